Source: an optimization exercise on an open RTL-to-GDS flow (aim: small area). Production flows keep margins and buffers that such runs may drop. Only simulation tests tie the RTL to the original design; equivalence was not proved. Runs are listed by start time; runs that overlapped did not see each other's results, and the first one shown may already differ from the original design. Some runs may be left out. An edit can pass the tests and still lose a function that they never use. In runs 10 to 15 the design's own scripts or RTL, not TritonCTS, make the clock network. The clock port is modelled as an ideal driver, which makes a skipped or thinned clock tree look cheaper than it is; a real chip needs a root buffer or a tree. Power is estimated from default activity; no workload was simulated.

==> flow/design.v <==
`timescale 1ns / 1ps
module main(clock_in,rst,A,B,C,D,E,F,G,anode,button,BIN2,TMP);
	input clock_in;
	input rst;
	output [3:0] anode;
	input button;
	output TMP;
	output A,B,C,D,E,F,G;
	output [3:0] BIN2;
	reg [4:0] c25;
	reg       h;
	reg [3:0] d10;
	reg [1:0] e4;
	reg [2:0] f5;
	reg [3:0] r1;
	reg [3:0] g1, g2, g3;
	reg [3:0] q1, q2, q3;
	reg [4:0] s;
	wire t25   = (c25 == 5'd24);
	wire t50   = t25 & h;
	wire t500  = t50 & (d10 == 4'd9);
	wire t2000 = t500 & (e4 == 2'd3);
	wire t1hz  = t2000 & (f5 == 3'd4);
	wire L4 = ~h;       
	wire L3 = ~e4[0];   
	wire L2 = ~e4[1];   
	wire [3:0] r2 = {r1[2:0], 1'b0} - {3'b000, L2};
	wire [3:0] r3 = d10 + {1'b0, e4, 1'b0} + {e4[0] ^ ~r1[0], 3'b000} + 4'd1;
	wire n1 = (q1 != g1);
	wire n2 = (q2 != g2);
	wire n3 = (q3 != g3);
	wire spin = n1 | n2 | n3;
	always @(posedge clock_in)
		if (rst) begin
			c25 <= 5'd24;
			h   <= 1'b1;
			d10 <= 4'd9;
			e4  <= 2'd3;
			f5  <= 3'd4;
			r1  <= 4'd0;
		end else begin
			c25 <= t25 ? 5'd0 : c25 + 5'd1;
			if (t25) h <= ~h;
			if (t50) d10 <= (d10 == 4'd9) ? 4'd0 : d10 + 4'd1;
			if (t500) e4 <= e4 + 2'd1;
			if (t2000) begin
				f5 <= (f5 == 3'd4) ? 3'd0 : f5 + 3'd1;
				r1 <= r1 + 4'd1;
			end
		end
	always @(posedge clock_in)
		if (rst) begin
			g1 <= 4'd0;
			g2 <= 4'd0;
			g3 <= 4'd0;
		end else begin
			if (button & L2) g1 <= r1;
			if (button & L3) g2 <= r2;
			if (button & L4) g3 <= r3;
		end
	always @(posedge clock_in)
		if (rst) begin
			q1 <= 4'd0;
			q2 <= 4'd0;
			q3 <= 4'd0;
			s  <= 5'd0;
		end else begin
			if (s[0]) begin
				q1 <= 4'd0;
				q2 <= 4'd0;
				q3 <= 4'd0;
			end else if (t1hz) begin
				if (n1) q1 <= q1 + 4'd1;
				if (n2) q2 <= q2 + 4'd1;
				if (n3) q3 <= q3 + 4'd1;
			end
			if (t1hz) s <= {~spin, s[4:1]};
		end
	assign TMP  = spin;
	assign BIN2 = g1;
	wire score = (g1 == g2) & (g1 == q3) & g1[0];
	reg [3:0] anode;
	reg [3:0] digit;
	always @(*)
		case (e4)
			2'd3:    begin anode = 4'b1110; digit = q1; end
			2'd0:    begin anode = 4'b1101; digit = q2; end
			2'd1:    begin anode = 4'b1011; digit = q3; end
			default: begin anode = 4'b0111; digit = {3'b000, score}; end
		endcase
	reg [6:0] seg;
	always @(*)
		case (digit)
			4'h1: seg = 7'b1111001;
			4'h2: seg = 7'b0100100;
			4'h3: seg = 7'b0110000;
			4'h4: seg = 7'b0011001;
			4'h5: seg = 7'b0010010;
			4'h6: seg = 7'b0000010;
			4'h7: seg = 7'b1111000;
			4'h8: seg = 7'b0000000;
			4'h9: seg = 7'b0010000;
			4'hA: seg = 7'b0001000;
			4'hB: seg = 7'b0000011;
			4'hC: seg = 7'b1000110;
			4'hD: seg = 7'b0100001;
			4'hE: seg = 7'b0000110;
			4'hF: seg = 7'b0001110;
			default: seg = 7'b1000000;
		endcase
	assign {G,F,E,D,C,B,A} = seg;
endmodule
==> flow/run.sh <==
#!/bin/bash
# synth_recipe.tcl (not shown) runs the flow's synth.tcl, then flattens the netlist and writes it again
# the make line also repeats each setting of config.mk as NAME=value (left out here)
make -C /OpenROAD-flow-scripts/flow DESIGN_CONFIG=/design/flow/config.mk WORK_HOME=/design/flow/orfs CLKGATE_MAP_FILE= SYNTH_SCRIPT=/design/flow/synth_recipe.tcl finish
==> flow/config.mk <==
export PLATFORM = sky130hd
export DESIGN_NAME = main
export DESIGN_NICKNAME = main
export VERILOG_FILES = /design/flow/design.v
export SDC_FILE = /design/flow/constraint.sdc
export NUM_CORES = 4
export LEC_CHECK = 0
export CAP_MARGIN = 20
export CORE_MARGIN = 2
export CORE_UTILIZATION = 40
export SLEW_MARGIN = 20
==> flow/constraint.sdc <==
create_clock -name core_clock -period 10.0 [get_ports {clock_in}]
set_input_delay 2.0000 -clock core_clock [delete_from_list [all_inputs] [get_ports {clock_in}]]
set_output_delay 2.0000 -clock core_clock [all_outputs]
set_load 0.01 [all_outputs]
==> impl_metrics.env, run 1 <==
export IMPL_status="timing/DRC/antenna clean"
export IMPL_cts_resized=0
export IMPL_synth_compound_gate_area_share_pct=12.2
export IMPL_grt_pass1_wl_um=10500
export IMPL_cts_num_sinks=48
export IMPL_clk_pin_slew_worst_paths_ps=90
export IMPL_die_area_um2=7740
export IMPL_rows=30
export IMPL_yosys_warnings=1
export IMPL_core_um2=6790
export IMPL_synthXorXnorAreaFrac_pct=10.9
export IMPL_gp_congestion=0.895
export IMPL_tightestPinTransition_ps=590
export IMPL_timing_final_crit_share_pct=54.5
export IMPL_post_cts_buffers=0
export IMPL_synthArstFlopShare_pct=0
export IMPL_die_h_um=88.0
export IMPL_netlist_cell_type_count=46
export IMPL_min_path_type="reg2reg"
export IMPL_vias_per_cell=5.05
export IMPL_dp_hpwl_um=4380
export IMPL_fin_crit_ps=5450
export IMPL_synth_edff_count=0
export IMPL_finalHoldViolCount=0
export IMPL_power_switching_w=0.000335
export IMPL_synth_area_um2=2820
export IMPL_num_vias=2130
export IMPL_grt_setup_unrepaired="false"
export IMPL_p_leak_nw=1.28
export IMPL_dp_worst_setup_slack_ps=4910
export IMPL_cap_violations=0
export IMPL_overflow=0
export IMPL_clockPowerShare_pct=15.5
export IMPL_syn_avg_cell_area_um2=9.04
export IMPL_ys_seq_area_share_pct=34.1
export IMPL_numPortBuffers=18
export IMPL_intPower_w=0.000442
export IMPL_final_cell_mix="48 x dfxtp_1, 36 x nor2_1, 23 x ha_1"
export IMPL_max_freq_mhz=183
export IMPL_setup_viol=0
export IMPL_chipWidth_um=88.0
export IMPL_syn_inst=312
export IMPL_synthFlopType="dfxtp_1"
export IMPL_dr_pass1_iters=4
export IMPL_clk_latency_ps=300
export IMPL_first_global_vias=2110
export IMPL_numCtsBuffers=5
export IMPL_ys_ff_latch=48
export IMPL_swShare_pct=43.1
export IMPL_cts_root_buffer="clkbuf_8"
export IMPL_crit_path_max_fanout=8
export IMPL_cts_buffer_depth=2
export IMPL_start_kind="flip-flop"
export IMPL_slew_violations=0
export IMPL_grt_util_all_layers_pct=17.3
export IMPL_cts_tree="built"
export IMPL_p_comb_share_pct=49.6
export IMPL_synth_simple_gate_area_share_pct=21.7
export IMPL_ir_worst_vdd_mv=0.182
export IMPL_wl_per_cell_um=14.0
export IMPL_drc_errors=0
export IMPL_critical_path_class="reg2out"
export IMPL_drt_iter0_drc=96
export IMPL_synth_top_family_by_area="simple AND/OR/NAND/NOR gates"
export IMPL_routed_wl_um=5930
export IMPL_areaGrowthSynthToFinish_pct=12.2
export IMPL_start_util_pct=41.5
export IMPL_final_antenna_net_count=0
export IMPL_nets=353
export IMPL_end_kind="output pin"
export IMPL_p_seq_share_pct=34.9
export IMPL_ios=19
export IMPL_fin_skew_ps=9.53
export IMPL_tns_ps=0
export IMPL_timing_slew_headroom_pct=60.7
export IMPL_cp_data_arrival_time_ps=3450
export IMPL_drive_above_1_share_pct=7.67
export IMPL_htree_levels=2
export IMPL_syn_nets=339
export IMPL_fin_ws_ps=4550
export IMPL_antenna_found_initial=0
export IMPL_required_ps=8000
export IMPL_grt_max_degree=38
export IMPL_n_antenna_cell=0
export IMPL_power_density_nw_per_um2=246
export IMPL_synth_mux_area_share_pct=4.97
export IMPL_layout_commonest_cell="dfxtp_1"
export IMPL_hold_buffers=0
export IMPL_synthAdderAreaFrac_pct=10.9
==> final cells by class <==
class                      instances  area, um^2
clock inverter                     1        8.76
multi-input combinational        229        1710
sequential                        48         961
clock buffer                       6        82.6
inverter                          20        75.1
fill                             671        3630
timing repair buffer              22         208
tap                               96         120
==> path summary, 6_finish.rpt <==
path	start	to	slack (ps)	depth (start not counted)
max reg2reg	e4[1]	q3[2]	7810	5
min	s[3]	s[2]	460	2
min reg2reg	s[3]	s[2]	460	2
max	e4[1]	C	4550	9
==> per-layer routing <==
metal | wire (um) | track usage (%) | vias up
met5 | 0 | 0 | -
met4 | 97 | 6.01 | 0
met3 | 153 | 2.92 | 8
met2 | 2750 | 27.5 | 24
met1 | 2930 | 23.6 | 990
li1 | - | - | 1108
==> worst max-delay path, cell delays in order, from the launching register on <==
cell             delay [ps]
dfxtp_1                 480
inv_1                   130
ha_1                    260
a222oi_1                360
nor2_1                   80
a21oi_1                 480
inv_1                   140
ha_1                    270
o41ai_1                 360
clkdlybuf4s50_1         590
==> power by group through the flow <==
stage / logic [W] / clock network, W / registers, W
floorplan: 0.000308 / 0 / 0.000264
global placement: 0.000385 / 0 / 0.000274
detailed placement: 0.000389 / 0 / 0.000276
CTS: 0.000391 / 0.000124 / 0.000271
global route: 0.000433 / 0.000133 / 0.000279
finish: 0.000386 / 0.000121 / 0.000271
==> flip-flops by register name, indices dropped and copies added (netlist names) <==
register and flops:
c25 5, d10 4, e4 2, f5 3, g1 4, g2 4
g3 4, h 1, q1 4, q2 4, q3 4, r1 4
s 5
==> through the flow <==
stage          instances  power (W)  hold WS (ps)  cell area [um^2]  util (%)
2_1_floorplan        312   0.000572           433              2820         -
3_3_place_gp         414   0.000659           441              3070      45.2
3_5_place_dp         414   0.000665           446              3070      45.2
4_1_cts              421   0.000786           463              3160      46.5
5_1_grt              422   0.000845           476              3170      46.6
6_report             422   0.000777           458              3170      46.6
==> Yosys cell counts (2+ instances only) <==
cell type | count | share of area (%)
nand2_1 | 8 | 1.1
nor4b_1 | 3 | 0.93
nor2_1 | 36 | 4.8
clkbuf_1 | 11 | 1.5
o21ai_0 | 11 | 2.0
nand3_1 | 10 | 1.8
dfxtp_1 | 48 | 34
xor2_1 | 14 | 4.3
nand4_1 | 2 | 0.44
a222oi_1 | 4 | 1.4
o22ai_1 | 3 | 0.67
buf_6 | 2 | 0.80
nor4_1 | 3 | 0.67
a211oi_1 | 6 | 1.6
inv_1 | 20 | 2.7
nor3b_1 | 2 | 0.53
nand2b_1 | 6 | 1.3
mux2i_1 | 14 | 5.0
nor3_1 | 6 | 1.1
a21oi_1 | 18 | 3.2
or2_2 | 2 | 0.44
a211o_1 | 2 | 0.62
ha_1 | 23 | 10
xnor2_1 | 21 | 6.5
or3_1 | 5 | 1.1
nor2b_1 | 5 | 1.1
o21bai_1 | 3 | 0.80
nor4_2 | 6 | 2.7
==> logic make-up (layout without fill, tap and decap cells) <==
kind of cell	Yosys count	count (layout)
AND/OR/NAND/NOR	102	102
adder cells (fa/ha/maj)	24	24
XOR/XNOR	35	35
multiplexers	14	14
buffers and inverters	35	49
AO/OA/AOI/OAI	54	54
flip-flops	48	48
==> run 2, diff against run 1 <==
--- a/flow/design.v
+++ b/flow/design.v
@@ -16,35 +16,35 @@
 	reg [3:0] g1, g2, g3;
 	reg [3:0] q1, q2, q3;
 	reg [4:0] s;
-	wire t25   = (c25 == 5'd24);
+	wire t25   = ~c25[4] & ~c25[3] & ~c25[0];
 	wire t50   = t25 & h;
-	wire t500  = t50 & (d10 == 4'd9);
+	wire t500  = t50 & d10[3] & d10[1];
 	wire t2000 = t500 & (e4 == 2'd3);
-	wire t1hz  = t2000 & (f5 == 3'd4);
+	wire t1hz  = t2000 & ~f5[2] & ~f5[0];
 	wire L4 = ~h;       
 	wire L3 = ~e4[0];   
 	wire L2 = ~e4[1];   
 	wire [3:0] r2 = {r1[2:0], 1'b0} - {3'b000, L2};
-	wire [3:0] r3 = d10 + {1'b0, e4, 1'b0} + {e4[0] ^ ~r1[0], 3'b000} + 4'd1;
+	wire [3:0] r3 = d10 + {1'b0, e4, 1'b0} + {e4[0] ^ ~r1[0], 3'b000};
 	wire n1 = (q1 != g1);
 	wire n2 = (q2 != g2);
 	wire n3 = (q3 != g3);
 	wire spin = n1 | n2 | n3;
 	always @(posedge clock_in)
 		if (rst) begin
-			c25 <= 5'd24;
+			c25 <= 5'b00110;
 			h   <= 1'b1;
-			d10 <= 4'd9;
+			d10 <= 4'd10;
 			e4  <= 2'd3;
-			f5  <= 3'd4;
+			f5  <= 3'b000;
 			r1  <= 4'd0;
 		end else begin
-			c25 <= t25 ? 5'd0 : c25 + 5'd1;
+			c25 <= {c25[3:0], c25[0] ^ c25[4] ^ (~c25[2] & c25[3])};
 			if (t25) h <= ~h;
-			if (t50) d10 <= (d10 == 4'd9) ? 4'd0 : d10 + 4'd1;
+			if (t50) d10 <= (d10[3] & d10[1]) ? 4'd1 : d10 + 4'd1;
 			if (t500) e4 <= e4 + 2'd1;
 			if (t2000) begin
-				f5 <= (f5 == 3'd4) ? 3'd0 : f5 + 3'd1;
+				f5 <= {f5[1:0], ~(f5[1] | f5[2])};
 				r1 <= r1 + 4'd1;
 			end
 		end
==> flow/flow/run.sh (new file) <==
#!/bin/bash
# Own layout flow: the standard synthesis, its combinational logic re-mapped
# for area by ABC (flip-flops untouched), then the standard ORFS layout steps.
set -euo pipefail
here=$(pwd)
R=$here/orfs/results/$FLOW_PLATFORM/main/base
bash standard.sh synth > standard_synth.log 2>&1
cp $R/1_2_yosys.v std_synth.v
export LIB_FILE=$FLOW_HOME/platforms/sky130hd/lib/sky130_fd_sc_hd__tt_025C_1v80.lib
export IN_NETLIST=$here/std_synth.v OUT_NETLIST=$here/remap.v ABC_SCRIPT=$here/flow/area.abc
export FF_CELLS=$(grep -oE "sky130_fd_sc_hd__(dfxtp|dfrtp|dfstp|dfbbp|dfrbp|edfxtp|sdf|dlx)[a-z0-9_]*" std_synth.v | sort -u | tr '\n' ' ')
yosys -c flow/remap.tcl > remap.log 2>&1
# same flip-flops, same names and cell types
ffs() { grep -oE "^\s*sky130_fd_sc_hd__(dfxtp|dfrtp|dfstp|dfbbp|dfrbp|edfxtp|sdf|dlx)[a-z0-9_]* +[^ ]+" "$1" | sed 's/^ *//' | sort; }
if ! diff <(ffs std_synth.v) <(ffs remap.v) > ff_diff.txt; then echo "flip-flops differ"; exit 1; fi
cp remap.v $R/1_2_yosys.v
rm -f $R/1_synth.odb $R/1_synth.sdc
export BUFFER_PORTS_ARGS="-buffer_cell sky130_fd_sc_hd__buf_1"
bash standard.sh > standard.log 2>&1
==> flow/flow/area.abc (new file) <==
strash
dc2
&get -n
&deepsyn -T 20
&put
dch -f
amap
==> flow/flow/remap.tcl (new file) <==
# Re-map the combinational logic of the standard synthesis netlist for area.
# The flip-flops of the standard synthesis are kept as they are (same
# instances, names and cell types); only the logic between them is remapped.
set lib $::env(LIB_FILE)
yosys read_liberty -ignore_miss_func $lib
yosys read_verilog $::env(IN_NETLIST)
yosys hierarchy -top $::env(FLOW_TOP)
foreach ff [split $::env(FF_CELLS)] { yosys blackbox $ff }
yosys flatten
yosys delete t:\$scopeinfo
yosys opt -purge
yosys abc -liberty $lib -dont_use sky130_fd_sc_hd__lpflow_bleeder_1 -dont_use sky130_fd_sc_hd__lpflow_clkbufkapwr_1 -dont_use sky130_fd_sc_hd__lpflow_clkbufkapwr_16 -dont_use sky130_fd_sc_hd__lpflow_clkbufkapwr_2 -dont_use sky130_fd_sc_hd__lpflow_clkbufkapwr_4 -dont_use sky130_fd_sc_hd__lpflow_clkbufkapwr_8 -dont_use sky130_fd_sc_hd__lpflow_clkinvkapwr_1 -dont_use sky130_fd_sc_hd__lpflow_clkinvkapwr_16 -dont_use sky130_fd_sc_hd__lpflow_clkinvkapwr_2 -dont_use sky130_fd_sc_hd__lpflow_clkinvkapwr_4 -dont_use sky130_fd_sc_hd__lpflow_clkinvkapwr_8 -dont_use sky130_fd_sc_hd__lpflow_decapkapwr_12 -dont_use sky130_fd_sc_hd__lpflow_decapkapwr_3 -dont_use sky130_fd_sc_hd__lpflow_decapkapwr_4 -dont_use sky130_fd_sc_hd__lpflow_decapkapwr_6 -dont_use sky130_fd_sc_hd__lpflow_decapkapwr_8 -dont_use sky130_fd_sc_hd__lpflow_inputiso0n_1 -dont_use sky130_fd_sc_hd__lpflow_inputiso0p_1 -dont_use sky130_fd_sc_hd__lpflow_inputiso1n_1 -dont_use sky130_fd_sc_hd__lpflow_inputiso1p_1 -dont_use sky130_fd_sc_hd__lpflow_inputisolatch_1 -dont_use sky130_fd_sc_hd__lpflow_isobufsrc_1 -dont_use sky130_fd_sc_hd__lpflow_isobufsrc_16 -dont_use sky130_fd_sc_hd__lpflow_isobufsrc_2 -dont_use sky130_fd_sc_hd__lpflow_isobufsrc_4 -dont_use sky130_fd_sc_hd__lpflow_isobufsrc_8 -dont_use sky130_fd_sc_hd__lpflow_isobufsrckapwr_16 -dont_use sky130_fd_sc_hd__lpflow_lsbuf_lh_hl_isowell_tap_1 -dont_use sky130_fd_sc_hd__lpflow_lsbuf_lh_hl_isowell_tap_2 -dont_use sky130_fd_sc_hd__lpflow_lsbuf_lh_hl_isowell_tap_4 -dont_use sky130_fd_sc_hd__lpflow_lsbuf_lh_isowell_4 -dont_use sky130_fd_sc_hd__lpflow_lsbuf_lh_isowell_tap_1 -dont_use sky130_fd_sc_hd__lpflow_lsbuf_lh_isowell_tap_2 -dont_use sky130_fd_sc_hd__lpflow_lsbuf_lh_isowell_tap_4 -dont_use sky130_fd_sc_hd__probe_p_8 -dont_use sky130_fd_sc_hd__probec_p_8  -script $::env(ABC_SCRIPT)
yosys opt_clean -purge
yosys hilomap -singleton -hicell sky130_fd_sc_hd__conb_1 HI -locell sky130_fd_sc_hd__conb_1 LO
yosys opt_clean -purge
yosys rename -hide {w:*.*}
yosys write_verilog -noattr -nohex -nodec $::env(OUT_NETLIST).tmp
# read back with the cells as black boxes so that ports are driven by cells directly
yosys design -reset
yosys read_liberty -lib $lib
yosys read_verilog $::env(OUT_NETLIST).tmp
yosys hierarchy -top $::env(FLOW_TOP)
yosys insbuf -buf sky130_fd_sc_hd__buf_1 A X
yosys opt_clean -purge
yosys tee -o remap_stat.txt stat -liberty $lib
yosys check -assert
yosys write_verilog -noattr -nohex -nodec $::env(OUT_NETLIST)
==> flow/standard.sh (new file) <==
#!/bin/bash
# synth_recipe.tcl (not shown) runs the flow's synth.tcl, then flattens the netlist and writes it again
# the make line also repeats each setting of config.mk as NAME=value (left out here)
make -C /OpenROAD-flow-scripts/flow DESIGN_CONFIG=/design/flow/config.mk WORK_HOME=/design/flow/orfs CLKGATE_MAP_FILE= SYNTH_SCRIPT=/design/flow/synth_recipe.tcl "${@:-finish}"
removed: flow/run.sh
==> run 2 against run 1 <==
Net effect: still clean on timing, DRC and antenna; die area shrank 23%; global-route usage is 0.95 points higher; final area is 25% lower; combinational power is 83% lower; largest cell class is now flip-flops and latches.
==> impl_metrics.env, run 2 <==
export IMPL_fin_skew_ps=6.50
export IMPL_min_path_type="reg2reg"
export IMPL_clockPowerShare_pct=28.6
export IMPL_routed_wl_um=4970
export IMPL_first_global_vias=1763
export IMPL_hold_buffers=0
export IMPL_power_total_w=0.000391
export IMPL_cts_resized=0
export IMPL_ir_worst_vdd_mv=0.0886
export IMPL_drive_above_1_share_pct=1.94
export IMPL_cp_data_arrival_time_ps=2860
export IMPL_numCtsBuffers=5
export IMPL_cap_violations=0
export IMPL_ios=19
export IMPL_gp_congestion=0.805
export IMPL_syn_avg_cell_area_um2=7.41
export IMPL_numPortBuffers=18
export IMPL_tns_ps=0
export IMPL_n_antenna_cell=0
export IMPL_status="timing/DRC/antenna clean"
export IMPL_dr_pass1_iters=4
export IMPL_areaGrowthSynthToFinish_pct=10.2
export IMPL_antenna_found_initial=0
export IMPL_slew_violations=0
export IMPL_p_leak_nw=0.795
export IMPL_synth_area_um2=2140
export IMPL_overflow=0
export IMPL_nets=313
export IMPL_reg_top3="c25 (5), s (5)"
export IMPL_dp_hpwl_um=3800
export IMPL_cts_buffer_depth=2
export IMPL_grt_max_degree=16
export IMPL_clk_pin_slew_worst_paths_ps=80
export IMPL_start_util_pct=41.7
export IMPL_crit_path_max_fanout=8
export IMPL_design_area_um2=2360
export IMPL_drt_iter0_drc=137
export IMPL_intPower_w=0.000272
export IMPL_grt_pass1_wl_um=8610
export IMPL_timing_slew_headroom_pct=51.9
export IMPL_syn_inst=289
export IMPL_timing_final_crit_share_pct=48.6
export IMPL_final_cell_mix="55 x clkinv_1, 48 x dfxtp_1, 39 x nor2_1"
export IMPL_tightestPinTransition_ps=714
export IMPL_cts_tree="built"
export IMPL_cts_root_buffer="clkbuf_8"
export IMPL_core_um2=5140
export IMPL_setup_viol=0
export IMPL_wl_per_cell_um=13.1
export IMPL_power_switching_w=0.000119
export IMPL_required_ps=8000
export IMPL_fin_util_pct=45.9
export IMPL_htree_levels=2
export IMPL_finalHoldViolCount=0
export IMPL_grt_util_all_layers_pct=18.2
export IMPL_grt_setup_unrepaired="false"
export IMPL_place_area_um2=2280
export IMPL_die_h_um=77.2
export IMPL_rows=26
export IMPL_num_vias=2005
export IMPL_fin_crit_ps=4860
export IMPL_layout_commonest_cell="clkinv_1"
export IMPL_post_cts_buffers=0
export IMPL_cts_num_sinks=48
export IMPL_swShare_pct=30.4
export IMPL_max_freq_mhz=206
export IMPL_yosys_warnings=1
export IMPL_p_comb_share_pct=17.0
export IMPL_start_kind="flip-flop"
export IMPL_critical_path_class="reg2out"
export IMPL_final_antenna_net_count=0
export IMPL_p_seq_share_pct=54.4
export IMPL_drc_errors=0
export IMPL_vias_per_cell=5.28
export IMPL_chipWidth_um=77.2
export IMPL_finalHoldWorstSlack_ps=416
export IMPL_power_density_nw_per_um2=166
export IMPL_end_kind="output pin"
export IMPL_clk_latency_ps=300
export IMPL_die_area_um2=5950
export IMPL_syn_nets=292
==> run 2: layout make-up <==
| type | instances | area (um^2) |
|---|---|---|
| clock inverter | 1 | 5.00 |
| sequential | 48 | 961 |
| fill | 579 | 2780 |
| timing repair buffer | 18 | 67.6 |
| tap | 70 | 87.6 |
| multi-input combinational | 182 | 958 |
| clock buffer | 6 | 72.6 |
| inverter | 55 | 206 |
==> run 2: through the flow <==
stage / setup WS (ps) / std cells
2_1_floorplan: 5890 / 289
3_3_place_gp: 5670 / 373
3_5_place_dp: 5480 / 373
4_1_cts: 5150 / 380
5_1_grt: 4680 / 380
6_report: 5140 / 380
==> run 2: critical path, cell delays in order, from the launching register on <==
cell	delay [ps]
dfxtp_1	440
clkinv_1	240
nand2_1	190
o22ai_1	100
a31oi_1	310
clkinv_1	150
a21oi_1	330
clkinv_1	150
nor2_1	180
nor2_1	90
a221o_1	260
buf_1	130
==> run 2: path summary, 6_finish.rpt <==
check	cells after the start	slack [ps]	endpoint	from
worst max-delay path	11	5140	D	e4[1]
worst max register to register	11	7030	q3[3]	c25[0]
worst min-delay path	1	420	c25[2]	c25[1]
worst min register to register	1	420	c25[2]	c25[1]
==> run 2: layer usage <==
layer	part of all wire, %	GRT usage (%)	vias up	wire (um)
met3	4.7	3.65	6	235
met2	42	27.1	37	2110
met1	52	26.7	906	2570
met5	0	0	-	0
met4	1.1	4.82	0	55
li1	-	-	1056	-
==> run 2: power by group through the flow <==
| stage | Clock (W) | Sequential (W) | Combinational, W |
|---|---|---|---|
| after floorplan | 0 | 0.000215 | 0.0000496 |
| after global placement | 0 | 0.000217 | 0.0000662 |
| after detailed placement | 0 | 0.000217 | 0.0000664 |
| after CTS | 0.000113 | 0.000213 | 0.0000669 |
| after global routing | 0.000121 | 0.000215 | 0.0000762 |
| final | 0.000112 | 0.000213 | 0.0000664 |
==> run 3, diff against run 2 <==
--- a/flow/config.mk
+++ b/flow/config.mk
@@ -8,4 +8,6 @@
 export CAP_MARGIN = 20
 export CORE_MARGIN = 2
 export CORE_UTILIZATION = 40
+export CTS_BUF_LIST = sky130_fd_sc_hd__clkbuf_8
+export CTS_CLUSTER_SIZE = 25
 export SLEW_MARGIN = 20
==> run 3 against run 2 <==
Net effect: synthesized area is the same; combinational power about the same; via count rose by 0.20%; clock power about the same; sequential cell count did not move; sequential share of layout area did not move; first-iteration DRC count stayed put; non-clock buffer count unchanged; critical path depth unchanged; critical path type unchanged; critical endpoint unchanged; highest routed layer unchanged.
==> impl_metrics.env, run 3 <==
export IMPL_timing_final_crit_share_pct=48.6
export IMPL_tightestPinTransition_ps=714
export IMPL_cts_resized=0
export IMPL_drt_iter0_drc=137
export IMPL_gp_congestion=0.805
export IMPL_hold_depth=1
export IMPL_critical_path_class="reg2out"
export IMPL_p_leak_nw=0.799
export IMPL_critPathBufInv=4
export IMPL_first_global_vias=1763
export IMPL_die_h_um=77.2
export IMPL_cap_violations=0
export IMPL_fin_skew_ps=6.49
export IMPL_drc_errors=0
export IMPL_wl_per_cell_um=13.1
export IMPL_tns_ps=0
export IMPL_dr_pass1_iters=4
export IMPL_hold_buffers=0
export IMPL_cts_num_sinks=48
export IMPL_required_ps=8000
export IMPL_power_density_nw_per_um2=165
export IMPL_r2r_worst_path_cells=11
export IMPL_finalHoldViolCount=0
export IMPL_numCtsBuffers=5
export IMPL_overflow=0
export IMPL_syn_nets=292
export IMPL_crit_path_max_fanout=8
export IMPL_slew_violations=0
export IMPL_reg_top3="c25 (5), s (5)"
export IMPL_cts_buffer_depth=2
export IMPL_min_from="c25[1]"
export IMPL_path_delay_family="compound AO/OA/AOI/OAI gates"
export IMPL_fin_crit_ps=4860
export IMPL_syn_inst=289
export IMPL_crit_top_cell="clkinv_1"
export IMPL_layout_commonest_cell="clkinv_1"
export IMPL_numPortBuffers=18
export IMPL_areaGrowthSynthToFinish_pct=10.2
export IMPL_min_path_type="reg2reg"
export IMPL_vias_per_cell=5.29
export IMPL_reg2reg_to="q3[3]"
export IMPL_grt_max_degree=16
export IMPL_drive_above_1_share_pct=1.94
export IMPL_cp_data_arrival_time_ps=2860
export IMPL_cpMaxStageDelayCell="dfxtp_1"
export IMPL_routed_wl_um=4980
export IMPL_grt_pass1_wl_um=8610
export IMPL_n_antenna_cell=0
export IMPL_antenna_found_initial=0
export IMPL_finalHoldWorstSlack_ps=415
export IMPL_r2r_setup_slack_ps=7040
export IMPL_timing_slew_headroom_pct=51.9
export IMPL_setup_viol=0
export IMPL_grt_setup_unrepaired="false"
export IMPL_syn_avg_cell_area_um2=7.41
export IMPL_clk_latency_ps=300
export IMPL_nets=313
export IMPL_synth_area_um2=2140
export IMPL_end_kind="output pin"
export IMPL_cts_tree="built"
export IMPL_start_kind="flip-flop"
export IMPL_core_um2=5140
export IMPL_cts_root_buffer="clkbuf_8"
export IMPL_yosys_warnings=1
export IMPL_crit_start="e4[1]"
export IMPL_status="timing/DRC/antenna clean"
export IMPL_dp_hpwl_um=3800
export IMPL_htree_levels=2
export IMPL_final_antenna_net_count=0
export IMPL_max_freq_mhz=206
export IMPL_die_area_um2=5950
export IMPL_ir_worst_vdd_mv=0.0886
export IMPL_clk_pin_slew_worst_paths_ps=80
export IMPL_path_cells="clkinv_1, nand2_1, o22ai_1, a31oi_1, clkinv_1, a21oi_1, clkinv_1, nor2_1, nor2_1, a221o_1, buf_1"
export IMPL_hold_end="c25[2]"
export IMPL_final_cell_mix="55 x clkinv_1, 48 x dfxtp_1, 39 x nor2_1"
export IMPL_r2r_start="c25[0]"
export IMPL_ios=19
export IMPL_grt_util_all_layers_pct=18.2
export IMPL_chipWidth_um=77.2
export IMPL_num_vias=2009
export IMPL_slowest_delay_ps=440
export IMPL_post_cts_buffers=0
export IMPL_rows=26
export IMPL_start_util_pct=41.7
==> run 3: metrics by stage <==
| step | total power [W] | utilization, % | setup slack [ps] | cells | instance area [um^2] |
|---|---|---|---|---|---|
| floorplan | 0.000264 | - | 5890 | 289 | 2140 |
| global placement | 0.000283 | 44.4 | 5670 | 373 | 2280 |
| detailed placement | 0.000284 | 44.4 | 5480 | 373 | 2280 |
| CTS | 0.000392 | 45.9 | 5150 | 380 | 2360 |
| global route | 0.000411 | 45.9 | 4680 | 380 | 2360 |
| finish | 0.000390 | 45.9 | 5140 | 380 | 2360 |
==> run 3: where the power goes <==
| group | switching [W] | internal (W) |
|---|---|---|
| clock network | 0.0000641 | 0.0000467 |
| logic | 0.0000449 | 0.0000215 |
| registers | 0.0000100 | 0.000203 |
| total | 0.000119 | 0.000271 |
==> run 3: cell type report <==
cell class / instances / area, um^2
fillers: 579 / 2780
flip-flops and latches: 48 / 961
multi-input cells: 182 / 958
inverters: 55 / 206
well taps: 70 / 87.6
clock buffers: 5 / 68.8
repair buffers: 18 / 67.6
clock inverters: 2 / 8.76
==> run 3: how the worst max path moves through the flow <==
stage,to,slack [ps],depth (start not counted)
3_5_place_dp,D,5480,11
5_1_grt,D,4680,11
6_report,D,5140,11
3_3_place_gp,D,5670,11
4_1_cts,D,5150,11
2_1_floorplan,D,5890,10
==> run 3: layer usage <==
layer  up-vias  GRT usage (%)  part of all wire (%)
met4         0           4.82                   1.1
met5         -              0                     0
li1       1056              -                     -
met2        37           27.1                    43
met1       910           26.7                    52
met3         6           3.65                   4.7
==> run 4, diff against run 3 <==
--- a/flow/design.v
+++ b/flow/design.v
@@ -14,7 +14,8 @@
 	reg [2:0] f5;
 	reg [3:0] r1;
 	reg [3:0] g1, g2, g3;
-	reg [3:0] q1, q2, q3;
+	reg [3:0] qn1, qn2, qn3;   
+	wire [3:0] q1 = ~qn1, q2 = ~qn2, q3 = ~qn3;
 	reg [4:0] s;
 	wire t25   = ~c25[4] & ~c25[3] & ~c25[0];
 	wire t50   = t25 & h;
@@ -60,19 +61,19 @@
 		end
 	always @(posedge clock_in)
 		if (rst) begin
-			q1 <= 4'd0;
-			q2 <= 4'd0;
-			q3 <= 4'd0;
+			qn1 <= 4'hf;
+			qn2 <= 4'hf;
+			qn3 <= 4'hf;
 			s  <= 5'd0;
 		end else begin
 			if (s[0]) begin
-				q1 <= 4'd0;
-				q2 <= 4'd0;
-				q3 <= 4'd0;
+				qn1 <= 4'hf;
+				qn2 <= 4'hf;
+				qn3 <= 4'hf;
 			end else if (t1hz) begin
-				if (n1) q1 <= q1 + 4'd1;
-				if (n2) q2 <= q2 + 4'd1;
-				if (n3) q3 <= q3 + 4'd1;
+				if (n1) qn1 <= qn1 - 4'd1;
+				if (n2) qn2 <= qn2 - 4'd1;
+				if (n3) qn3 <= qn3 - 4'd1;
 			end
 			if (t1hz) s <= {~spin, s[4:1]};
 		end
==> flow/flow/run.sh (replaced) <==
#!/bin/bash
# Own layout flow: the standard synthesis, its combinational logic re-mapped
# for area by ABC (flip-flops untouched; the smallest of several seeded runs
# is kept), then the standard ORFS layout steps.
set -euo pipefail
here=$(pwd)
R=$here/orfs/results/$FLOW_PLATFORM/main/base
bash standard.sh synth > standard_synth.log 2>&1
cp $R/1_2_yosys.v std_synth.v
export LIB_FILE=$FLOW_HOME/platforms/sky130hd/lib/sky130_fd_sc_hd__tt_025C_1v80.lib
export IN_NETLIST=$here/std_synth.v
export FF_CELLS=$(grep -oE "sky130_fd_sc_hd__(dfxtp|dfrtp|dfstp|dfbbp|dfrbp|edfxtp|sdf|dlx)[a-z0-9_]*" std_synth.v | sort -u | tr '\n' ' ')
mkdir -p remap
remap_one() {
  sed "s/SEED/$1/" flow/area.abc > remap/area_$1.abc
  ABC_SCRIPT=$here/remap/area_$1.abc OUT_NETLIST=$here/remap/remap_$1.v STAT_FILE=$here/remap/stat_$1.txt \
    yosys -c flow/remap.tcl > remap/remap_$1.log 2>&1 || true
}
for s in 1 2 3 4; do remap_one $s & done; wait
for s in 5 6 7 8; do remap_one $s & done; wait
best=""; bestarea=""
for s in 1 2 3 4 5 6 7 8; do
  [[ -f remap/stat_$s.txt && -f remap/remap_$s.v ]] || continue
  a=$(awk '/Chip area/ {print $NF}' remap/stat_$s.txt)
  echo "seed $s area $a" >> remap/areas.txt
  if [[ -z "$best" ]] || awk -v a=$a -v b=$bestarea 'BEGIN{exit !(a<b)}'; then best=$s; bestarea=$a; fi
done
[[ -n "$best" ]] || { echo "no remap result"; exit 1; }
echo "best seed $best area $bestarea" >> remap/areas.txt
cp remap/remap_$best.v remap.v
# same flip-flops, same names and cell types
ffs() { grep -oE "^\s*sky130_fd_sc_hd__(dfxtp|dfrtp|dfstp|dfbbp|dfrbp|edfxtp|sdf|dlx)[a-z0-9_]* +[^ ]+" "$1" | sed 's/^ *//' | sort; }
if ! diff <(ffs std_synth.v) <(ffs remap.v) > ff_diff.txt; then echo "flip-flops differ"; exit 1; fi
cp remap.v $R/1_2_yosys.v
rm -f $R/1_synth.odb $R/1_synth.sdc
export BUFFER_PORTS_ARGS="-buffer_cell sky130_fd_sc_hd__buf_1"
bash standard.sh > standard.log 2>&1
==> flow/flow/area.abc (replaced) <==
strash
dc2
&get -n
&deepsyn -T 20 -S SEED
&put
dch -f
amap
--- a/flow/flow/remap.tcl
+++ b/flow/flow/remap.tcl
@@ -22,6 +22,6 @@
 yosys hierarchy -top $::env(FLOW_TOP)
 yosys insbuf -buf sky130_fd_sc_hd__buf_1 A X
 yosys opt_clean -purge
-yosys tee -o remap_stat.txt stat -liberty $lib
+yosys tee -o $::env(STAT_FILE) stat -liberty $lib
 yosys check -assert
 yosys write_verilog -noattr -nohex -nodec $::env(OUT_NETLIST)
--- a/flow/config.mk
+++ b/flow/config.mk
@@ -8,6 +8,4 @@
 export CAP_MARGIN = 20
 export CORE_MARGIN = 2
 export CORE_UTILIZATION = 40
-export CTS_BUF_LIST = sky130_fd_sc_hd__clkbuf_8
-export CTS_CLUSTER_SIZE = 25
 export SLEW_MARGIN = 20
==> run 4 against run 3 <==
Net effect: still clean on timing, DRC and antenna; count of clock-buffer cells in the layout is 2 higher; via count is 3.8% lower; final area fell by 0.32%; non-clock buffer count unchanged; synthesized cell count is 3.8% lower; clock skew fell by 2.5 ps; synthesized area decreased by 1.2%; register-to-register slack lost 250 ps.
==> impl_metrics.env, run 4 <==
export IMPL_status="timing/DRC/antenna clean"
export IMPL_cts_root_buffer="clkbuf_8"
export IMPL_timing_slew_headroom_pct=50.3
export IMPL_start_kind="flip-flop"
export IMPL_grt_setup_unrepaired="false"
export IMPL_layout_commonest_cell="clkinv_1"
export IMPL_use_met3_pct=3.65
export IMPL_clk_latency_ps=300
export IMPL_synth_area_um2=2110
export IMPL_tns_ps=0
export IMPL_power_density_nw_per_um2=169
export IMPL_htree_levels=2
export IMPL_syn_inst=278
export IMPL_areaGrowthSynthToFinish_pct=11.2
export IMPL_start_util_pct=41.4
export IMPL_required_ps=8000
export IMPL_setup_viol=0
export IMPL_min_path_type="reg2reg"
export IMPL_busiest_layer="met2"
export IMPL_slew_violations=0
export IMPL_cts_resized=0
export IMPL_cap_violations=0
export IMPL_syn_avg_cell_area_um2=7.61
export IMPL_die_h_um=76.7
export IMPL_reg_top3="c25 (5), s (5)"
export IMPL_crit_path_max_fanout=10
export IMPL_finalHoldViolCount=0
export IMPL_max_freq_mhz=201
export IMPL_core_um2=5110
export IMPL_num_vias=1932
export IMPL_fin_crit_ps=4980
export IMPL_ios=19
export IMPL_routed_wl_um=4790
export IMPL_chipWidth_um=76.7
export IMPL_cts_tree="built"
export IMPL_rows=26
export IMPL_cts_buffer_depth=2
export IMPL_power_total_w=0.000398
export IMPL_dr_pass1_iters=5
export IMPL_first_global_vias=1752
export IMPL_wl_per_cell_um=13.0
export IMPL_p_leak_nw=0.812
export IMPL_numCtsBuffers=5
export IMPL_grt_pass1_wl_um=8280
export IMPL_antenna_found_initial=0
export IMPL_grt_max_degree=18
export IMPL_syn_nets=281
export IMPL_gp_congestion=0.864
export IMPL_vias_per_cell=5.24
export IMPL_drc_errors=0
export IMPL_final_antenna_net_count=0
export IMPL_hold_buffers=0
export IMPL_timing_final_crit_share_pct=49.8
export IMPL_grtUsageMet1_pct=22.6
export IMPL_nets=302
export IMPL_final_cell_mix="58 x clkinv_1, 48 x dfxtp_1, 39 x nor2_1"
export IMPL_end_kind="output pin"
export IMPL_drive_above_1_share_pct=2.34
export IMPL_n_antenna_cell=0
export IMPL_die_area_um2=5880
export IMPL_cp_data_arrival_time_ps=2980
export IMPL_fin_skew_ps=4.02
export IMPL_post_cts_buffers=0
export IMPL_met2_usage_pct=29.0
export IMPL_yosys_warnings=1
export IMPL_dp_hpwl_um=3700
export IMPL_cts_num_sinks=48
export IMPL_tightestPinTransition_ps=745
export IMPL_ir_worst_vdd_mv=0.0853
export IMPL_overflow=0
export IMPL_clk_pin_slew_worst_paths_ps=80
export IMPL_numPortBuffers=18
export IMPL_critical_path_class="reg2out"
export IMPL_grt_util_all_layers_pct=17.6
export IMPL_drt_iter0_drc=197
## run 4: changes by cell type in the layout (fill, tap and decap cells not counted), sizes merged, moves of 3 or more
cell / delta
nand2: -3
nor3: -3
o211ai: +7
a21oi: -6
a31oi: -5
o21ai: -6
a222oi: +3
a211oi: -5
o22ai: +5
a211o: +3
nand3: -3
## run 4: routing by layer
| layer | share of wire (%) | vias up |
|---|---|---|
| met5 | 0 | - |
| met4 | 0.38 | 0 |
| met3 | 4.4 | 2 |
| met2 | 47 | 43 |
| met1 | 48 | 858 |
| li1 | - | 1029 |
## run 4: metrics by stage
| step | setup slack (ps) | cell area (um^2) | instances | util [%] | hold WS [ps] |
|---|---|---|---|---|---|
| 2_1_floorplan | 5720 | 2110 | 278 | - | 391 |
| 3_3_place_gp | 5550 | 2250 | 362 | 44.1 | 395 |
| 3_5_place_dp | 5420 | 2250 | 362 | 44.1 | 403 |
| 4_1_cts | 5070 | 2350 | 369 | 46.0 | 423 |
| 5_1_grt | 4760 | 2350 | 369 | 46.0 | 443 |
| 6_report | 5020 | 2350 | 369 | 46.0 | 419 |
## run 4: worst paths after layout
check	from	end	slack (ps)	depth (start not counted)
setup reg to reg	c25[4]	qn1[3]	6790	14
hold / removal	c25[1]	c25[2]	420	1
setup / recovery	e4[1]	G	5020	9
hold reg to reg	c25[1]	c25[2]	420	1
## run 4: power breakdown
group / leakage (nW) / internal (W) / total [W] / switching [W]
combinational: 0.371 / 0.0000211 / 0.0000635 / 0.0000424
sequential: 0.391 / 0.000202 / 0.000211 / 0.00000903
clock: 0.0503 / 0.0000617 / 0.000124 / 0.0000619
total: 0.812 / 0.000285 / 0.000398 / 0.000113
## run 4: area by class of cell
cell class	instances	area, um^2
clock buffer	7	96.3
fill	522	2760
inverter	58	218
multi-input combinational	168	921
sequential	48	961
tap	70	87.6
timing repair buffer	18	67.6
## run 4: worst max-delay path, cell delays in order, from the launching register on
cell and delay [ps]:
dfxtp_1 510, nor2_1 180, a222oi_1 730, clkinv_1 240
o22ai_1 240, o22ai_1 140, nor2_1 160, nor2_1 70
o32ai_1 240, buf_1 180
==> run 5, diff against run 4 <==
--- a/flow/flow/run.sh
+++ b/flow/flow/run.sh
@@ -34,4 +34,5 @@
 cp remap.v $R/1_2_yosys.v
 rm -f $R/1_synth.odb $R/1_synth.sdc
 export BUFFER_PORTS_ARGS="-buffer_cell sky130_fd_sc_hd__buf_1"
+export CTS_ARGS="-sink_clustering_enable -repair_clock_nets -buf_list sky130_fd_sc_hd__clkbuf_8 -dont_use_dummy_load"
 bash standard.sh > standard.log 2>&1
==> run 5 against run 4 <==
Net effect: critical endpoint unchanged; setup slack better by 2.0 ps; final area down 1.2%; power down 5.1%; synthesized area unchanged; largest power group unchanged; first-iteration DRC count up 3.6%; count of clock-buffer cells in the layout down 2; sequential cell count unchanged; largest cell class unchanged; clock power down 17%; die area unchanged; register-to-register slack about the same.
==> impl_metrics.env, run 5 <==
export IMPL_grt_util_all_layers_pct=17.5
export IMPL_syn_avg_cell_area_um2=7.61
export IMPL_max_freq_mhz=201
export IMPL_grtUsageMet1_pct=22.3
export IMPL_r2r_setup_slack_ps=6780
export IMPL_rows=26
export IMPL_use_met3_pct=3.65
export IMPL_syn_nets=281
export IMPL_power_density_nw_per_um2=163
export IMPL_p_leak_nw=0.798
export IMPL_final_antenna_net_count=0
export IMPL_cap_violations=0
export IMPL_crit_path_max_fanout=10
export IMPL_die_h_um=76.7
export IMPL_slowest_delay_ps=740
export IMPL_endpoint="G"
export IMPL_min_path_type="reg2reg"
export IMPL_core_um2=5110
export IMPL_drc_errors=0
export IMPL_cts_resized=0
export IMPL_instances_no_fill=367
export IMPL_grt_max_degree=18
export IMPL_fin_skew_ps=8.71
export IMPL_n_antenna_cell=0
export IMPL_r2r_worst_path_cells=14
export IMPL_busiest_layer="met2"
export IMPL_clk_latency_ps=290
export IMPL_power_total_w=0.000378
export IMPL_timing_final_crit_share_pct=49.8
export IMPL_drt_iter0_drc=204
export IMPL_wl_per_cell_um=13.1
export IMPL_clk_pin_slew_worst_paths_ps=80
export IMPL_start_kind="flip-flop"
export IMPL_antenna_found_initial=0
export IMPL_reg_top3="c25 (5), s (5)"
export IMPL_setup_viol=0
export IMPL_cts_root_buffer="clkbuf_8"
export IMPL_tightestPinTransition_ps=766
export IMPL_dp_hpwl_um=3700
export IMPL_die_area_um2=5880
export IMPL_reg2reg_to="qn1[3]"
export IMPL_finalHoldViolCount=0
export IMPL_dp_cells=362
export IMPL_finalHoldWorstSlack_ps=419
export IMPL_areaGrowthSynthToFinish_pct=9.88
export IMPL_gp_congestion=0.864
export IMPL_met2_usage_pct=29.6
export IMPL_syn_inst=278
export IMPL_slew_violations=0
export IMPL_synth_area_um2=2110
export IMPL_path_cells="nor2_1, a222oi_1, clkinv_1, o22ai_1, o22ai_1, nor2_1, nor2_1, o32ai_1, buf_1"
export IMPL_ios=19
export IMPL_cpMaxStageDelayCell="a222oi_1"
export IMPL_status="timing/DRC/antenna clean"
export IMPL_dr_pass1_iters=5
export IMPL_critical_path_class="reg2out"
export IMPL_first_global_vias=1762
export IMPL_vias_per_cell=5.31
export IMPL_cts_tree="built"
export IMPL_htree_levels=2
export IMPL_nets=302
export IMPL_hold_depth=1
export IMPL_end_kind="output pin"
export IMPL_fillCellCount=526
export IMPL_chipWidth_um=76.7
export IMPL_start_util_pct=41.4
export IMPL_yosys_warnings=1
export IMPL_area_sequential_um2=961
export IMPL_routed_wl_um=4800
export IMPL_multi_input_area_um2=921
export IMPL_timing_slew_headroom_pct=48.9
export IMPL_crit_start="e4[1]"
export IMPL_ir_worst_vdd_mv=0.0888
export IMPL_fin_crit_ps=4980
export IMPL_num_vias=1950
export IMPL_hold_buffers=0
export IMPL_tns_ps=0
export IMPL_cts_num_sinks=48
export IMPL_overflow=0
export IMPL_drive_above_1_share_pct=1.68
export IMPL_grt_pass1_wl_um=8290
export IMPL_required_ps=8000
export IMPL_r2r_start="c25[4]"
export IMPL_cts_buffer_depth=2
export IMPL_numPortBuffers=18
export IMPL_grt_setup_unrepaired="false"
export IMPL_cp_data_arrival_time_ps=2980
export IMPL_final_cell_mix="58 x clkinv_1, 48 x dfxtp_1, 39 x nor2_1"
export IMPL_numCtsBuffers=5
export IMPL_crit_top_cell="nor2_1"
export IMPL_post_cts_buffers=0
export IMPL_layout_commonest_cell="clkinv_1"
[run 5: worst min path at each step]
| stage | from | endpoint | slack (ps) |
|---|---|---|---|
| detailed placement | c25[1] | c25[2] | 400 |
| CTS | c25[1] | c25[2] | 420 |
| global route | c25[1] | c25[2] | 440 |
| finish | c25[1] | c25[2] | 420 |
| floorplan | c25[1] | c25[2] | 390 |
| global placement | c25[1] | c25[2] | 390 |
[run 5: final cells by class]
class	count	share of cell area, %
Sequential cell	48	41.4
Multi-Input combinational cell	168	39.6
Inverter	58	9.37
Tap cell	70	3.77
Clock buffer	5	2.96
Timing Repair Buffer	18	2.91
[run 5: worst max-delay path: cells and delay by family (launching register included)]
kind	cells	cell delay, ps
buffers and inverters	2	430
AOI/OAI and AO/OA	4	1350
and+or+nand+nor	3	400
DFF	1	510
[run 5: layer usage]
metal | part of all wire, % | vias up
met5 | 0 | -
met4 | 0.83 | 0
met3 | 4.7 | 5
met2 | 47 | 47
met1 | 47 | 870
li1 | - | 1028
[run 5: per-stage QoR]
| stage | cell area [um^2] | worst slack, ps | utilization (%) |
|---|---|---|---|
| after floorplan | 2110 | 5720 | - |
| after global placement | 2250 | 5550 | 44.1 |
| after detailed placement | 2250 | 5420 | 44.1 |
| after CTS | 2320 | 5080 | 45.5 |
| after global routing | 2320 | 4770 | 45.5 |
| final | 2320 | 5020 | 45.5 |
[run 5: power by group]
group / switching, W / leakage, nW / internal (W)
sequential: 0.00000902 / 0.391 / 0.000202
clock: 0.0000579 / 0.0359 / 0.0000452
combinational: 0.0000425 / 0.371 / 0.0000211
==> run 6, diff against run 5 <==
--- a/flow/flow/run.sh
+++ b/flow/flow/run.sh
@@ -34,5 +34,5 @@
 cp remap.v $R/1_2_yosys.v
 rm -f $R/1_synth.odb $R/1_synth.sdc
 export BUFFER_PORTS_ARGS="-buffer_cell sky130_fd_sc_hd__buf_1"
-export CTS_ARGS="-sink_clustering_enable -repair_clock_nets -buf_list sky130_fd_sc_hd__clkbuf_8 -dont_use_dummy_load"
+export CTS_ARGS="-sink_clustering_enable -repair_clock_nets -buf_list sky130_fd_sc_hd__clkbuf_16 -dont_use_dummy_load"
 bash standard.sh > standard.log 2>&1
==> run 6 against run 5 <==
Net effect: largest power group unchanged; register-to-register slack improved by 50 ps; setup slack got worse by 13 ps; maximum frequency decreased by 0.25%; still clean on timing, DRC and antenna; first-iteration DRC count decreased by 4.4%; clock skew decreased by 3.6 ps; sequential share of layout area decreased by 0.98 points.
==> impl_metrics.env, run 6 <==
export IMPL_numPortBuffers=18
export IMPL_die_h_um=76.7
export IMPL_instances_no_fill=367
export IMPL_hold_buffers=0
export IMPL_status="timing/DRC/antenna clean"
export IMPL_dp_cells=362
export IMPL_yosys_warnings=1
export IMPL_power_density_nw_per_um2=180
export IMPL_max_freq_mhz=200
export IMPL_cts_num_sinks=48
export IMPL_tightestPinTransition_ps=793
export IMPL_first_global_vias=1735
export IMPL_fin_skew_ps=5.09
export IMPL_dp_hpwl_um=3700
export IMPL_grt_max_degree=18
export IMPL_cp_data_arrival_time_ps=2990
export IMPL_clk_pin_slew_worst_paths_ps=60
export IMPL_slew_violations=0
export IMPL_synth_area_um2=2110
export IMPL_cts_root_buffer="clkbuf_16"
export IMPL_routed_wl_um=4800
export IMPL_ir_worst_vdd_mv=0.0890
export IMPL_wl_per_cell_um=13.1
export IMPL_crit_path_max_fanout=10
export IMPL_drt_iter0_drc=195
export IMPL_tns_ps=0
export IMPL_drc_errors=0
export IMPL_setup_viol=0
export IMPL_layout_commonest_cell="clkinv_1"
export IMPL_areaGrowthSynthToFinish_pct=12.5
export IMPL_vias_per_cell=5.36
export IMPL_ios=19
export IMPL_antenna_found_initial=0
export IMPL_cts_resized=0
export IMPL_post_cts_buffers=0
export IMPL_reg_top3="c25 (5), s (5)"
export IMPL_grt_pass1_wl_um=8190
export IMPL_dr_pass1_iters=6
export IMPL_fin_crit_ps=4990
export IMPL_required_ps=8000
export IMPL_cts_buffer_depth=2
export IMPL_min_path_type="reg2reg"
export IMPL_rows=26
export IMPL_htree_levels=2
export IMPL_critical_path_class="reg2out"
export IMPL_n_antenna_cell=0
export IMPL_core_um2=5110
export IMPL_end_kind="output pin"
export IMPL_numCtsBuffers=5
export IMPL_finalHoldViolCount=0
export IMPL_fillCellCount=519
export IMPL_final_cell_mix="58 x clkinv_1, 48 x dfxtp_1, 39 x nor2_1"
export IMPL_gp_congestion=0.864
export IMPL_clk_latency_ps=290
export IMPL_die_area_um2=5880
export IMPL_start_kind="flip-flop"
export IMPL_final_antenna_net_count=0
export IMPL_grt_setup_unrepaired="false"
export IMPL_chipWidth_um=76.7
export IMPL_syn_nets=281
export IMPL_start_util_pct=41.4
export IMPL_cts_tree="built"
export IMPL_drive_above_1_share_pct=1.68
export IMPL_syn_avg_cell_area_um2=7.61
export IMPL_syn_inst=278
export IMPL_num_vias=1967
export IMPL_cap_violations=0
export IMPL_power_total_w=0.000428
export IMPL_nets=302
export IMPL_grt_util_all_layers_pct=17.6
export IMPL_fin_util_pct=46.6
export IMPL_overflow=0
export IMPL_p_leak_nw=0.824
export IMPL_timing_slew_headroom_pct=47.1
export IMPL_timing_final_crit_share_pct=49.9
## run 6: area by class of cell
cell class,instances,area (um^2),area share [%]
Tap cell,70,87.6,3.68
Sequential cell,48,961,40.4
Timing Repair Buffer,18,67.6,2.84
Clock buffer,5,125,5.26
Multi-Input combinational cell,168,921,38.7
Inverter,58,218,9.15
## run 6: power by group
group / internal (W) / switching, W / leakage, nW / total, W
Clock: 0.0000884 / 0.0000650 / 0.0616 / 0.000153
Combinational: 0.0000211 / 0.0000424 / 0.371 / 0.0000634
Sequential: 0.000202 / 0.00000906 / 0.391 / 0.000211
## run 6: path summary, 6_finish.rpt
path,start,end,slack (ps),cells past startpoint
setup / recovery,e4[1],G,5010,9
setup reg to reg,c25[4],qn1[3],6830,14
hold reg to reg,c25[1],c25[2],410,1
hold / removal,c25[1],c25[2],410,1
## run 6: layer usage
| metal | GRT usage (%) | part of all wire, % | vias to the layer above |
|---|---|---|---|
| li1 | - | - | 1029 |
| met1 | 22.4 | 47 | 876 |
| met2 | 28.6 | 45 | 54 |
| met3 | 4.35 | 5.6 | 8 |
| met4 | 6.55 | 1.5 | 0 |
| met5 | 0 | 0 | - |
## run 6: stage by stage
step | hold slack, ps | setup WS, ps | area [um^2]
floorplan | 391 | 5720 | 2110
global placement | 395 | 5550 | 2250
detailed placement | 403 | 5420 | 2250
CTS | 417 | 5100 | 2380
global route | 436 | 4820 | 2380
finish | 413 | 5010 | 2380
## run 6: worst max-delay path: stages, from the launching register on
cell and delay, ps:
dfxtp_1 500, nor2_1 180, a222oi_1 740, clkinv_1 250, o22ai_1 240, o22ai_1 140
nor2_1 160, nor2_1 70, o32ai_1 240, buf_1 180
==> run 7, diff against run 6 <==
--- a/flow/design.v
+++ b/flow/design.v
@@ -9,7 +9,7 @@
 	output [3:0] BIN2;
 	reg [4:0] c25;
 	reg       h;
-	reg [3:0] d10;
+	reg [3:0] z;     
 	reg [1:0] e4;
 	reg [2:0] f5;
 	reg [3:0] r1;
@@ -19,14 +19,15 @@
 	reg [4:0] s;
 	wire t25   = ~c25[4] & ~c25[3] & ~c25[0];
 	wire t50   = t25 & h;
-	wire t500  = t50 & d10[3] & d10[1];
+	wire dw    = ~z[0] & (z[1] ^ e4[0]) & (z[2] == (e4[0] ^ e4[1])) & (z[3] ^ e4[0] & e4[1]);
+	wire t500  = t50 & dw;
 	wire t2000 = t500 & (e4 == 2'd3);
 	wire t1hz  = t2000 & ~f5[2] & ~f5[0];
 	wire L4 = ~h;       
 	wire L3 = ~e4[0];   
 	wire L2 = ~e4[1];   
 	wire [3:0] r2 = {r1[2:0], 1'b0} - {3'b000, L2};
-	wire [3:0] r3 = d10 + {1'b0, e4, 1'b0} + {e4[0] ^ ~r1[0], 3'b000};
+	wire [3:0] r3 = {z[3] ^ e4[0] ^ ~r1[0], z[2:0]};
 	wire n1 = (q1 != g1);
 	wire n2 = (q2 != g2);
 	wire n3 = (q3 != g3);
@@ -35,14 +36,14 @@
 		if (rst) begin
 			c25 <= 5'b00110;
 			h   <= 1'b1;
-			d10 <= 4'd10;
+			z   <= 4'd0;
 			e4  <= 2'd3;
 			f5  <= 3'b000;
 			r1  <= 4'd0;
 		end else begin
 			c25 <= {c25[3:0], c25[0] ^ c25[4] ^ (~c25[2] & c25[3])};
 			if (t25) h <= ~h;
-			if (t50) d10 <= (d10[3] & d10[1]) ? 4'd1 : d10 + 4'd1;
+			if (t50) z <= dw ? {z[3] ^ ~(e4[0] & e4[1]), z[2:1], 1'b1} : z + 4'd1;
 			if (t500) e4 <= e4 + 2'd1;
 			if (t2000) begin
 				f5 <= {f5[1:0], ~(f5[1] | f5[2])};
--- a/flow/flow/run.sh
+++ b/flow/flow/run.sh
@@ -18,8 +18,9 @@
 }
 for s in 1 2 3 4; do remap_one $s & done; wait
 for s in 5 6 7 8; do remap_one $s & done; wait
+for s in 9 10 11 12; do remap_one $s & done; wait
 best=""; bestarea=""
-for s in 1 2 3 4 5 6 7 8; do
+for s in 1 2 3 4 5 6 7 8 9 10 11 12; do
   [[ -f remap/stat_$s.txt && -f remap/remap_$s.v ]] || continue
   a=$(awk '/Chip area/ {print $NF}' remap/stat_$s.txt)
   echo "seed $s area $a" >> remap/areas.txt
@@ -34,5 +35,5 @@
 cp remap.v $R/1_2_yosys.v
 rm -f $R/1_synth.odb $R/1_synth.sdc
 export BUFFER_PORTS_ARGS="-buffer_cell sky130_fd_sc_hd__buf_1"
-export CTS_ARGS="-sink_clustering_enable -repair_clock_nets -buf_list sky130_fd_sc_hd__clkbuf_16 -dont_use_dummy_load"
+export CTS_ARGS="-sink_clustering_enable -repair_clock_nets -buf_list sky130_fd_sc_hd__clkbuf_8 -dont_use_dummy_load"
 bash standard.sh > standard.log 2>&1
==> run 7 against run 6 <==
Net effect: largest power group unchanged; setup slack better by 200 ps; highest routed layer unchanged; combinational power down 26%; synthesized cell count decreased by 2.5%; largest cell class unchanged; count of clock-buffer cells in the layout is the same; final area down 3.5%; still clean on timing, DRC and antenna; power shrank 17%; non-clock buffer count is the same; critical path depth unchanged; clock skew grew 14 ps.
==> impl_metrics.env, run 7 <==
export IMPL_rows=26
export IMPL_cts_num_sinks=48
export IMPL_tightestPinTransition_ps=665
export IMPL_end_kind="output pin"
export IMPL_fin_skew_ps=19.0
export IMPL_drive_above_1_share_pct=1.72
export IMPL_crit_top_cell="o21ai_0"
export IMPL_synth_area_um2=2090
export IMPL_areaGrowthSynthToFinish_pct=10.0
export IMPL_dr_pass1_iters=4
export IMPL_htree_levels=2
export IMPL_syn_inst=271
export IMPL_dp_hpwl_um=3720
export IMPL_cap_violations=0
export IMPL_n_antenna_cell=0
export IMPL_antenna_found_initial=0
export IMPL_wl_per_cell_um=13.2
export IMPL_core_um2=5070
export IMPL_reg_top3="c25 (5), s (5)"
export IMPL_post_cts_buffers=0
export IMPL_path_cells="clkinv_1, nand2_1, o22ai_1, a31oi_1, nor2_1, o21ai_0, o21ai_0, o32ai_1, buf_1"
export IMPL_grt_setup_unrepaired="false"
export IMPL_required_ps=8000
export IMPL_syn_nets=274
export IMPL_fin_crit_ps=4790
export IMPL_cpMaxStageDelayCell="dfxtp_1"
export IMPL_overflow=0
export IMPL_timing_slew_headroom_pct=55.5
export IMPL_cts_buffer_depth=2
export IMPL_nets=295
export IMPL_grt_max_degree=17
export IMPL_grt_util_all_layers_pct=17.2
export IMPL_slew_violations=0
export IMPL_dp_cells=355
export IMPL_max_freq_mhz=209
export IMPL_power_density_nw_per_um2=156
export IMPL_die_h_um=76.3
export IMPL_num_vias=1954
export IMPL_timing_final_crit_share_pct=47.9
export IMPL_clk_pin_slew_worst_paths_ps=70
export IMPL_yosys_warnings=1
export IMPL_finalHoldViolCount=0
export IMPL_start_util_pct=41.1
export IMPL_ir_worst_vdd_mv=0.0882
export IMPL_vias_per_cell=5.43
export IMPL_place_area_um2=2230
export IMPL_status="timing/DRC/antenna clean"
export IMPL_first_global_vias=1665
export IMPL_cts_root_buffer="clkbuf_8"
export IMPL_tns_ps=0
export IMPL_gp_congestion=0.833
export IMPL_layout_commonest_cell="clkinv_1"
export IMPL_final_cell_mix="54 x clkinv_1, 48 x dfxtp_1, 33 x o22ai_1"
export IMPL_p_leak_nw=0.755
export IMPL_min_path_type="reg2reg"
export IMPL_critical_path_class="reg2out"
export IMPL_design_area_um2=2300
export IMPL_drt_iter0_drc=93
export IMPL_drc_errors=0
export IMPL_crit_path_max_fanout=8
export IMPL_final_antenna_net_count=0
export IMPL_power_total_w=0.000358
export IMPL_slowest_delay_ps=460
export IMPL_numCtsBuffers=5
export IMPL_hold_buffers=0
export IMPL_routed_wl_um=4760
export IMPL_finalHoldWorstSlack_ps=421
export IMPL_chipWidth_um=76.3
export IMPL_grt_pass1_wl_um=7870
export IMPL_syn_avg_cell_area_um2=7.71
export IMPL_r2r_worst_path_cells=13
export IMPL_numPortBuffers=18
export IMPL_die_area_um2=5810
export IMPL_clk_latency_ps=300
export IMPL_cp_data_arrival_time_ps=2790
export IMPL_fillCellCount=517
export IMPL_setup_viol=0
export IMPL_instances_no_fill=360
export IMPL_start_kind="flip-flop"
export IMPL_cts_tree="built"
export IMPL_ios=19
export IMPL_hold_depth=1
export IMPL_cts_resized=0
run 7: layout make-up:
cell class | instances | area [um^2] | share of cell area, %
timing repair buffer | 18 | 67.6 | 2.94
tap | 70 | 87.6 | 3.81
sequential | 48 | 961 | 41.8
clock buffer | 5 | 68.8 | 3.00
inverter | 54 | 203 | 8.82
multi-input combinational | 165 | 910 | 39.6
run 7: power by group:
group / switching, W / internal [W] / leakage, nW
Sequential: 0.00000745 / 0.000200 / 0.390
Clock: 0.0000583 / 0.0000452 / 0.0359
Combinational: 0.0000324 / 0.0000147 / 0.329
run 7: final timing paths:
kind / from / to / slack [ps]
setup / recovery: e4[1] / A / 5210
hold / removal: c25[1] / c25[2] / 420
setup reg to reg: e4[1] / qn3[3] / 7190
hold reg to reg: c25[1] / c25[2] / 420
run 7: worst max-delay path, delay by kind of cell, from the launching register on:
family | cells | cell delay (ps)
buf+inv | 2 | 430
flops | 1 | 460
simple gates | 2 | 360
compound gates | 5 | 1250
run 7: routing by layer:
| metal | up-vias | part of all wire [%] | track usage, % |
|---|---|---|---|
| met3 | 9 | 3.8 | 3.79 |
| met1 | 885 | 47 | 21.8 |
| met2 | 45 | 47 | 28.1 |
| met4 | 0 | 2.2 | 7.45 |
| li1 | 1015 | - | - |
| met5 | - | 0 | 0 |
run 7: per-stage QoR:
stage / utilization [%] / setup slack, ps
global route: 45.3 / 4850
global placement: 43.9 / 5580
CTS: 45.3 / 5210
finish: 45.3 / 5210
floorplan: - / 5790
detailed placement: 43.9 / 5550
==> run 8, diff against run 7 <==
--- a/flow/flow/run.sh
+++ b/flow/flow/run.sh
@@ -35,5 +35,5 @@
 cp remap.v $R/1_2_yosys.v
 rm -f $R/1_synth.odb $R/1_synth.sdc
 export BUFFER_PORTS_ARGS="-buffer_cell sky130_fd_sc_hd__buf_1"
-export CTS_ARGS="-sink_clustering_enable -repair_clock_nets -buf_list sky130_fd_sc_hd__clkbuf_8 -dont_use_dummy_load"
+export CTS_ARGS="-repair_clock_nets -buf_list sky130_fd_sc_hd__clkbuf_8 -dont_use_dummy_load"
 bash standard.sh > standard.log 2>&1
==> run 8 against run 7 <==
Net effect: setup slack stayed put; non-clock buffer count stayed put; sequential power hardly changed; synthesized area stayed put; via count stayed put; cell count stayed put; count of clock-buffer cells in the layout stayed put; register-to-register slack hardly changed; final area stayed put; critical path depth stayed put; critical endpoint unchanged; largest power group unchanged.
==> impl_metrics.env, run 8 <==
export IMPL_power_switching_w=0.0000981
export IMPL_r2r_worst_path_cells=13
export IMPL_gp_congestion=0.833
export IMPL_timing_final_crit_share_pct=47.9
export IMPL_instances_no_fill=360
export IMPL_cp_data_arrival_time_ps=2790
export IMPL_post_cts_buffers=0
export IMPL_first_global_vias=1665
export IMPL_max_freq_mhz=209
export IMPL_ir_worst_vdd_mv=0.0882
export IMPL_grtUsageMet1_pct=21.8
export IMPL_cap_violations=0
export IMPL_p_leak_nw=0.755
export IMPL_critical_path_class="reg2out"
export IMPL_core_um2=5070
export IMPL_clk_latency_ps=300
export IMPL_fillCellCount=517
export IMPL_die_area_um2=5810
export IMPL_grt_max_degree=17
export IMPL_grt_setup_unrepaired="false"
export IMPL_numPortBuffers=18
export IMPL_fin_skew_ps=19.0
export IMPL_routed_wl_um=4760
export IMPL_r2r_start="e4[1]"
export IMPL_drc_errors=0
export IMPL_drt_iter0_drc=93
export IMPL_start_util_pct=41.1
export IMPL_antenna_found_initial=0
export IMPL_nets=295
export IMPL_num_vias=1954
export IMPL_p_comb_share_pct=13.2
export IMPL_cts_buffer_depth=2
export IMPL_layout_commonest_cell="clkinv_1"
export IMPL_intPower_w=0.000259
export IMPL_fin_crit_ps=4790
export IMPL_cts_num_sinks=48
export IMPL_r2r_setup_slack_ps=7190
export IMPL_crit_path_max_fanout=8
export IMPL_yosys_warnings=1
export IMPL_clockPowerShare_pct=28.9
export IMPL_reg2reg_to="qn3[3]"
export IMPL_hold_depth=1
export IMPL_min_from="c25[1]"
export IMPL_start_kind="flip-flop"
export IMPL_die_h_um=76.3
export IMPL_min_path_type="reg2reg"
export IMPL_hold_buffers=0
export IMPL_met2_usage_pct=28.1
export IMPL_power_density_nw_per_um2=156
export IMPL_syn_inst=271
export IMPL_timing_slew_headroom_pct=55.5
export IMPL_final_antenna_net_count=0
export IMPL_overflow=0
export IMPL_end_kind="output pin"
export IMPL_finalHoldViolCount=0
export IMPL_htree_levels=2
export IMPL_wl_per_cell_um=13.2
export IMPL_slew_violations=0
export IMPL_n_antenna_cell=0
export IMPL_drive_above_1_share_pct=1.72
export IMPL_status="timing/DRC/antenna clean"
export IMPL_clk_pin_slew_worst_paths_ps=70
export IMPL_syn_avg_cell_area_um2=7.71
export IMPL_dp_cells=355
export IMPL_ios=19
export IMPL_swShare_pct=27.4
export IMPL_setup_viol=0
export IMPL_grt_pass1_wl_um=7870
export IMPL_areaGrowthSynthToFinish_pct=10.0
export IMPL_rows=26
export IMPL_cts_tree="built"
export IMPL_reg_top3="c25 (5), s (5)"
export IMPL_p_seq_share_pct=57.9
export IMPL_busiest_layer="met2"
export IMPL_synth_area_um2=2090
export IMPL_dp_hpwl_um=3720
export IMPL_hold_end="c25[2]"
export IMPL_required_ps=8000
export IMPL_tightestPinTransition_ps=665
export IMPL_final_cell_mix="54 x clkinv_1, 48 x dfxtp_1, 33 x o22ai_1"
export IMPL_fin_util_pct=45.3
export IMPL_use_met3_pct=3.79
export IMPL_dr_pass1_iters=4
export IMPL_grt_util_all_layers_pct=17.2
export IMPL_numCtsBuffers=5
export IMPL_cts_root_buffer="clkbuf_8"
export IMPL_chipWidth_um=76.3
export IMPL_tns_ps=0
export IMPL_vias_per_cell=5.43
export IMPL_cts_resized=0
export IMPL_syn_nets=274
-- run 8: power by group through the flow --
stage	clock, W	sequential [W]	combinational (W)
2_1_floorplan	0	0.000210	0.0000348
3_3_place_gp	0	0.000211	0.0000472
3_5_place_dp	0	0.000211	0.0000470
4_1_cts	0.000106	0.000207	0.0000472
5_1_grt	0.000112	0.000208	0.0000537
6_report	0.000103	0.000207	0.0000471
-- run 8: metrics by stage --
step	total power, W	setup slack (ps)	instance area (um^2)	hold WS, ps
after floorplan	0.000245	5790	2090	391
after global placement	0.000259	5580	2230	405
after detailed placement	0.000258	5550	2230	415
after CTS	0.000361	5210	2300	429
after global routing	0.000375	4850	2300	466
final	0.000358	5210	2300	421
-- run 8: how the worst max path moves through the flow --
stage,slack [ps],cells after the start,end,from
finish,5210,9,A,e4[1]
global route,4850,9,A,e4[0]
CTS,5210,10,A,g1[3]
detailed placement,5550,10,A,g1[3]
global placement,5580,10,A,g1[3]
floorplan,5790,10,A,e4[1]
-- run 8: cell type report --
| class | instances | area, um^2 | share of cell area, % |
|---|---|---|---|
| Clock buffer | 5 | 68.8 | 3.00 |
| Inverter | 54 | 203 | 8.82 |
| Multi-Input combinational cell | 165 | 910 | 39.6 |
| Sequential cell | 48 | 961 | 41.8 |
| Tap cell | 70 | 87.6 | 3.81 |
| Timing Repair Buffer | 18 | 67.6 | 2.94 |
-- run 8: layer usage --
metal  up-vias  wire (um)
met5         -          0
met4         0        105
met3         9        179
met2        45       2230
met1       885       2240
li1       1015          -
-- run 8: worst max-delay path, cell delays in order (launching register included) --
cell and delay, ps:
dfxtp_1 460, clkinv_1 250, nand2_1 220, o22ai_1 100
a31oi_1 400, nor2_1 140, o21ai_0 310, o21ai_0 190
o32ai_1 250, buf_1 180
==> run 9, diff against run 8 <==
--- a/flow/flow/run.sh
+++ b/flow/flow/run.sh
@@ -35,5 +35,5 @@
 cp remap.v $R/1_2_yosys.v
 rm -f $R/1_synth.odb $R/1_synth.sdc
 export BUFFER_PORTS_ARGS="-buffer_cell sky130_fd_sc_hd__buf_1"
-export CTS_ARGS="-repair_clock_nets -buf_list sky130_fd_sc_hd__clkbuf_8 -dont_use_dummy_load"
+export CTS_ARGS="-sink_clustering_enable -sink_clustering_size 30 -sink_clustering_max_diameter 200 -repair_clock_nets -buf_list sky130_fd_sc_hd__clkbuf_16 -dont_use_dummy_load"
 bash standard.sh > standard.log 2>&1
==> run 9 against run 8 <==
Net effect: die area is the same; highest routed layer unchanged; critical endpoint unchanged; largest power group unchanged; global-route usage about the same; power is 14% higher; still clean on timing, DRC and antenna; setup slack better by 3.5 ps; critical path depth is 2 higher; sequential cell count did not move.
==> impl_metrics.env, run 9 <==
export IMPL_finalHoldWorstSlack_ps=417
export IMPL_drive_above_1_share_pct=1.72
export IMPL_final_cell_mix="54 x clkinv_1, 48 x dfxtp_1, 33 x o22ai_1"
export IMPL_rows=26
export IMPL_finalHoldViolCount=0
export IMPL_areaGrowthSynthToFinish_pct=12.7
export IMPL_reg_top3="c25 (5), s (5)"
export IMPL_ios=19
export IMPL_ir_worst_vdd_mv=0.0848
export IMPL_grt_pass1_wl_um=7890
export IMPL_setup_viol=0
export IMPL_core_um2=5070
export IMPL_path_cells="clkinv_1, nand2_1, o22ai_1, a31oi_1, o41ai_1, clkinv_1, nor2_1, or2_0, o21ai_0, o32ai_1, buf_1"
export IMPL_htree_levels=2
export IMPL_nets=295
export IMPL_crit_top_cell="clkinv_1"
export IMPL_final_antenna_net_count=0
export IMPL_tns_ps=0
export IMPL_fin_skew_ps=12.5
export IMPL_design_area_um2=2350
export IMPL_slowest_delay_ps=460
export IMPL_critPathBufInv=3
export IMPL_post_cts_buffers=0
export IMPL_synth_area_um2=2090
export IMPL_num_vias=1945
export IMPL_cp_data_arrival_time_ps=2790
export IMPL_fin_crit_ps=4790
export IMPL_overflow=0
export IMPL_cap_violations=0
export IMPL_cts_buffer_depth=2
export IMPL_drt_iter0_drc=102
export IMPL_n_antenna_cell=0
export IMPL_power_density_nw_per_um2=173
export IMPL_timing_slew_headroom_pct=55.7
export IMPL_slew_violations=0
export IMPL_syn_avg_cell_area_um2=7.71
export IMPL_dr_pass1_iters=4
export IMPL_grt_max_degree=17
export IMPL_timing_final_crit_share_pct=47.9
export IMPL_cpMaxStageDelayCell="dfxtp_1"
export IMPL_syn_nets=274
export IMPL_dp_hpwl_um=3720
export IMPL_drc_errors=0
export IMPL_critical_path_class="reg2out"
export IMPL_cts_num_sinks=48
export IMPL_crit_path_max_fanout=8
export IMPL_max_freq_mhz=209
export IMPL_numCtsBuffers=5
export IMPL_first_global_vias=1683
export IMPL_cts_tree="built"
export IMPL_routed_wl_um=4760
export IMPL_die_h_um=76.3
export IMPL_wl_per_cell_um=13.2
export IMPL_cts_root_buffer="clkbuf_16"
export IMPL_grt_util_all_layers_pct=17.2
export IMPL_place_area_um2=2230
export IMPL_yosys_warnings=1
export IMPL_gp_congestion=0.833
export IMPL_die_area_um2=5810
export IMPL_end_kind="output pin"
export IMPL_start_util_pct=41.1
export IMPL_chipWidth_um=76.3
export IMPL_syn_inst=271
export IMPL_required_ps=8000
export IMPL_layout_commonest_cell="clkinv_1"
export IMPL_vias_per_cell=5.40
export IMPL_grt_setup_unrepaired="false"
export IMPL_tightestPinTransition_ps=662
export IMPL_hold_buffers=0
export IMPL_antenna_found_initial=0
export IMPL_min_path_type="reg2reg"
export IMPL_status="timing/DRC/antenna clean"
export IMPL_start_kind="flip-flop"
export IMPL_clk_pin_slew_worst_paths_ps=50
export IMPL_clk_latency_ps=290
export IMPL_numPortBuffers=18
export IMPL_path_delay_family="compound AO/OA/AOI/OAI gates"
export IMPL_cts_resized=0
export IMPL_p_leak_nw=0.781
[run 9: worst reg2reg max path, stage by stage, from the launching register on]
cell      delay (ps)
dfxtp_1          460
clkinv_1         250
nor2_1           210
o211ai_1         100
nor2_1           250
nand2_1          200
nor3_1           250
clkinv_1         200
nor2_1           170
nand2_1          100
nor2_1           180
nand2_1          140
clkinv_1          60
o221ai_1         100
[run 9: cell type report]
type	count	area (um^2)
repair buffers	18	67.6
clock buffers	5	125
well taps	70	87.6
fillers	512	2720
flip-flops and latches	48	961
multi-input cells	165	910
inverters	54	203
[run 9: report_power, final]
part,switching [W],internal (W)
sequential,0.00000745,0.000200
combinational,0.0000326,0.0000147
clock,0.0000634,0.0000884
[run 9: per-layer routing]
layer | GRT usage, % | share of wire [%] | up-vias
met2 | 28.7 | 47 | 36
met4 | 6.91 | 2.3 | 0
li1 | - | - | 1020
met3 | 4.15 | 3.4 | 11
met5 | 0 | 0 | -
met1 | 21.4 | 47 | 878
[run 9: through the flow]
stage               std cells  setup WS, ps  utilization, %  power (W)
floorplan                 271          5790               -   0.000245
global placement          355          5580            43.9   0.000259
detailed placement        355          5550            43.9   0.000258
CTS                       360          5230            46.4   0.000409
global route              360          4870            46.4   0.000423
finish                    360          5210            46.4   0.000406
[run 9: path summary, 6_finish.rpt]
check / from / end / slack (ps) / depth (start not counted)
setup / recovery: e4[1] / A / 5210 / 11
hold / removal: c25[1] / c25[2] / 420 / 1
setup reg to reg: e4[1] / qn3[3] / 7170 / 13
hold reg to reg: c25[1] / c25[2] / 420 / 1
==> run 10, diff against run 9 <==
--- a/flow/flow/run.sh
+++ b/flow/flow/run.sh
@@ -35,5 +35,15 @@
 cp remap.v $R/1_2_yosys.v
 rm -f $R/1_synth.odb $R/1_synth.sdc
 export BUFFER_PORTS_ARGS="-buffer_cell sky130_fd_sc_hd__buf_1"
-export CTS_ARGS="-sink_clustering_enable -sink_clustering_size 30 -sink_clustering_max_diameter 200 -repair_clock_nets -buf_list sky130_fd_sc_hd__clkbuf_16 -dont_use_dummy_load"
+# clock tree: three clkbuf_8 leaves fed by the clock port (flow/manual_cts.tcl)
+clk=$(sed -nE 's/.*create_clock.*get_ports \{?([A-Za-z0-9_]+)\}?.*/\1/p' "$FLOW_SDC" | head -1)
+cat > pre_cts.tcl <<EOT
+set ::env(MANUAL_CTS_NET) $clk
+set ::env(MANUAL_CTS_GROUPS) 3
+set ::env(MANUAL_CTS_BUF) sky130_fd_sc_hd__clkbuf_8
+source $here/flow/manual_cts.tcl
+rename clock_tree_synthesis orfs_clock_tree_synthesis
+proc clock_tree_synthesis { args } { manual_clock_tree }
+EOT
+export PRE_CTS_TCL=$here/pre_cts.tcl
 bash standard.sh > standard.log 2>&1
==> flow/flow/manual_cts.tcl (new file) <==
# Clock tree of a few leaf buffers: the flip-flops are split into
# MANUAL_CTS_GROUPS groups by location (k-means), each group is driven by
# one MANUAL_CTS_BUF placed at its centre, and the clock port drives the
# leaf buffers directly. It replaces clock_tree_synthesis, whose H-tree
# adds a root buffer and more leaves than this small design needs.
proc manual_clock_tree { } {
  set block [ord::get_db_block]
  set clknet [$block findNet $::env(MANUAL_CTS_NET)]
  set sinks [list]
  foreach it [$clknet getITerms] {
    set inst [$it getInst]
    lassign [$inst getLocation] x y
    set m [$inst getMaster]
    lappend sinks [list $it [expr {$x + [$m getWidth] / 2}] [expr {$y + [$m getHeight] / 2}]]
  }
  set k $::env(MANUAL_CTS_GROUPS)
  set n [llength $sinks]
  # initial centres: spread along the sinks sorted by x
  set sorted [lsort -integer -index 1 $sinks]
  set cs [list]
  for {set i 0} {$i < $k} {incr i} {
    set s [lindex $sorted [expr {int(($i + 0.5) * $n / $k)}]]
    lappend cs [list [lindex $s 1] [lindex $s 2]]
  }
  for {set iter 0} {$iter < 50} {incr iter} {
    # balanced assignment: nearest centre first, at most cap sinks per group
    set cap [expr {($n + $k - 1) / $k}]
    set pairs [list]
    for {set j 0} {$j < $n} {incr j} {
      set s [lindex $sinks $j]
      for {set i 0} {$i < $k} {incr i} {
        lassign [lindex $cs $i] cx cy
        lappend pairs [list $j $i [expr {abs([lindex $s 1] - $cx) + abs([lindex $s 2] - $cy)}]]
      }
    }
    set groups [lrepeat $k {}]
    set done [dict create]
    foreach pr [lsort -integer -index 2 $pairs] {
      lassign $pr j i d
      if {[dict exists $done $j]} { continue }
      if {[llength [lindex $groups $i]] >= $cap} { continue }
      dict set done $j 1
      lset groups $i [concat [lindex $groups $i] [list [lindex $sinks $j]]]
    }
    set ncs [list]
    for {set i 0} {$i < $k} {incr i} {
      set g [lindex $groups $i]
      if {[llength $g] == 0} { lappend ncs [lindex $cs $i]; continue }
      set sx 0; set sy 0
      foreach s $g { set sx [expr {$sx + [lindex $s 1]}]; set sy [expr {$sy + [lindex $s 2]}] }
      lappend ncs [list [expr {$sx / [llength $g]}] [expr {$sy / [llength $g]}]]
    }
    set cs $ncs
  }
  set master [[ord::get_db] findMaster $::env(MANUAL_CTS_BUF)]
  for {set i 0} {$i < $k} {incr i} {
    set g [lindex $groups $i]
    if {[llength $g] == 0} { continue }
    lassign [lindex $cs $i] cx cy
    set buf [odb::dbInst_create $block $master clkbuf_leaf_$i]
    $buf setLocation [expr {$cx - [$master getWidth] / 2}] [expr {$cy - [$master getHeight] / 2}]
    $buf setPlacementStatus PLACED
    set net [odb::dbNet_create $block clknet_leaf_$i]
    $net setSigType CLOCK
    foreach s $g { set it [lindex $s 0]; $it disconnect; $it connect $net }
    [$buf findITerm A] connect $clknet
    [$buf findITerm X] connect $net
    puts "manual CTS: clkbuf_leaf_$i drives [llength $g] sinks"
  }
  $clknet setSigType CLOCK
  set_propagated_clock [all_clocks]
}
==> run 10 against run 9 <==
Net effect: power down 15%; critical path type unchanged; first-iteration DRC count fell by 12%; synthesized cell count fell by 0.74%; combinational power grew 22%; largest power group unchanged; utilization fell by 1.7 points; global-route usage shrank 1.8 points; largest cell class unchanged; synthesized area is 0.12% lower; cell count shrank 1.1%; still clean; clock power shrank 49%; die area shrank 0.12%; sequential share of layout area increased by 1.6 points; final area fell by 3.7%.
==> impl_metrics.env, run 10 <==
export IMPL_power_density_nw_per_um2=152
export IMPL_num_vias=1847
export IMPL_grt_util_all_layers_pct=15.4
export IMPL_critical_path_class="reg2out"
export IMPL_routed_wl_um=4630
export IMPL_intPower_w=0.000247
export IMPL_post_cts_buffers=0
export IMPL_synth_area_um2=2090
export IMPL_layout_commonest_cell="clkinv_1"
export IMPL_final_antenna_net_count=0
export IMPL_syn_nets=272
export IMPL_syn_inst=269
export IMPL_required_ps=8000
export IMPL_p_comb_share_pct=16.8
export IMPL_ios=19
export IMPL_start_util_pct=41.1
export IMPL_n_antenna_cell=0
export IMPL_start_kind="flip-flop"
export IMPL_fin_skew_ps=8.43
export IMPL_drt_iter0_drc=90
export IMPL_final_cell_mix="52 x clkinv_1, 48 x dfxtp_1, 35 x nor2_1"
export IMPL_finalHoldViolCount=0
export IMPL_power_switching_w=0.0000975
export IMPL_cts_resized=0
export IMPL_tightestPinTransition_ps=734
export IMPL_drc_errors=0
export IMPL_numPortBuffers=18
export IMPL_tns_ps=0
export IMPL_reg_top3="c25 (5), s (5)"
export IMPL_p_seq_share_pct=60.6
export IMPL_antenna_found_initial=0
export IMPL_ir_worst_vdd_mv=0.135
export IMPL_grt_max_degree=18
export IMPL_slew_violations=0
export IMPL_r2r_start="e4[0]"
export IMPL_r2r_worst_path_cells=15
export IMPL_nets=291
export IMPL_chipWidth_um=76.2
export IMPL_die_area_um2=5810
export IMPL_crit_path_max_fanout=7
export IMPL_timing_slew_headroom_pct=51.1
export IMPL_end_kind="output pin"
export IMPL_gp_congestion=0.925
export IMPL_grt_setup_unrepaired="false"
export IMPL_wl_per_cell_um=13.0
export IMPL_fin_ws_ps=5040
export IMPL_overflow=0
export IMPL_yosys_warnings=1
export IMPL_die_h_um=76.2
export IMPL_vias_per_cell=5.19
export IMPL_min_from="c25[1]"
export IMPL_rows=26
export IMPL_setup_viol=0
export IMPL_min_path_type="reg2reg"
export IMPL_core_um2=5070
export IMPL_clockPowerShare_pct=22.6
export IMPL_drive_above_1_share_pct=1.05
export IMPL_status="timing/DRC/antenna clean"
export IMPL_dp_worst_setup_slack_ps=5260
export IMPL_fin_crit_ps=4960
export IMPL_finalHoldWorstSlack_ps=436
export IMPL_areaGrowthSynthToFinish_pct=8.70
export IMPL_syn_avg_cell_area_um2=7.75
export IMPL_dr_pass1_iters=4
export IMPL_instances_no_fill=356
export IMPL_cp_data_arrival_time_ps=2960
export IMPL_clk_latency_ps=160
export IMPL_timing_final_crit_share_pct=49.6
export IMPL_hold_buffers=0
export IMPL_first_global_vias=1619
export IMPL_cap_violations=0
export IMPL_dp_cells=353
export IMPL_p_leak_nw=0.751
export IMPL_dp_hpwl_um=3560
export IMPL_clk_pin_slew_worst_paths_ps=100
export IMPL_crit_start="e4[0]"
export IMPL_grt_pass1_wl_um=7600
export IMPL_max_freq_mhz=202
export IMPL_hold_depth=1
export IMPL_swShare_pct=28.3
-- run 10: cell types whose count changed in the layout (fill, tap and decap cells not counted), moves of 3 or more --
cell	before	now
o21ai_0	16	11
nor2_1	28	35
a21oi_1	9	6
a31oi_1	4	0
a221oi_1	0	3
clkbuf_8	0	3
clkbuf_16	5	0
o21a_1	1	4
a22oi_1	0	3
-- run 10: cell type report --
cell class / count / area, um^2
fill: 530 / 2810
sequential: 48 / 961
multi-input combinational: 165 / 915
inverter: 52 / 195
tap: 70 / 87.6
timing repair buffer: 18 / 67.6
buffer: 3 / 41.3
-- run 10: layer usage --
layer	share of wire, %	GRT usage (%)
met5	0	0
met4	1.6	2.55
met3	3.3	0.948
met2	45	26.3
met1	50	21.9
-- run 10: power groups by stage --
stage	clock network (W)	registers, W	logic (W)
floorplan	0	0.000211	0.0000426
global placement	0	0.000212	0.0000572
detailed placement	0	0.000213	0.0000576
CTS	0.0000812	0.000208	0.0000580
global route	0.0000880	0.000210	0.0000648
finish	0.0000777	0.000208	0.0000579
-- run 10: final timing paths --
path / slack, ps / endpoint
hold reg to reg: 440 / c25[2]
setup reg to reg: 6350 / qn3[3]
setup / recovery: 5040 / F
hold / removal: 440 / c25[2]
-- run 10: worst max-delay path: stages, from the launching register on --
cell and delay, ps:
dfxtp_1 460, clkinv_1 180, nand2_1 110, a21oi_1 40, o2111ai_1 80, o41ai_1 100
a222oi_1 610, nand2_1 200, o22ai_1 350, nor2_1 130, nand3_1 120, o31ai_1 100
o21a_1 200, buf_1 120
-- run 10: through the flow --
step           instance area (um^2)  total power (W)  util [%]
2_1_floorplan                  2090         0.000253         -
3_3_place_gp                   2230         0.000270      43.9
3_5_place_dp                   2230         0.000270      43.9
4_1_cts                        2270         0.000348      44.7
5_1_grt                        2270         0.000362      44.7
6_report                       2270         0.000344      44.7
==> run 11, diff against run 10 <==
--- a/flow/flow/run.sh
+++ b/flow/flow/run.sh
@@ -19,8 +19,9 @@
 for s in 1 2 3 4; do remap_one $s & done; wait
 for s in 5 6 7 8; do remap_one $s & done; wait
 for s in 9 10 11 12; do remap_one $s & done; wait
+for s in 13 14 15 16; do remap_one $s & done; wait
 best=""; bestarea=""
-for s in 1 2 3 4 5 6 7 8 9 10 11 12; do
+for s in $(seq 1 16); do
   [[ -f remap/stat_$s.txt && -f remap/remap_$s.v ]] || continue
   a=$(awk '/Chip area/ {print $NF}' remap/stat_$s.txt)
   echo "seed $s area $a" >> remap/areas.txt
==> flow/flow/area.abc (replaced) <==
strash
dc2
&get -n
&deepsyn -T 20 -S SEED
&put
dch -f
amap -F 2 -A 8 -C 2000
==> run 11 against run 10 <==
Net effect: via count increased by 3.4%; still clean on timing, DRC and antenna; critical endpoint is now A; sequential cell count unchanged; synthesized cell count is 1.5% lower; largest power group unchanged; sequential share of layout area about the same; clock power shrank 3.3%; critical path type unchanged.
==> impl_metrics.env, run 11 <==
export IMPL_status="timing/DRC/antenna clean"
export IMPL_core_um2=5070
export IMPL_vias_per_cell=5.41
export IMPL_power_density_nw_per_um2=145
export IMPL_end_kind="output pin"
export IMPL_met2_length_um=2170
export IMPL_final_antenna_net_count=0
export IMPL_path_cells="nor2_1, a222oi_1, clkinv_1, a21oi_1, clkinv_1, a21oi_1, o21ai_0, o32ai_1, buf_1"
export IMPL_syn_avg_cell_area_um2=7.85
export IMPL_slew_violations=0
export IMPL_timing_slew_headroom_pct=45.8
export IMPL_drc_errors=0
export IMPL_wl_per_cell_um=13.1
export IMPL_nets=288
export IMPL_post_cts_buffers=0
export IMPL_finalHoldViolCount=0
export IMPL_fillCellCount=547
export IMPL_grt_setup_unrepaired="false"
export IMPL_cts_resized=0
export IMPL_areaGrowthSynthToFinish_pct=9.09
export IMPL_die_area_um2=5790
export IMPL_syn_inst=265
export IMPL_met1Wirelength_um=2200
export IMPL_overflow=0
export IMPL_gp_congestion=0.842
export IMPL_routed_wl_um=4620
export IMPL_chipWidth_um=76.1
export IMPL_tns_ps=0
export IMPL_reg_top3="c25 (5), s (5)"
export IMPL_final_cell_mix="58 x clkinv_1, 48 x dfxtp_1, 32 x o22ai_1"
export IMPL_clk_latency_ps=160
export IMPL_path_delay_family="compound AO/OA/AOI/OAI gates"
export IMPL_cpMaxStageDelayCell="dfxtp_1"
export IMPL_cp_data_arrival_time_ps=2760
export IMPL_design_area_um2=2270
export IMPL_setup_viol=0
export IMPL_die_h_um=76.1
export IMPL_timing_final_crit_share_pct=47.6
export IMPL_fin_ws_ps=5240
export IMPL_ios=19
export IMPL_multi_input_area_um2=886
export IMPL_fin_crit_ps=4760
export IMPL_fin_skew_ps=10.8
export IMPL_cap_violations=0
export IMPL_hold_buffers=0
export IMPL_syn_nets=268
export IMPL_required_ps=8000
export IMPL_yosys_warnings=1
export IMPL_grt_pass1_wl_um=8050
export IMPL_n_antenna_cell=0
export IMPL_tightestPinTransition_ps=813
export IMPL_drt_iter0_drc=128
export IMPL_start_kind="flip-flop"
export IMPL_drive_above_1_share_pct=1.41
export IMPL_slowest_delay_ps=500
export IMPL_synth_area_um2=2080
export IMPL_crit_path_max_fanout=9
export IMPL_dp_worst_setup_slack_ps=5470
export IMPL_rows=26
export IMPL_dp_hpwl_um=3560
export IMPL_dr_pass1_iters=6
export IMPL_routed_top_layer="met4"
export IMPL_grt_util_all_layers_pct=15.9
export IMPL_area_sequential_um2=961
export IMPL_antenna_found_initial=0
export IMPL_start_util_pct=41.0
export IMPL_numPortBuffers=18
export IMPL_place_area_um2=2230
export IMPL_p_leak_nw=0.735
export IMPL_num_vias=1909
export IMPL_critPathBufInv=3
export IMPL_min_path_type="reg2reg"
export IMPL_clk_pin_slew_worst_paths_ps=90
export IMPL_layout_commonest_cell="clkinv_1"
export IMPL_critical_path_class="reg2out"
export IMPL_ir_worst_vdd_mv=0.108
export IMPL_grt_max_degree=18
export IMPL_first_global_vias=1740
export IMPL_max_freq_mhz=210
export IMPL_wl_met3_um=184
==> run 11: path summary, 6_finish.rpt <==
kind / start / to / slack, ps / cells after the start
setup / recovery: e4[1] / A / 5240 / 9
hold / removal: c25[1] / c25[2] / 440 / 1
setup reg to reg: e4[1] / qn1[3] / 7260 / 13
hold reg to reg: c25[1] / c25[2] / 440 / 1
==> run 11: cell type report <==
cell class                      instances  area share [%]
Sequential cell                        48            42.4
Timing Repair Buffer                   19            3.31
Inverter                               58            9.60
Tap cell                               70            3.86
Buffer                                  3            1.82
Multi-Input combinational cell        155            39.1
==> run 11: per-stage QoR <==
step	util, %	power [W]	hold WS (ps)	instances
2_1_floorplan	-	0.000244	391	265
3_3_place_gp	43.9	0.000259	406	350
3_5_place_dp	43.9	0.000259	407	350
4_1_cts	44.7	0.000333	446	353
5_1_grt	44.7	0.000348	477	353
6_report	44.7	0.000330	445	353
==> run 11: routing by layer <==
layer	GRT usage [%]	vias up
met5	0	-
met4	2.36	0
met3	1.30	8
met2	28.5	51
met1	21.5	866
li1	-	984
==> run 11: report_power, final <==
part	total, W	switching (W)	internal [W]	leakage (nW)
clock	0.0000751	0.0000473	0.0000278	0.0216
combinational	0.0000476	0.0000331	0.0000146	0.323
sequential	0.000207	0.00000752	0.000200	0.390
==> run 12, diff against run 11 <==
--- a/flow/config.mk
+++ b/flow/config.mk
@@ -8,4 +8,5 @@
 export CAP_MARGIN = 20
 export CORE_MARGIN = 2
 export CORE_UTILIZATION = 40
+export GPL_TIMING_DRIVEN = 0
 export SLEW_MARGIN = 20
==> run 12 against run 11 <==
Net effect: global-route usage shrank 0.67 points; combinational power down 1%; synthesized area is the same; clock skew shrank 4.5 ps; via count fell by 1.0%; sequential share of layout area is 0.14 points lower; critical endpoint unchanged; largest power group unchanged; highest routed layer unchanged.
==> impl_metrics.env, run 12 <==
export IMPL_reg_top3="c25 (5), s (5)"
export IMPL_fin_crit_ps=4800
export IMPL_place_area_um2=2230
export IMPL_num_vias=1890
export IMPL_dp_hpwl_um=3480
export IMPL_first_global_vias=1677
export IMPL_status="timing/DRC/antenna clean"
export IMPL_vias_per_cell=5.31
export IMPL_overflow=0
export IMPL_critical_path_class="reg2out"
export IMPL_cts_resized=0
export IMPL_numPortBuffers=18
export IMPL_yosys_warnings=1
export IMPL_areaGrowthSynthToFinish_pct=9.45
export IMPL_layout_commonest_cell="clkinv_1"
export IMPL_drt_iter0_drc=96
export IMPL_start_kind="flip-flop"
export IMPL_fin_ws_ps=5200
export IMPL_dr_pass1_iters=6
export IMPL_core_um2=5070
export IMPL_cap_violations=0
export IMPL_synth_area_um2=2080
export IMPL_grt_pass1_wl_um=7690
export IMPL_final_antenna_net_count=0
export IMPL_drc_errors=0
export IMPL_clk_pin_slew_worst_paths_ps=90
export IMPL_grt_max_degree=18
export IMPL_fin_skew_ps=6.29
export IMPL_timing_final_crit_share_pct=48.0
export IMPL_die_h_um=76.1
export IMPL_tns_ps=0
export IMPL_gp_congestion=0.815
export IMPL_design_area_um2=2280
export IMPL_nets=291
export IMPL_antenna_found_initial=0
export IMPL_chipWidth_um=76.1
export IMPL_min_path_type="reg2reg"
export IMPL_final_cell_mix="58 x clkinv_1, 48 x dfxtp_1, 32 x o22ai_1"
export IMPL_required_ps=8000
export IMPL_dp_worst_setup_slack_ps=5480
export IMPL_slowest_delay_ps=490
export IMPL_grt_setup_unrepaired="false"
export IMPL_slew_violations=0
export IMPL_timing_slew_headroom_pct=46.2
export IMPL_cpMaxStageDelayCell="dfxtp_1"
export IMPL_cp_data_arrival_time_ps=2800
export IMPL_ios=19
export IMPL_syn_avg_cell_area_um2=7.85
export IMPL_start_util_pct=41.0
export IMPL_finalHoldViolCount=0
export IMPL_end_kind="output pin"
export IMPL_p_leak_nw=0.735
export IMPL_rows=26
export IMPL_post_cts_buffers=0
export IMPL_clk_latency_ps=160
export IMPL_power_total_w=0.000329
export IMPL_die_area_um2=5790
export IMPL_routed_wl_um=4550
export IMPL_setup_viol=0
export IMPL_power_density_nw_per_um2=145
export IMPL_drive_above_1_share_pct=1.05
export IMPL_hold_buffers=0
export IMPL_max_freq_mhz=209
export IMPL_syn_nets=268
export IMPL_syn_inst=265
export IMPL_grt_util_all_layers_pct=15.2
export IMPL_fin_util_pct=44.8
export IMPL_wl_per_cell_um=12.8
export IMPL_path_cells="nor2_1, a222oi_1, clkinv_1, a21oi_1, clkinv_1, a21oi_1, o21ai_0, o32ai_1, buf_1"
export IMPL_n_antenna_cell=0
export IMPL_ir_worst_vdd_mv=0.102
export IMPL_crit_path_max_fanout=9
export IMPL_tightestPinTransition_ps=807
-- run 12: per-stage QoR --
step,cells,hold slack [ps]
detailed placement,353,400
floorplan,265,391
global route,356,468
CTS,356,438
global placement,353,401
finish,356,437
-- run 12: final timing paths --
kind / start / end / slack, ps / cells after the start
hold / removal: c25[1] / c25[2] / 440 / 1
setup reg to reg: c25[0] / qn3[3] / 7220 / 14
setup / recovery: e4[1] / A / 5200 / 9
hold reg to reg: c25[1] / c25[2] / 440 / 1
-- run 12: layout make-up --
type,instances,area [um^2]
fillers,547,2800
flip-flops and latches,48,961
multi-input cells,155,886
inverters,58,218
well taps,70,87.6
repair buffers,18,67.6
plain buffers,7,56.3
-- run 12: power by group --
group	switching [W]	total (W)	internal [W]
combinational	0.0000327	0.0000471	0.0000144
clock	0.0000470	0.0000748	0.0000278
sequential	0.00000751	0.000207	0.000200
-- run 12: worst max-delay path: cells and delay by family (launching register included) --
family	cells	cell delay, ps
AOI/OAI and AO/OA	5	1460
buffers and inverters	3	520
DFF	1	490
and+or+nand+nor	1	170
-- run 12: per-layer routing --
layer | global-route usage, % | share of wire (%) | vias up | routed length, um
met1 | 20.7 | 48 | 853 | 2180
li1 | - | - | 998 | -
met4 | 2.18 | 1.8 | 0 | 83
met3 | 1.07 | 3.3 | 6 | 148
met5 | 0 | 0 | - | 0
met2 | 27.3 | 47 | 33 | 2130
==> run 13, diff against run 12 <==
--- a/flow/flow/remap.tcl
+++ b/flow/flow/remap.tcl
@@ -15,12 +15,11 @@
 yosys opt_clean -purge
 yosys rename -hide {w:*.*}
 yosys write_verilog -noattr -nohex -nodec $::env(OUT_NETLIST).tmp
-# read back with the cells as black boxes so that ports are driven by cells directly
+# read back with the cells as black boxes
 yosys design -reset
 yosys read_liberty -lib $lib
 yosys read_verilog $::env(OUT_NETLIST).tmp
 yosys hierarchy -top $::env(FLOW_TOP)
-yosys insbuf -buf sky130_fd_sc_hd__buf_1 A X
 yosys opt_clean -purge
 yosys tee -o $::env(STAT_FILE) stat -liberty $lib
 yosys check -assert
==> run 13 against run 12 <==
Net effect: still clean; sequential share of layout area up 0.28 points; clock skew up 12 ps; setup slack better by 46 ps; global-route usage up 0.47 points; synthesized cell count down 1.5%; critical path type unchanged; critical endpoint unchanged.
==> impl_metrics.env, run 13 <==
export IMPL_min_from="c25[1]"
export IMPL_intPower_w=0.000242
export IMPL_power_density_nw_per_um2=147
export IMPL_core_um2=5040
export IMPL_critical_path_class="reg2out"
export IMPL_nets=287
export IMPL_ios=19
export IMPL_max_freq_mhz=211
export IMPL_dr_pass1_iters=4
export IMPL_finalHoldViolCount=0
export IMPL_overflow=0
export IMPL_r2r_worst_path_cells=13
export IMPL_vias_per_cell=5.18
export IMPL_drc_errors=0
export IMPL_status="timing/DRC/antenna clean"
export IMPL_slowest_delay_ps=500
export IMPL_hold_end="c25[2]"
export IMPL_p_seq_share_pct=62.4
export IMPL_cp_data_arrival_time_ps=2750
export IMPL_clk_pin_slew_worst_paths_ps=100
export IMPL_start_util_pct=40.9
export IMPL_die_h_um=75.8
export IMPL_r2r_setup_slack_ps=7310
export IMPL_drive_above_1_share_pct=1.06
export IMPL_cpMaxStageDelayCell="dfxtp_1"
export IMPL_grt_setup_unrepaired="false"
export IMPL_cap_violations=0
export IMPL_swShare_pct=27.1
export IMPL_reg_top3="c25 (5), s (5)"
export IMPL_reg2reg_to="qn2[3]"
export IMPL_p_leak_nw=0.730
export IMPL_power_total_w=0.000332
export IMPL_r2r_start="e4[1]"
export IMPL_timing_final_crit_share_pct=47.5
export IMPL_antenna_found_initial=0
export IMPL_tightestPinTransition_ps=788
export IMPL_finalHoldWorstSlack_ps=423
export IMPL_areaGrowthSynthToFinish_pct=9.52
export IMPL_timing_slew_headroom_pct=47.3
export IMPL_syn_nets=264
export IMPL_synth_area_um2=2060
export IMPL_tns_ps=0
export IMPL_hold_depth=1
export IMPL_p_comb_share_pct=14.0
export IMPL_numPortBuffers=18
export IMPL_first_global_vias=1515
export IMPL_grt_util_all_layers_pct=15.7
export IMPL_chipWidth_um=75.8
export IMPL_cts_resized=0
export IMPL_routed_wl_um=4490
export IMPL_fillCellCount=509
export IMPL_grt_max_degree=18
export IMPL_post_cts_buffers=0
export IMPL_power_switching_w=0.0000897
export IMPL_drt_iter0_drc=86
export IMPL_design_area_um2=2260
export IMPL_required_ps=8000
export IMPL_num_vias=1823
export IMPL_path_cells="nor2_1, a222oi_1, clkinv_1, a21oi_1, clkinv_1, a21oi_1, o21ai_0, o32ai_1, buf_1"
export IMPL_place_area_um2=2220
export IMPL_wl_per_cell_um=12.8
export IMPL_final_cell_mix="58 x clkinv_1, 48 x dfxtp_1, 32 x o22ai_1"
export IMPL_grt_pass1_wl_um=7100
export IMPL_rows=26
export IMPL_clk_latency_ps=170
export IMPL_start_kind="flip-flop"
export IMPL_yosys_warnings=1
export IMPL_hold_buffers=0
export IMPL_n_antenna_cell=0
export IMPL_min_path_type="reg2reg"
export IMPL_die_area_um2=5750
export IMPL_clockPowerShare_pct=23.6
export IMPL_fin_crit_ps=4750
export IMPL_end_kind="output pin"
export IMPL_setup_viol=0
export IMPL_layout_commonest_cell="clkinv_1"
export IMPL_slew_violations=0
export IMPL_dp_hpwl_um=3460
export IMPL_syn_avg_cell_area_um2=7.91
export IMPL_ir_worst_vdd_mv=0.0776
export IMPL_gp_congestion=0.877
export IMPL_syn_inst=261
export IMPL_fin_skew_ps=18.1
export IMPL_crit_path_max_fanout=9
export IMPL_final_antenna_net_count=0
==> run 13: cell types whose count changed in the layout (fill, tap and decap cells not counted), sizes merged <==
cell  previous run  this run
buf             22        18
==> run 13: worst max-delay path, delay by kind of cell (launching register included) <==
kind / cells / cell delay [ps]
AO/OA/AOI/OAI: 5 / 1420
buffers and inverters: 3 / 510
flip-flops: 1 / 500
AND/OR/NAND/NOR: 1 / 170
==> run 13: how the worst max path moves through the flow <==
stage	to	slack (ps)	start
after floorplan	C	5650	e4[0]
after global placement	A	5500	e4[1]
after detailed placement	A	5470	e4[1]
after CTS	A	5270	e4[1]
after global routing	C	4950	e4[1]
final	A	5250	e4[1]
==> run 13: per-stage QoR <==
step	util, %	setup slack [ps]	cells
6_report	44.8	5250	352
5_1_grt	44.8	4950	352
4_1_cts	44.8	5270	352
3_5_place_dp	44.0	5470	349
3_3_place_gp	44.0	5500	349
2_1_floorplan	-	5650	261
==> run 13: per-layer routing <==
| layer | GRT usage [%] | part of all wire (%) | vias to the layer above |
|---|---|---|---|
| met3 | 0.926 | 2.9 | 5 |
| li1 | - | - | 1001 |
| met4 | 2.14 | 1.6 | 0 |
| met2 | 28.4 | 46 | 28 |
| met1 | 21.0 | 50 | 789 |
| met5 | 0 | 0 | - |
==> run 13: area by class of cell <==
cell class                 instances  area, um^2  area share (%)
inverter                          58         218            9.63
sequential                        48         961            42.5
timing repair buffer              18        67.6            2.99
tap                               70        87.6            3.87
buffer                             3        41.3            1.83
multi-input combinational        155         886            39.2
==> run 13: power groups by stage <==
stage	registers [W]	logic, W	clock network [W]
CTS	0.000207	0.0000472	0.0000804
global route	0.000209	0.0000539	0.0000882
global placement	0.000211	0.0000465	0
finish	0.000207	0.0000464	0.0000783
floorplan	0.000209	0.0000342	0
detailed placement	0.000211	0.0000468	0
==> run 14, diff against run 13 <==
==> flow/flow/area.abc (replaced) <==
strash
dc2
&get -n
&deepsyn -T 40 -S SEED
&put
dch -f
amap -F 2 -A 8 -C 2000
==> run 14 against run 13 <==
Net effect: via count is the same; register-to-register slack is essentially flat; die area is the same; still clean; utilization is the same; first-iteration DRC count is the same; clock skew is the same; largest cell class unchanged; highest routed layer unchanged; critical path depth is the same.
==> impl_metrics.env, run 14 <==
export IMPL_reg_top3="c25 (5), s (5)"
export IMPL_tightestPinTransition_ps=788
export IMPL_end_kind="output pin"
export IMPL_drive_above_1_share_pct=1.06
export IMPL_core_um2=5040
export IMPL_power_switching_w=0.0000897
export IMPL_fin_ws_ps=5250
export IMPL_power_density_nw_per_um2=147
export IMPL_layout_commonest_cell="clkinv_1"
export IMPL_clockPowerShare_pct=23.6
export IMPL_cap_violations=0
export IMPL_swShare_pct=27.1
export IMPL_grt_setup_unrepaired="false"
export IMPL_yosys_warnings=1
export IMPL_status="timing/DRC/antenna clean"
export IMPL_areaGrowthSynthToFinish_pct=9.52
export IMPL_routed_wl_um=4490
export IMPL_max_freq_mhz=211
export IMPL_wl_per_cell_um=12.8
export IMPL_numPortBuffers=18
export IMPL_hold_buffers=0
export IMPL_timing_final_crit_share_pct=47.5
export IMPL_fin_crit_ps=4750
export IMPL_syn_inst=261
export IMPL_drc_errors=0
export IMPL_min_path_type="reg2reg"
export IMPL_nets=287
export IMPL_rows=26
export IMPL_start_kind="flip-flop"
export IMPL_required_ps=8000
export IMPL_synth_area_um2=2060
export IMPL_cp_data_arrival_time_ps=2750
export IMPL_overflow=0
export IMPL_first_global_vias=1515
export IMPL_vias_per_cell=5.18
export IMPL_cts_resized=0
export IMPL_tns_ps=0
export IMPL_die_area_um2=5750
export IMPL_dr_pass1_iters=4
export IMPL_final_cell_mix="58 x clkinv_1, 48 x dfxtp_1, 32 x o22ai_1"
export IMPL_fillCellCount=509
export IMPL_grt_max_degree=18
export IMPL_finalHoldViolCount=0
export IMPL_num_vias=1823
export IMPL_grt_util_all_layers_pct=15.7
export IMPL_p_seq_share_pct=62.4
export IMPL_dp_worst_setup_slack_ps=5470
export IMPL_syn_nets=264
export IMPL_ir_worst_vdd_mv=0.0776
export IMPL_chipWidth_um=75.8
export IMPL_dp_cells=349
export IMPL_final_antenna_net_count=0
export IMPL_clk_latency_ps=170
export IMPL_dp_hpwl_um=3460
export IMPL_die_h_um=75.8
export IMPL_fin_util_pct=44.8
export IMPL_setup_viol=0
export IMPL_slew_violations=0
export IMPL_timing_slew_headroom_pct=47.3
export IMPL_post_cts_buffers=0
export IMPL_grt_pass1_wl_um=7100
export IMPL_syn_avg_cell_area_um2=7.91
export IMPL_instances_no_fill=352
export IMPL_start_util_pct=40.9
export IMPL_ios=19
export IMPL_place_area_um2=2220
export IMPL_crit_path_max_fanout=9
export IMPL_intPower_w=0.000242
export IMPL_n_antenna_cell=0
export IMPL_design_area_um2=2260
export IMPL_p_leak_nw=0.730
export IMPL_antenna_found_initial=0
export IMPL_fin_skew_ps=18.1
export IMPL_p_comb_share_pct=14.0
export IMPL_gp_congestion=0.877
export IMPL_critical_path_class="reg2out"
export IMPL_clk_pin_slew_worst_paths_ps=100
export IMPL_drt_iter0_drc=86
[run 14: power by group through the flow]
stage	clock network (W)	logic, W	registers, W
3_3_place_gp	0	0.0000465	0.000211
2_1_floorplan	0	0.0000342	0.000209
4_1_cts	0.0000804	0.0000472	0.000207
5_1_grt	0.0000882	0.0000539	0.000209
3_5_place_dp	0	0.0000468	0.000211
6_report	0.0000783	0.0000464	0.000207
[run 14: cell type report]
cell class / instances / area (um^2) / area share, %
Inverter: 58 / 218 / 9.63
Sequential cell: 48 / 961 / 42.5
Tap cell: 70 / 87.6 / 3.87
Multi-Input combinational cell: 155 / 886 / 39.2
Timing Repair Buffer: 18 / 67.6 / 2.99
Buffer: 3 / 41.3 / 1.83
[run 14: routing by layer]
layer  wire length, um  track usage [%]  up-vias
met5                 0                0        -
met2              2050             28.4       28
met3               130            0.926        5
met1              2230             21.0      789
met4                72             2.14        0
li1                  -                -     1001
[run 14: critical path: stages (launching register included)]
cell      delay, ps
dfxtp_1         500
nor2_1          170
a222oi_1        360
clkinv_1        200
a21oi_1         430
clkinv_1        120
a21oi_1         240
o21ai_0         150
o32ai_1         240
buf_1           190
[run 14: worst paths after layout]
check / from / end / slack, ps / depth (start not counted)
min: c25[1] / c25[2] / 420 / 1
min reg2reg: c25[1] / c25[2] / 420 / 1
max reg2reg: e4[1] / qn2[3] / 7310 / 13
max: e4[1] / A / 5250 / 9
[run 14: stage by stage]
stage	power, W	hold slack, ps
floorplan	0.000244	391
global placement	0.000258	395
detailed placement	0.000258	402
CTS	0.000335	428
global route	0.000351	453
finish	0.000332	423
==> run 15, diff against run 14 <==
--- a/flow/flow/run.sh
+++ b/flow/flow/run.sh
@@ -16,12 +16,11 @@
   ABC_SCRIPT=$here/remap/area_$1.abc OUT_NETLIST=$here/remap/remap_$1.v STAT_FILE=$here/remap/stat_$1.txt \
     yosys -c flow/remap.tcl > remap/remap_$1.log 2>&1 || true
 }
-for s in 1 2 3 4; do remap_one $s & done; wait
-for s in 5 6 7 8; do remap_one $s & done; wait
-for s in 9 10 11 12; do remap_one $s & done; wait
-for s in 13 14 15 16; do remap_one $s & done; wait
+for r in $(seq 0 11); do
+  for i in 1 2 3 4; do remap_one $((4 * r + i)) & done; wait
+done
 best=""; bestarea=""
-for s in $(seq 1 16); do
+for s in $(seq 1 48); do
   [[ -f remap/stat_$s.txt && -f remap/remap_$s.v ]] || continue
   a=$(awk '/Chip area/ {print $NF}' remap/stat_$s.txt)
   echo "seed $s area $a" >> remap/areas.txt
==> flow/flow/area.abc (replaced) <==
strash
dc2
&get -n
&deepsyn -T 20 -S SEED
&put
dch -f
amap -F 2 -A 8 -C 2000
==> run 15 against run 14 <==
Net effect: still clean; register-to-register slack barely moved; synthesized area did not move; utilization did not move; sequential power hardly changed; maximum frequency unchanged; final area did not move; setup slack unchanged; cell count unchanged; synthesized cell count unchanged; global-route usage is the same.
==> impl_metrics.env, run 15 <==
export IMPL_start_kind="flip-flop"
export IMPL_post_cts_buffers=0
export IMPL_dr_pass1_iters=4
export IMPL_cap_violations=0
export IMPL_cts_resized=0
export IMPL_numPortBuffers=18
export IMPL_required_ps=8000
export IMPL_slew_violations=0
export IMPL_fin_skew_ps=18.1
export IMPL_die_h_um=75.8
export IMPL_timing_final_crit_share_pct=47.5
export IMPL_drc_errors=0
export IMPL_yosys_warnings=1
export IMPL_overflow=0
export IMPL_p_leak_nw=0.730
export IMPL_ir_worst_vdd_mv=0.0776
export IMPL_tns_ps=0
export IMPL_critical_path_class="reg2out"
export IMPL_cp_data_arrival_time_ps=2750
export IMPL_gp_congestion=0.877
export IMPL_instances_no_fill=352
export IMPL_nets=287
export IMPL_drive_above_1_share_pct=1.06
export IMPL_r2r_start="e4[1]"
export IMPL_clk_latency_ps=170
export IMPL_reg_top3="c25 (5), s (5)"
export IMPL_syn_avg_cell_area_um2=7.91
export IMPL_layout_commonest_cell="clkinv_1"
export IMPL_timing_slew_headroom_pct=47.3
export IMPL_dp_cells=349
export IMPL_routed_wl_um=4490
export IMPL_crit_start="e4[1]"
export IMPL_min_path_type="reg2reg"
export IMPL_rows=26
export IMPL_hold_buffers=0
export IMPL_antenna_found_initial=0
export IMPL_finalHoldViolCount=0
export IMPL_syn_inst=261
export IMPL_first_global_vias=1515
export IMPL_tightestPinTransition_ps=788
export IMPL_clk_pin_slew_worst_paths_ps=100
export IMPL_power_density_nw_per_um2=147
export IMPL_setup_viol=0
export IMPL_min_from="c25[1]"
export IMPL_die_area_um2=5750
export IMPL_max_freq_mhz=211
export IMPL_grt_setup_unrepaired="false"
export IMPL_end_kind="output pin"
export IMPL_wl_per_cell_um=12.8
export IMPL_ios=19
export IMPL_num_vias=1823
export IMPL_status="timing/DRC/antenna clean"
export IMPL_drt_iter0_drc=86
export IMPL_final_antenna_net_count=0
export IMPL_fin_crit_ps=4750
export IMPL_crit_path_max_fanout=9
export IMPL_grt_util_all_layers_pct=15.7
export IMPL_final_cell_mix="58 x clkinv_1, 48 x dfxtp_1, 32 x o22ai_1"
export IMPL_power_total_w=0.000332
export IMPL_grt_pass1_wl_um=7100
export IMPL_syn_nets=264
export IMPL_start_util_pct=40.9
export IMPL_synth_area_um2=2060
export IMPL_n_antenna_cell=0
export IMPL_grt_max_degree=18
export IMPL_dp_hpwl_um=3460
export IMPL_areaGrowthSynthToFinish_pct=9.52
export IMPL_fillCellCount=509
export IMPL_chipWidth_um=75.8
export IMPL_vias_per_cell=5.18
export IMPL_fin_util_pct=44.8
export IMPL_core_um2=5040
-- run 15: area by class of cell --
class / instances / area, um^2 / area share [%]
Timing Repair Buffer: 18 / 67.6 / 2.99
Sequential cell: 48 / 961 / 42.5
Tap cell: 70 / 87.6 / 3.87
Inverter: 58 / 218 / 9.63
Buffer: 3 / 41.3 / 1.83
Multi-Input combinational cell: 155 / 886 / 39.2
-- run 15: power by group --
group          internal (W)  leakage [nW]  switching, W
logic             0.0000143         0.319     0.0000321
clock network     0.0000279        0.0216     0.0000504
registers          0.000200         0.390    0.00000731
total              0.000242         0.730     0.0000897
-- run 15: through the flow --
| step | hold slack, ps | worst slack, ps | instance area, um^2 |
|---|---|---|---|
| after floorplan | 391 | 5650 | 2060 |
| after global placement | 395 | 5500 | 2220 |
| after detailed placement | 402 | 5470 | 2220 |
| after CTS | 428 | 5270 | 2260 |
| after global routing | 453 | 4950 | 2260 |
| final | 423 | 5250 | 2260 |
-- run 15: worst paths after layout --
kind / end / slack, ps / depth (start not counted)
setup reg to reg: qn2[3] / 7310 / 13
setup / recovery: A / 5250 / 9
hold reg to reg: c25[2] / 420 / 1
hold / removal: c25[2] / 420 / 1
-- run 15: routing by layer --
layer  track usage [%]  vias to the layer above  wire length [um]
met1              21.0                      789              2230
met2              28.4                       28              2050
li1                  -                     1001                 -
met3             0.926                        5               130
met5                 0                        -                 0
met4              2.14                        0                72
-- run 15: worst max-delay path, cell delays in order, from the launching register on --
cell	delay, ps
dfxtp_1	500
nor2_1	170
a222oi_1	360
clkinv_1	200
a21oi_1	430
clkinv_1	120
a21oi_1	240
o21ai_0	150
o32ai_1	240
buf_1	190

what the ideal ports hide:
In the flow no input, the clock included, has a driving cell. The finished layouts below were timed again as built, in two steps.
Step 1 sets driving cells, clkbuf_16 on the clock port and buf_2 on the other inputs (assumed; they add their load-dependent delay and slew).
Step 2, shift: input delay + t, output delay - t, t = (earliest + latest rising clock arrival at the registers) / 2. This alone moves slack from input paths to output paths.
Slacks: ideal ports / drivers / drivers and shift; pairs: ideal ports / drivers.
run | t (ns) | setup slack, ns | clock arrival spread, ns | slew at the worst register clock pin (ns)
run 1 | 0.326 | 4.547 / 4.518 / 4.844 | 0.010 / 0.010 | 0.09 / 0.09
run 2 | 0.322 | 5.139 / 5.112 / 5.434 | 0.007 / 0.006 | 0.09 / 0.09
run 3 | 0.322 | 5.138 / 5.110 / 5.432 | 0.007 / 0.006 | 0.09 / 0.09
run 4 | 0.322 | 5.022 / 4.995 / 5.317 | 0.004 / 0.004 | 0.08 / 0.08
run 5 | 0.315 | 5.024 / 4.997 / 5.312 | 0.009 / 0.009 | 0.08 / 0.08
run 6 | 0.315 | 5.012 / 4.980 / 5.295 | 0.006 / 0.006 | 0.06 / 0.06
run 7 | 0.323 | 5.211 / 5.184 / 5.506 | 0.019 / 0.019 | 0.09 / 0.09
run 8 | 0.323 | 5.211 / 5.184 / 5.506 | 0.019 / 0.019 | 0.09 / 0.09
run 9 | 0.310 | 5.215 / 5.183 / 5.493 | 0.012 / 0.013 | 0.07 / 0.07
run 10 | 0.205 | 5.039 / 4.990 / 5.194 | 0.009 / 0.009 | 0.10 / 0.10
run 11 | 0.200 | 5.239 / 5.192 / 5.392 | 0.011 / 0.010 | 0.10 / 0.10
run 12 | 0.202 | 5.204 / 5.154 / 5.356 | 0.007 / 0.006 | 0.10 / 0.10
run 13 | 0.202 | 5.250 / 5.206 / 5.408 | 0.018 / 0.018 | 0.11 / 0.11
run 14 | 0.202 | 5.250 / 5.206 / 5.408 | 0.018 / 0.018 | 0.11 / 0.11
run 15 | 0.202 | 5.250 / 5.206 / 5.408 | 0.018 / 0.018 | 0.11 / 0.11
After both steps setup and hold are still met in every run listed.
